What follows belongs to an exercise in optimizing a design on an open flow for small area; a production flow would make more cautious choices. RTL that was checked went through simulation tests only; none was proved equivalent to the original. Order is by start time. A run may have started before the one above it ended, and the first run may already hold edits. Some runs may be left out. An edit can pass the tests and still lose a function that they never use. The RTL of run 3 was laid out without a check of its function. No activity file was given, so power comes from the tool's default toggle rates.

## flow/config.mk

```make
export PLATFORM = sky130hd
export DESIGN_NAME = cpu
export DESIGN_NICKNAME = cpu
export VERILOG_FILES = /design/flow/design.v
export SDC_FILE = /design/flow/constraint.sdc
export NUM_CORES = 4
export LEC_CHECK = 0
export CAP_MARGIN = 20
export CORE_MARGIN = 2
export CORE_UTILIZATION = 40
export SLEW_MARGIN = 20
```

## flow/constraint.sdc

```tcl
create_clock -name core_clock -period 7.0 [get_ports {CLK}]
set_input_delay 1.4000 -clock core_clock [delete_from_list [all_inputs] [get_ports {CLK}]]
set_output_delay 1.4000 -clock core_clock [all_outputs]
set_load 0.01 [all_outputs]
```

## flow/run.sh

```bash
#!/bin/bash
# synth_recipe.tcl (not shown) runs the flow's synth.tcl, then flattens the netlist and writes it again
# the make line also repeats each setting of config.mk as NAME=value (left out here)
make -C /OpenROAD-flow-scripts/flow DESIGN_CONFIG=/design/flow/config.mk WORK_HOME=/design/flow/orfs CLKGATE_MAP_FILE= SYNTH_SCRIPT=/design/flow/synth_recipe.tcl finish
```

## flow/design.v

```verilog
module ALU(
  OP,
  FLGIN,
  A,
  B,
  flgOut,
  out,
  shouldWriteBack
  );
input [3:0] OP;
input [7:0] FLGIN;
input [15:0] A;
input [15:0] B;
output [7:0] flgOut;
output [15:0] out;
output shouldWriteBack;
wire [15:0] nopWire;
wire [16:0] addWire;
wire [16:0] addcWire;
wire [15:0] subWire;
wire [15:0] subcWire;
wire [15:0] bslWire;
wire [15:0] bsrWire;
wire [15:0] andWire;
wire [15:0] orWire;
wire [15:0] invWire;
wire [15:0] xorWire;
wire [15:0] outputMuxWire[15:0];
assign nopWire=0;
assign addWire=A+B;
assign addcWire=A+B+FLGIN[1];
assign subWire=A-B;
assign subcWire=A-B-FLGIN[1];
assign bslWire=A<<B;
assign bsrWire=A>>B;
assign andWire=A&B;
assign orWire=A|B;
assign invWire=~A;
assign xorWire=A^B;
assign outputMuxWire[0]=nopWire;
assign outputMuxWire[1]=addWire[15:0];
assign outputMuxWire[2]=addcWire[15:0];
assign outputMuxWire[3]=subWire;
assign outputMuxWire[4]=subcWire;
assign outputMuxWire[5]=bslWire;
assign outputMuxWire[6]=bsrWire;
assign outputMuxWire[7]=andWire;
assign outputMuxWire[8]=orWire;
assign outputMuxWire[9]=invWire;
assign outputMuxWire[10]=xorWire;
assign outputMuxWire[11]=nopWire;
assign outputMuxWire[12]=nopWire;
assign outputMuxWire[13]=nopWire;
assign outputMuxWire[14]=nopWire;
assign outputMuxWire[15]=nopWire;
assign out=outputMuxWire[OP];
assign shouldWriteBack=OP>0&&OP<11;  
wire zero, carry, overflow, negative;
wire zeroMuxWire[15:0];
assign zeroMuxWire[0]=nopWire==0;
assign zeroMuxWire[1]=addWire==0;
assign zeroMuxWire[2]=addcWire==0;
assign zeroMuxWire[3]=subWire==0;
assign zeroMuxWire[4]=subcWire==0;
assign zeroMuxWire[5]=bslWire==0;
assign zeroMuxWire[6]=bsrWire==0;
assign zeroMuxWire[7]=andWire==0;
assign zeroMuxWire[8]=orWire==0;
assign zeroMuxWire[9]=invWire==0;
assign zeroMuxWire[10]=xorWire==0;
assign zeroMuxWire[11]=nopWire==0;  
assign zeroMuxWire[12]=nopWire==0;
assign zeroMuxWire[13]=nopWire==0;
assign zeroMuxWire[14]=nopWire==0;
assign zeroMuxWire[15]=nopWire==0;
assign zero=zeroMuxWire[OP];
assign carry=addWire[16]&&(OP==1)||addcWire[16]&&(OP==2);
assign overflow=0;
assign negative=subWire<0&&(OP==3)||subcWire<0&&(OP==4);
assign flgOut[0]=zero;
assign flgOut[1]=carry;
assign flgOut[2]=overflow;
assign flgOut[3]=negative;
assign flgOut[7:4]=0;
endmodule
module aluOpU(
  OP1,
  OP2,
  OP3,
  OP4,
  OP5,
  aluOp
  );
input [6:0] OP1;
input [6:0] OP2;
input [6:0] OP3;
input [6:0] OP4;
input [6:0] OP5;
output [4:0] aluOp;
assign aluOp[0]=OP1<11&&(OP1!=0);  
assign aluOp[1]=OP2<11&&OP2!=0;
assign aluOp[2]=OP3<11&&OP3!=0;
assign aluOp[3]=OP4<11&&OP4!=0;
assign aluOp[4]=OP5<11&&OP5!=0;
endmodule
module comparator(
  A,
  B,
  greater,
  less,
  same
  );
input [15:0] A;
input [15:0] B;
output greater;
output less;
output same;
assign greater=A>B;
assign same=A==B;
assign less=~(greater||same);  
endmodule
module pipeBlockedU(
  DAT1,
  DAT2,
  DAT3,
  DAT4,
  DAT5,
  blocked
  );
input [15:0] DAT1;
input [15:0] DAT2;
input [15:0] DAT3;
input [15:0] DAT4;
input [15:0] DAT5;
output blocked;
wire [6:0] o1;
wire [6:0] o2;
wire [6:0] o3;
wire [6:0] o4;
wire [6:0] o5;
assign o1=DAT1[15:9];
assign o2=DAT2[15:9];
assign o3=DAT3[15:9];
assign o4=DAT4[15:9];
assign o5=DAT5[15:9];
wire blocked1, blocked2, blocked3, blocked4, blocked5;
assign blocked1=(o1>41 && o1<46) || (o1>50 && o1<55) || o1==60 || o1==61; 
assign blocked2=(o2>41 && o2<46) || (o2>50 && o2<55) || o2==60 || o2==61 || o2==41;  
assign blocked3=(o3>41 && o3<46) || (o3>50 && o3<55) || o3==60 || o3==61 || o3==41;
assign blocked4=(o4>41 && o4<46) || (o4>50 && o4<55) || o4==60 || o4==61; 
assign blocked5=(o5==44 || o5==45); 
assign blocked=blocked1||blocked2||blocked3||blocked4||blocked5;
endmodule
module pipeBreakU(
  OS1,
  OS2,
  OS3,
  OS4,
  OS5,
  op1,
  op2,
  op3,
  op4,
  op5,
  aSel2,
  aSel3,
  aSel4,
  bSel2,
  bSel3,
  bSel4,
  cSel2,
  cSel3,
  cSel4,
  literalV
  );
input [15:0] OS1;
input [15:0] OS2;
input [15:0] OS3;
input [15:0] OS4;
input [15:0] OS5;
output [6:0] op1;
output [6:0] op2;
output [6:0] op3;
output [6:0] op4;
output [6:0] op5;
output [2:0] aSel2;
output [2:0] aSel3;
output [2:0] aSel4;
output [2:0] bSel2;
output [2:0] bSel3;
output [2:0] bSel4;
output [2:0] cSel2;
output [2:0] cSel3;
output [2:0] cSel4;
output [14:0] literalV;
assign literalV=OS2[14:0];
assign op1=OS1[15:9];
assign op2=OS2[15:9];
assign op3=OS3[15:9];
assign op4=OS4[15:9];
assign op5=OS5[15:9];
assign aSel2=OS2[8:6];
assign aSel3=OS3[8:6];
assign aSel4=OS4[8:6];
assign bSel2=OS2[5:3];
assign bSel3=OS3[5:3];
assign bSel4=OS4[5:3];
assign cSel2=OS2[2:0];
assign cSel3=OS3[2:0];
assign cSel4=OS4[2:0];
endmodule
module cpu(
  CLK,
  rst,
  MEMD,
  MEMRDY,
  addr,
  memDat,
  memWrite,
  halted
  );
input CLK;
input rst;  
input [15:0] MEMD;
input MEMRDY;
output [31:0] addr;
output [15:0] memDat;
output memWrite;
output halted;
reg halt;
assign halted=halt;
reg [15:0] memOut;
assign memDat=memOut;
reg memW;
assign memWrite=memW;
reg [15:0] opShifter[4:0];  
wire [6:0] op1;
wire [6:0] op2;
wire [6:0] op3;
wire [6:0] op4;
wire [6:0] op5;
wire [2:0] aSel2;
wire [2:0] aSel3;
wire [2:0] aSel4;
wire [2:0] bSel2;
wire [2:0] bSel3;
wire [2:0] bSel4;
wire [2:0] cSel2;
wire [2:0] cSel3;
wire [2:0] cSel4;
wire [14:0] literalValue;
pipeBreakU pbru(opShifter[0], opShifter[1], opShifter[2], opShifter[3], opShifter[4], op1, op2, op3, op4, op5, aSel2, aSel3, aSel4, bSel2, bSel3, bSel4, cSel2, cSel3, cSel4, literalValue);
reg [14:0] literalValueIntermediary;
wire [4:0] aluOp;
aluOpU aou(op1, op2, op3, op4, op5, aluOp);
wire [7:0] procFlags;  
reg [15:0] registers[7:0];  
wire [15:0] r0;
assign r0=registers[0];
wire [15:0] r1;
assign r1=registers[1];
wire [15:0] r2;
assign r2=registers[2];
wire [15:0] r3;
assign r3=registers[3];
wire [15:0] r4;
assign r4=registers[4];
wire [15:0] r5;
assign r5=registers[5];
wire [15:0] r6;
assign r6=registers[6];
wire [15:0] r7;
assign r7=registers[7];
reg [15:0] aShifter[0:3];  
reg [15:0] bShifter[0:3];
wire [15:0] as3;
assign as3=aShifter[3];
wire [15:0] as2;
assign as2=aShifter[2];
wire [15:0] as1;
assign as1=aShifter[1];
wire [15:0] as0;
assign as0=aShifter[0];
wire [15:0] bs3;
assign bs3=bShifter[3];
wire [15:0] bs2;
assign bs2=bShifter[2];
wire [15:0] bs1;
assign bs1=bShifter[1];
wire [15:0] bs0;
assign bs0=bShifter[0];
reg [31:0] abCombined;
wire [7:0] flagsOut;  
reg [7:0] flags;
assign procFlags=flags;  
wire [15:0] aluOut;
wire aluShouldWriteBack;
ALU alu(op3[3:0], procFlags, aShifter[0], bShifter[0], flagsOut, aluOut, aluShouldWriteBack); 
reg [15:0] intermediateResult;
wire z, c, o, n;
assign z=flags[0];
assign c=flags[1];
assign o=flags[2];
assign n=flags[3];
wire greater, less, same;
reg g, l, s;
comparator cmp(aShifter[0], bShifter[0], greater, less, same);
reg [31:0] pCtr;
reg [31:0] stackPointer;
reg [1:0] addrMuxSelector;
wire [31:0] addrMux[2:0];
assign addrMux[0]=pCtr;
assign addrMux[1]=stackPointer;
assign addrMux[2]=abCombined;
assign addr=addrMux[addrMuxSelector];
wire pipeBlocked;
pipeBlockedU pbu(opShifter[0], opShifter[1], opShifter[2], opShifter[3], opShifter[4], pipeBlocked);
reg [31:0] shadowPc;  
wire [15:0] aDataMux[4:0];
assign aDataMux[0]=registers[aSel2];
assign aDataMux[1]=aluOut;
assign aDataMux[2]=literalValueIntermediary;
assign aDataMux[3]=stackPointer[15:0];
assign aDataMux[4][7:0]=flags;
assign aDataMux[4][15:8]=0;
integer ri;
always@(posedge CLK) begin
if(rst) begin
  addrMuxSelector<=0;
  abCombined<=0;
  halt<=0;
  pCtr<=0;
  stackPointer<=0;
  for(ri=0; ri<8; ri=ri+1) begin
    registers[ri]<=0;
  end
  memW<=0;
  for(ri=0; ri<5; ri=ri+1) begin
    opShifter[ri]<=0;
  end
  for(ri=0; ri<4; ri=ri+1) begin
    aShifter[ri]<=0;
    bShifter[ri]<=0;
  end
  memOut<=0;
  flags<=0;
  g<=0;
  l<=0;
  s<=0;
  intermediateResult<=0;
  literalValueIntermediary<=0;
  shadowPc<=0;
end
else if(~halt) begin
  if(pipeBlocked) begin
    opShifter[0]<=0;  
  end
  else begin
    opShifter[0]<=MEMD;  
    pCtr<=pCtr+1;
  end
  opShifter[1]<=opShifter[0];
  opShifter[2]<=opShifter[1];
  opShifter[3]<=opShifter[2];
  opShifter[4]<=opShifter[3];
  if(op3>63&&aSel2==7) begin  
    aShifter[0]<=aDataMux[2];
  end
  else if(op3==40&&cSel3==aSel2) begin
    aShifter[0]<=aDataMux[3];
  end
  else if(op3==63&&cSel3==aSel2) begin
    aShifter[0]<=aDataMux[4];
  end
  else if(cSel3==aSel2&&(op3>0&&op3<11)) begin  
    aShifter[0]<=aDataMux[1];
  end
  else if(cSel4==aSel2&&(op4>0&&op4<11)) begin  
    aShifter[0]<=intermediateResult;
  end
  else if((op4>63) && (aSel2==7)) begin
    aShifter[0]<=aDataMux[2];
  end
  else begin
    aShifter[0]<=registers[aSel2]; 
  end
  aShifter[1]<=aShifter[0];
  aShifter[2]<=aShifter[1];
  aShifter[3]<=aShifter[2];
  if((op3>63)&&bSel2==7) begin  
    bShifter[0]<=aDataMux[2];
  end
  else if(op3==40&&cSel3==bSel2) begin
    bShifter[0]<=aDataMux[3];
  end
  else if(op3==63&&cSel3==bSel2) begin
    bShifter[0]<=aDataMux[4];
  end
  else if(cSel3==bSel2&&(op3>0&&op3<11)) begin  
    bShifter[0]<=aDataMux[1];
  end
  else if(cSel4==bSel2&&(op4>0&&op4<11)) begin  
    bShifter[0]<=intermediateResult;
  end
  else if((op4>63) && (bSel2==7)) begin
    bShifter[0]<=aDataMux[2];
  end
  else begin
    bShifter[0]<=registers[bSel2];
  end
  bShifter[1]<=bShifter[0];
  bShifter[2]<=bShifter[1];
  bShifter[3]<=bShifter[2];
  if(op4<11 && op4>0) begin
    registers[cSel4]<=intermediateResult; 
    flags<=flagsOut;
  end
  if(op3<11 && op3>0) begin
    intermediateResult<=aluOut;
  end
    if(op2>63) begin  
      literalValueIntermediary<=literalValue;
    end
    else if(op2==40) begin  
    end
    else if(op2==41) begin  
    end
    else if(op2==42) begin  
      addrMuxSelector<=1;
      stackPointer<=stackPointer-1;
    end
    else if(op2==43) begin  
      addrMuxSelector<=1;
    end
    else if(op2==44) begin  
      addrMuxSelector<=1;
      abCombined[31:16]<=aShifter[0]; 
      abCombined[15:0]<=bShifter[0]; 
    end
    else if(op2==45) begin  
      addrMuxSelector<=1;
    end
    else if(op2==50) begin  
    end
    else if(op2>=51&&op2<=54) begin  
      abCombined[31:16]<=aShifter[0]; 
      abCombined[15:0]<=bShifter[0]; 
    end
    else if(op2==60) begin  
      abCombined[31:16]<=aShifter[0]; 
      abCombined[15:0]<=bShifter[0]; 
      addrMuxSelector<=2;
    end
    else if(op2==61) begin  
      abCombined[31:16]<=aShifter[0]; 
      abCombined[15:0]<=bShifter[0]; 
      addrMuxSelector<=2;
      memOut<=registers[cSel2]; 
    end
    else if(op2==62) begin  
    end
    else if(op2==63) begin  
    end
    if(op3>63) begin  
    end
    else if(op3==40) begin  
    end
    else if(op3==41) begin  
    end
    else if(op3==42) begin  
      memW<=1;
      memOut<=aShifter[0];
    end
    else if(op3==43) begin  
      registers[cSel3]<=MEMD;
    end
    else if(op3==44) begin  
      memOut<=pCtr[31:16];
      memW<=1;
      stackPointer<=stackPointer-1;
    end
    else if(op3==45) begin  
      pCtr[15:0]<=MEMD;
      stackPointer<=stackPointer+1;
    end
    else if(op3==50) begin  
      g<=greater;
      l<=less;
      s<=same;
    end
    else if(op3>=51&&op3<=54) begin  
      abCombined[31:16]<=aShifter[0]; 
      abCombined[15:0]<=bShifter[0]; 
    end
    else if(op3==60) begin  
      abCombined[31:16]<=aShifter[0]; 
      abCombined[15:0]<=bShifter[0]; 
      addrMuxSelector<=2;
    end
    else if(op3==61) begin  
      abCombined[31:16]<=aShifter[0]; 
      abCombined[15:0]<=bShifter[0]; 
      addrMuxSelector<=2;
      if(op4>63&&cSel3==7) begin
	memOut[14:0]<=literalValueIntermediary;
	memOut[15]<=0;
      end
      else if(cSel4==cSel3) begin  
	if(op4>0&&op4<11) begin
	  memOut<=intermediateResult;
	end
	else if(op4==41) begin
	  memOut<=stackPointer[15:0];
	end
	else begin  
	  memOut<=registers[cSel3];
	end
      end
      else begin
	memOut<=registers[cSel3];
      end
      memW<=1;
    end
    else if(op3==62) begin  
    end
    else if(op3==63) begin  
    end
    if(op4>63) begin  
      registers[7][14:0]<=literalValueIntermediary;
      registers[7][15]<=1'b0;
    end
    else if(op4==40) begin  
      registers[cSel4]<=stackPointer[15:0];
    end
    else if(op4==41) begin  
      stackPointer[31:16]<=aShifter[1];
      stackPointer[15:0]<=bShifter[1];
    end
    else if(op4==42) begin  
      memW<=0;
      addrMuxSelector<=0;
    end
    else if(op4==43) begin  
      stackPointer<=stackPointer+1;
      addrMuxSelector<=0;
    end
    else if(op4==44) begin  
      memOut<=pCtr[15:0];
      stackPointer<=stackPointer-1;
      shadowPc[31:16]<=registers[aSel4];
      shadowPc[15:0]<=registers[bSel4];
    end
    else if(op4==45) begin  
      pCtr[31:16]<=MEMD;
      stackPointer<=stackPointer+1;
    end
    else if(op4==50) begin  
      flags[7]<=g;  
      flags[6]<=l;
      flags[5]<=s;
    end
    else if(op4==59) begin  
      halt<=1;
    end
    else if(op4==60) begin  
      registers[cSel4]<=MEMD;
      addrMuxSelector<=0;
    end
    else if(op4==51) begin  
      pCtr<=abCombined;
    end
    else if(op4==52) begin  
      if(s) begin
	pCtr<=abCombined;
      end
     end
     else if(op4==53) begin  
      if(g) begin
	pCtr[31:16]<=aShifter[2]; 
	pCtr[15:0]<=bShifter[2]; 
      end
    end
    else if(op4==54) begin  
      if(n) begin
	pCtr[31:16]<=registers[aSel4]; 
	pCtr[15:0]<=registers[bSel4]; 
      end
    end
    else if(op4==61) begin  
      memW<=0;
      addrMuxSelector<=0;
    end
    else if(op4==62) begin  
      flags<=aShifter[2][7:0];
    end
    else if(op4==63) begin  
      registers[cSel4][7:0]<=flags;
    end
    if(op5==44) begin  
      pCtr<=shadowPc;
      memW<=0;  
      addrMuxSelector<=0;  
    end
    else if(op5==45) begin  
      addrMuxSelector<=0;
    end
end
end
endmodule
```

==> results of run 1 <==
-- cell families after synthesis --
group / count (synthesis) / share of synthesized area
compound gates: 1476 / 0.248
fa+ha+maj: 59 / 0.0185
xor+xnor: 120 / 0.0258
flops: 503 / 0.279
simple gates: 1639 / 0.189
mux: 486 / 0.187
buf+inv: 557 / 0.0531
-- cells in the mapped netlist (23+ instances only) --
cell type,count
a22oi_1,61
nand4_1,50
nand2_1,504
o21ai_1,25
o211ai_1,75
mux2i_1,247
edfxtp_1,128
inv_1,73
ha_1,57
xor2_1,44
buf_1,58
o31ai_1,124
a21oi_1,332
o221ai_1,60
a22o_1,23
nand3_1,118
nor3_1,112
nor2_1,530
a211oi_1,121
and3_1,38
dfxtp_1,375
clkbuf_1,371
buf_2,48
xnor2_1,76
nor4_1,35
a221oi_1,102
nor2b_1,43
or3_1,30
a31oi_1,36
mux4_2,218
a221o_1,28
nand2b_1,32
o21ai_0,244
o22ai_1,49
-- power by group --
part / internal, mW / total (mW) / switching, mW
Clock: 1.76 / 3.13 / 1.37
Sequential: 3.08 / 3.29 / 0.210
Combinational: 0.756 / 2.20 / 1.44
Total: 5.59 / 8.62 / 3.02
-- routing by layer --
metal,wire length (um),global-route usage,vias up
met1,79100,0.513,20600
met5,79,0,-
met3,29500,0.125,639
li1,-,-,18100
met4,16100,0.247,10
met2,80700,0.521,3363
-- stage by stage --
| stage | setup WS (ns) | cells | utilization | power (mW) |
|---|---|---|---|---|
| global route | 1.89 | 6039 | 0.437 | 8.83 |
| floorplan | 2.98 | 4840 | - | 4.67 |
| detailed placement | 1.61 | 5937 | 0.419 | 5.44 |
| global placement | 1.67 | 5937 | 0.419 | 5.43 |
| CTS | 2.27 | 6039 | 0.437 | 8.51 |
| finish | 2.04 | 6045 | 0.437 | 8.62 |
-- how the worst max path moves through the flow --
| stage | to | cells after the start | startpoint |
|---|---|---|---|
| global placement | registers[3][7]$_DFFE_PP_ | 9 | rst |
| global route | flags[0]$_SDFFE_PP0N_ | 12 | bShifter[0][5]$_SDFFE_PP0N_ |
| floorplan | bShifter[0][15]$_SDFFE_PP0N_ | 15 | bShifter[0][2]$_SDFFE_PP0N_ |
| detailed placement | registers[1][1]$_DFFE_PP_ | 9 | rst |
| finish | aShifter[0][11]$_SDFFE_PP0N_ | 12 | bShifter[0][5]$_SDFFE_PP0N_ |
| CTS | aShifter[0][14]$_SDFFE_PP0N_ | 12 | bShifter[0][7]$_SDFFE_PP0N_ |
-- state kept, by name, summed over array words and instances, names as in the netlist, 32 cells and up, named ones only --
name	count
registers	128
opShifter	71
aShifter	48
bShifter	48
abCombined	32
pCtr	32
shadowPc	32
stackPointer	32
-- critical path, stage by stage (launching register included) --
cell,delay (ns)
dfxtp_1,0.71
inv_1,0.24
ha_1,0.72
or3b_2,0.22
nand4_1,0.11
a211oi_2,0.42
nand4_1,0.26
nor3_1,0.61
nand3_1,0.17
xor2_1,0.30
a221o_1,0.21
o21ai_0,0.34
o31ai_1,0.46
-- cell type report --
cell class / instances / area share
multi-input cells: 3780 / 0.617
flip-flops and latches: 503 / 0.256
repair buffers: 209 / 0.0395
well taps: 1368 / 0.0386
clock buffers: 81 / 0.0367
inverters: 77 / 0.00651
clock inverters: 21 / 0.00541
diodes: 6 / 0.000338
==> flow_metrics.tcl, run 1 <==
set metrics [dict create \
    status "no timing/DRC/antenna violations" \
    synth_nets 4918 \
    top_level_ports 69 \
    syn_area_um2 40800 \
    report.final.slew_viol_count 0 \
    grt_pass1_vias 38300 \
    leakage_nw 14.5 \
    final_cell_mix "nor2_1 (524), nand2_1 (503), dfxtp_1 (365)" \
    dr.pass1.iters 8 \
    whs_ns 0.452 \
    fin_area_um2 44400 \
    syn_avg_cell_area_um2 8.42 \
    cp_max_fo 17 \
    clock.fmax_mhz 201 \
    port_buffers 67 \
    synth_edf_count 128 \
    period_needed_ns 4.96 \
    maxCapViolations 0 \
    setup_viol 0 \
    final_common_cell "nor2_1" \
    dieArea_um2 104000 \
    cts_resized 0 \
    postCtsSetupRepairBufs 0 \
    vdd_drop_max_uv 155 \
    drive_gt1_frac 0.125 \
    rsz0062_at_grt "no" \
    wl_per_cell_um 34.0 \
    rrSetupSlack_ns 2.04 \
    ys_ff_latch 503 \
    synth_top_area_frac 0.184 \
    fin_tns_setup_ns 0 \
    clk_latency_ns 0.68 \
    rows 117 \
    holdCritStartpoint "memOut[10]$_SDFFE_PP0N_" \
    fp.dieW_um 323 \
    cts_made_buffers 55 \
    dr.first_iter.drc_count 7200 \
    numClockSinks 503 \
    crit_type "register to register" \
    antenna_found_initial 8 \
    hold_violations 0 \
    cts_hold_buf 0 \
    clk_pin_slew_worst_paths_ns 0.06 \
    ys_warn_count 8 \
    r2r_cells 12 \
    grt_max_degree 123 \
    gp_congestion 1.02 \
    start_kind "register" \
    worstHoldEndpoint "memOut[10]$_SDFFE_PP0N_" \
    routed_wl_mm 206 \
    seqCellArea_um2 11400 \
    cts_tree "built" \
    root_buffer "clkbuf_16" \
    area_delta_synth_final_pct 8.91 \
    period_share 0.709 \
    min_path_type "register to register" \
    vias_per_cell 7.05 \
    grt_pass1_wl_mm 289 \
    whs_path_depth 2 \
    multi_input_area_um2 27400 \
    power_density_nw_per_um2 194 \
    drcViolationCount 0 \
    ys_seq_area_frac 0.279 \
    htreeDepth 2 \
    worstMarginPinSlew_ns 1.15 \
    r2r_start "bShifter[0][5]$_SDFFE_PP0N_" \
    grt_overflow 0 \
    cp.required_ns 7.51 \
    hpwl_mm 149 \
    r2r-end "aShifter[0][11]$_SDFFE_PP0N_" \
    end_kind "register" \
    die_height_um 323 \
    dpl_cell_area_um2 42500 \
    ys_types 104 \
    ys.flop_type "dfxtp_1" \
    layout.nets 4704 \
    ys_top_cells_by_area "dfxtp_1 (18%), mux4_2 (12%), edfxtp_1 (9.4%)" \
    synthArstFlopShare 0 \
    syn_inst 4840 \
    yosys.area.top_type "dfxtp_1" \
    start_util 0.402 \
    slew_headroom 0.223 \
    num-fill-cells 10100 \
    core_area_um2 101000 \
    crit_arrival_ns 5.47 \
    track_usage 0.382 \
    cts_buffer_depth 3 \
    skew_ns 0.0546 \
    num_vias 42600 \
    antenna_left 0 \
]
==> run 2: changes to the inputs <==
==> flow/design.v (replaced) <==
module ALU(
  input  [3:0]  OP,
  input         CIN,
  input  [15:0] A,
  input  [15:0] B,
  output [1:0]  flgOut,
  output [15:0] out
  );
wire isAdd  = OP==4'd1;
wire isAddc = OP==4'd2;
wire isSub  = OP==4'd3;
wire isSubc = OP==4'd4;
wire sub    = isSub | isSubc;
wire cin    = isAddc ? CIN : isSub ? 1'b1 : isSubc ? ~CIN : 1'b0;
wire [16:0] sum = {1'b0, A} + {1'b0, B ^ {16{sub}}} + {16'b0, cin};
wire big = |B[15:4];
wire [15:0] shl = big ? 16'd0 : (A << B[3:0]);
wire [15:0] shr = big ? 16'd0 : (A >> B[3:0]);
reg [15:0] r;
always @(*) begin
  case (OP)
    4'd1, 4'd2, 4'd3, 4'd4: r = sum[15:0];
    4'd5:  r = shl;
    4'd6:  r = shr;
    4'd7:  r = A & B;
    4'd8:  r = A | B;
    4'd9:  r = ~A;
    4'd10: r = A ^ B;
    default: r = 16'd0;
  endcase
end
assign out = r;
wire carry = (isAdd | isAddc) & sum[16];
assign flgOut = {carry, (r == 16'd0) & ~carry};
endmodule
module cpu(
  CLK,
  rst,
  MEMD,
  MEMRDY,
  addr,
  memDat,
  memWrite,
  halted
  );
input CLK;
input rst;
input [15:0] MEMD;
input MEMRDY;
output [31:0] addr;
output [15:0] memDat;
output memWrite;
output halted;
reg halt;
reg [15:0] os0, os1, os2, os3;  
reg c5, r5;                     
reg [5:0] ab5;                  
reg [15:0] registers[7:0];
reg [15:0] aS0, bS0;            
reg [31:0] abCombined;
reg [15:0] intermediateResult;
reg [15:0] memOut;
reg memW;
reg [7:0] flags;
reg g, s;
reg [31:0] pCtr;
reg [31:0] stackPointer;
reg [1:0] addrMuxSelector;
reg popHi, popLo;               
assign halted = halt;
assign memDat = memOut;
assign memWrite = memW;
assign addr = addrMuxSelector == 2'd0 ? pCtr :
              addrMuxSelector == 2'd1 ? stackPointer : abCombined;
wire [6:0] op1 = os0[15:9];
wire [6:0] op2 = os1[15:9];
wire [6:0] op3 = os2[15:9];
wire [6:0] op4 = os3[15:9];
wire [2:0] aSel2 = os1[8:6];
wire [2:0] bSel2 = os1[5:3];
wire [2:0] cSel3 = os2[2:0];
wire [2:0] aSel4 = os3[8:6];
wire [2:0] bSel4 = os3[5:3];
wire [2:0] cSel4 = os3[2:0];
function blk;
  input [6:0] op;
  blk = (op >= 7'd42 && op <= 7'd45) || (op >= 7'd51 && op <= 7'd54) || op == 7'd60 || op == 7'd61;
endfunction
function isAlu;
  input [6:0] op;
  isAlu = op >= 7'd1 && op <= 7'd10;
endfunction
wire l3 = os2[15];
wire l4 = os3[15];
wire alu3 = isAlu(op3);
wire alu4 = isAlu(op4);
wire st3 = op3 == 7'd61;
wire jn4 = op4 == 7'd54;
wire cl4 = op4 == 7'd44;
wire pipeBlocked = halt || blk(op1) || blk(op2) || op2 == 7'd41 ||
                   blk(op3) || op3 == 7'd41 || blk(op4) || c5 || r5;
wire [2:0] pa = aSel2 | ({3{st3}} & cSel3) | ({3{jn4}} & aSel4) | ({3{c5}} & ab5[5:3]);
wire [2:0] pb = bSel2 | ({3{jn4}} & bSel4) | ({3{c5}} & ab5[2:0]);
wire [15:0] rA = registers[pa];
wire [15:0] rB = registers[pb];
wire [15:0] aluOut;
wire [1:0] aluFlags;
ALU alu(op3[3:0], flags[1], aS0, bS0, aluFlags, aluOut);
wire greater = aS0 > bS0;
wire same = aS0 == bS0;
wire [15:0] lit4 = {1'b0, l3 ? os2[14:0] : os3[14:0]};
reg [15:0] aNext, bNext;
always @(*) begin
  if (l3 && aSel2 == 3'd7) aNext = {1'b0, os2[14:0]};
  else if (op3 == 7'd40 && cSel3 == aSel2) aNext = stackPointer[15:0];
  else if (op3 == 7'd63 && cSel3 == aSel2) aNext = {8'd0, flags};
  else if (cSel3 == aSel2 && alu3) aNext = aluOut;
  else if (cSel4 == aSel2 && alu4) aNext = intermediateResult;
  else if (l4 && aSel2 == 3'd7) aNext = {1'b0, os3[14:0]};
  else aNext = rA;
  if (l3 && bSel2 == 3'd7) bNext = {1'b0, os2[14:0]};
  else if (op3 == 7'd40 && cSel3 == bSel2) bNext = stackPointer[15:0];
  else if (op3 == 7'd63 && cSel3 == bSel2) bNext = {8'd0, flags};
  else if (cSel3 == bSel2 && alu3) bNext = aluOut;
  else if (cSel4 == bSel2 && alu4) bNext = intermediateResult;
  else if (l4 && bSel2 == 3'd7) bNext = {1'b0, os3[14:0]};
  else bNext = rB;
end
reg [15:0] storeVal;
always @(*) begin
  if (l4 && cSel3 == 3'd7) storeVal = {1'b0, os3[14:0]};
  else if (cSel4 == cSel3 && alu4) storeVal = intermediateResult;
  else if (cSel4 == cSel3 && op4 == 7'd41) storeVal = stackPointer[15:0];
  else storeVal = rA;
end
wire popW = op4 == 7'd43;
wire weHi = alu4 || l4 || op4 == 7'd40 || op4 == 7'd60 || (popW && popHi);
wire weLo = alu4 || l4 || op4 == 7'd40 || op4 == 7'd60 || op4 == 7'd63 || (popW && popLo);
wire [2:0] wSel = l4 ? 3'd7 : cSel4;
reg [15:0] wData;
always @(*) begin
  if (alu4) wData = intermediateResult;
  else if (l4) wData = lit4;
  else if (op4 == 7'd40) wData = stackPointer[15:0];
  else if (op4 == 7'd60) wData = MEMD;
  else if (op4 == 7'd63) wData = {8'd0, flags};
  else wData = memOut;
end
integer ri;
always @(posedge CLK) begin
  for (ri = 0; ri < 8; ri = ri + 1) begin
    if (rst || (weHi && wSel == ri)) registers[ri][15:8] <= rst ? 8'd0 : wData[15:8];
    if (rst || (weLo && wSel == ri)) registers[ri][7:0] <= rst ? 8'd0 : wData[7:0];
  end
end
always @(posedge CLK) begin
  aS0 <= aNext;
  bS0 <= bNext;
  intermediateResult <= aluOut;
  if (!halt && op3 != 7'd53) abCombined <= {aS0, bS0};
  if (!halt) begin
    if (st3) memOut <= storeVal;
    else if (op3 == 7'd44) memOut <= pCtr[31:16];
    else if (cl4) memOut <= pCtr[15:0];
    else if (op3 == 7'd43) memOut <= MEMD;
    else if (op3 == 7'd62) memOut <= abCombined[31:16];
    else memOut <= aS0;
  end
  if (op3 == 7'd43) begin
    popHi <= !((l4 && cSel3 == 3'd7) || (op4 == 7'd40 && cSel4 == cSel3));
    popLo <= !((l4 && cSel3 == 3'd7) || ((op4 == 7'd40 || op4 == 7'd63) && cSel4 == cSel3));
  end
  ab5 <= os3[8:3];
end
always @(posedge CLK) begin
  if (rst) begin
    halt <= 1'b0;
    os0 <= 16'd0; os1 <= 16'd0; os2 <= 16'd0; os3 <= 16'd0;
    c5 <= 1'b0; r5 <= 1'b0;
    memW <= 1'b0;
    flags <= 8'd0;
    g <= 1'b0; s <= 1'b0;
    pCtr <= 32'd0;
    stackPointer <= 32'd0;
    addrMuxSelector <= 2'd0;
  end else begin
    if (op4 == 7'd59) begin
      halt <= 1'b1;
      os0 <= 16'd0; os1 <= 16'd0; os2 <= 16'd0; os3 <= 16'd0;
      c5 <= 1'b0; r5 <= 1'b0;
    end else begin
      os0 <= pipeBlocked ? 16'd0 : MEMD;
      os1 <= os0; os2 <= os1; os3 <= os2;
      c5 <= cl4; r5 <= op4 == 7'd45;
    end
    if (op3 == 7'd42 || op3 == 7'd44 || st3) memW <= 1'b1;
    else if (op4 == 7'd42 || op4 == 7'd61 || c5) memW <= 1'b0;
    if (alu4) flags <= {6'd0, aluFlags};
    else if (op4 == 7'd50) flags[7:5] <= {g, ~(g | s), s};
    else if (op4 == 7'd62) flags <= memOut[7:0];
    if (op3 == 7'd50) begin
      g <= greater;
      s <= same;
    end
    if (c5 || (jn4 && flags[3])) pCtr <= {rA, rB};
    else if (op4 == 7'd51 || (op4 == 7'd52 && s) || (op4 == 7'd53 && g)) pCtr <= abCombined;
    else if (op4 == 7'd45) pCtr[31:16] <= MEMD;
    else if (op3 == 7'd45) pCtr[15:0] <= MEMD;
    else if (!pipeBlocked) pCtr <= pCtr + 32'd1;
    if (op4 == 7'd41) stackPointer <= abCombined;
    else if (op4 == 7'd43 || op4 == 7'd45 || op3 == 7'd45) stackPointer <= stackPointer + 32'd1;
    else if (cl4 || op3 == 7'd44 || op2 == 7'd42) stackPointer <= stackPointer - 32'd1;
    if (c5 || r5 || op4 == 7'd42 || op4 == 7'd43 || op4 == 7'd60 || op4 == 7'd61) addrMuxSelector <= 2'd0;
    else if (op3 == 7'd60 || op3 == 7'd61 || op2 == 7'd60 || op2 == 7'd61) addrMuxSelector <= 2'd2;
    else if (op2 >= 7'd42 && op2 <= 7'd45) addrMuxSelector <= 2'd1;
  end
end
endmodule
==> run 2 against run 1 <==
Still clean. Total power shrank 14%. Sequential cell count shrank 127. Setup slack got worse by 0.96 ns. Cell count down 36%. Critical path depth increased by 4. Non-clock buffer count decreased by 59. Count of clock-buffer cells in the layout decreased by 27. Core utilization grew 1.1 points.
==> flow_metrics.tcl, run 2 <==
set metrics [dict create \
    clk_pin_slew_worst_paths_ns 0.06 \
    vdd_drop_max_uv 146 \
    largest_register_ffs 128 \
    end_kind "register" \
    max_stage_delay_ns 0.82 \
    crit_type "register to register" \
    fin_util 0.449 \
    port_buffers 67 \
    leakage_nw 10.9 \
    start_kind "register" \
    htreeDepth 2 \
    cts_hold_buf 0 \
    grt_pass1_vias 24300 \
    syn_area_um2 25800 \
    p_int_mw 4.70 \
    status "no timing/DRC/antenna violations" \
    ys_top_cells_by_area "edfxtp_1 (21%), dfxtp_1 (15%), nand2_1 (4.8%)" \
    antenna_left 0 \
    power_density_nw_per_um2 256 \
    cp.required_ns 7.51 \
    whs_ns 0.426 \
    synthArstFlopShare 0 \
    num_vias 26300 \
    syn_inst 3014 \
    die_height_um 258 \
    hold_violations 0 \
    top_register "registers" \
    crit_chain "nor2b_1 > buf_4 > nand3_1 > buf_4 > nand2_1 > inv_1 > ha_1 > nor2b_1 > o2111ai_1 > a211oi_1 > a21oi_1 > o21ai_0 > a221o_1 > a31oi_1 > or4_1 > o211ai_1" \
    cts_tree "built" \
    start_util 0.403 \
    skew_ns 0.0314 \
    report.final.slew_viol_count 0 \
    grt_pass1_wl_mm 171 \
    ys_types 105 \
    cp_slowest_cell "dfxtp_1" \
    min_path_type "register to register" \
    fp.dieW_um 258 \
    synth_top_area_frac 0.207 \
    drive_gt1_frac 0.0827 \
    top_level_ports 69 \
    ys_warn_count 3 \
    clkPwrFrac 0.321 \
    cts_made_buffers 42 \
    clk_latency_ns 0.61 \
    routed_wl_mm 120 \
    drcViolationCount 0 \
    yosys.area.top_type "edfxtp_1" \
    dr.pass1.iters 10 \
    syn_avg_cell_area_um2 8.57 \
    ys_seq_area_frac 0.361 \
    fin_tns_setup_ns 0 \
    antenna_found_initial 7 \
    seqCellArea_um2 9320 \
    hpwl_mm 86.1 \
    crit_arrival_ns 6.43 \
    gp_congestion 1.09 \
    track_usage 0.348 \
    combPwrFrac 0.267 \
    rows 93 \
    vias_per_cell 6.80 \
    cp_max_fo 27 \
    clock.fmax_mhz 169 \
    cts_buffer_depth 3 \
    p_sw_frac 0.363 \
    grt_max_degree 66 \
    worstMarginPinSlew_ns 1.20 \
    cts_resized 0 \
    area_delta_synth_final_pct 11.5 \
    ys_ff_latch 376 \
    grt_overflow 0 \
    dr.first_iter.drc_count 4093 \
    layout.nets 3095 \
    multi_input_area_um2 15300 \
    power_frac_seq 0.411 \
    synth_common_cells "nand2_1 (331), nor2_1 (274), a21oi_1 (233), dfxtp_1 (198), o21ai_0 (186)" \
    dieArea_um2 66600 \
    setup_viol 0 \
    period_share 0.846 \
    numClockSinks 376 \
    synth_edf_count 178 \
    root_buffer "clkbuf_16" \
    slew_headroom 0.194 \
    synth_nets 3131 \
    period_needed_ns 5.92 \
    maxCapViolations 0 \
    total_power_mw 7.38 \
    wl_per_cell_um 31.0 \
    yosys.cell_count.top_type "nand2_1" \
    rsz0062_at_grt "no" \
    p_switching_mw 2.68 \
    ys.flop_type "dfxtp_1" \
    num-fill-cells 6190 \
    final_cell_mix "nand2_1 (331), nor2_1 (271), a21oi_1 (230)" \
    final_common_cell "nand2_1" \
    postCtsSetupRepairBufs 0 \
    core_area_um2 64100 \
]
==> run 2: cell count changes in the layout (fill, tap and decap cells not counted), sizes merged, moves of 59 or more <==
cell,before,now
o31ai,125,12
mux4,218,20
o21ai,269,196
mux2i,247,121
a221oi,104,25
dfxtp,375,198
buf,143,84
nor2,530,274
a21oi,332,234
nor3,118,59
nand2,505,331
==> run 2: layout make-up <==
class / instances / area share
timing repair buffer: 150 / 0.0457
multi-input combinational: 2324 / 0.532
tap: 855 / 0.0372
clock buffer: 54 / 0.0406
clock inverter: 24 / 0.00987
sequential: 376 / 0.324
antenna: 3 / 0.000261
inverter: 84 / 0.0110
==> run 2: logic make-up after synthesis <==
kind of cell | count (synthesis) | share of synthesized area
XOR/XNOR | 90 | 0.0305
flip-flops | 376 | 0.361
buffers and inverters | 314 | 0.0499
multiplexers | 158 | 0.0719
adder cells (fa/ha/maj) | 98 | 0.0484
AND/OR/NAND/NOR | 1014 | 0.186
AO/OA/AOI/OAI | 964 | 0.253
==> run 2: through the flow <==
step	worst slack (ns)	std cells	cell area [um^2]
after floorplan	2.06	3014	25800
after CTS	1.46	3866	28700
after detailed placement	1.50	3788	27300
final	1.08	3870	28800
after global placement	1.58	3786	27200
after global routing	0.980	3867	28800
==> run 2: metal layers <==
layer / part of all wire / wire length, um / vias to the layer above / global-route usage
met3: 0.12 / 14500 / 464 / 0.0970
met1: 0.39 / 46700 / 12700 / 0.455
met4: 0.071 / 8570 / 6 / 0.205
met2: 0.42 / 50200 / 1903 / 0.512
met5: 0.00037 / 44 / - / 0
li1: - / - / 11200 / -
==> run 2: worst paths after layout <==
path	end	slack, ns	from	cells past startpoint
min	os1[8]$_SDFF_PP0_	0.43	os0[8]$_SDFF_PP0_	1
max	stackPointer[28]$_SDFFE_PP0P_	1.08	os2[9]$_SDFF_PP0_	16
max reg2reg	stackPointer[28]$_SDFFE_PP0P_	1.08	os2[9]$_SDFF_PP0_	16
min reg2reg	os1[8]$_SDFF_PP0_	0.43	os0[8]$_SDFF_PP0_	1
==> run 2: critical path: cells and delay by family, from the launching register on <==
family | cells | cell delay (ns)
buf+inv | 3 | 0.97
simple gates | 5 | 1.44
flops | 1 | 0.82
compound gates | 7 | 2.13
fa+ha+maj | 1 | 0.46
==> run 2: power groups by stage <==
| stage | combinational, mW | sequential (mW) | clock, mW |
|---|---|---|---|
| after floorplan | 1.25 | 2.81 | 0 |
| after global placement | 1.86 | 3.04 | 0 |
| after detailed placement | 1.89 | 3.04 | 0 |
| after CTS | 1.90 | 3.00 | 2.38 |
| after global routing | 2.09 | 3.03 | 2.47 |
| final | 1.97 | 3.04 | 2.37 |
==> run 3: changes to the inputs <==
--- a/flow/design.v
+++ b/flow/design.v
@@ -14,8 +14,15 @@
 wire cin    = isAddc ? CIN : isSub ? 1'b1 : isSubc ? ~CIN : 1'b0;
 wire [16:0] sum = {1'b0, A} + {1'b0, B ^ {16{sub}}} + {16'b0, cin};
 wire big = |B[15:4];
-wire [15:0] shl = big ? 16'd0 : (A << B[3:0]);
-wire [15:0] shr = big ? 16'd0 : (A >> B[3:0]);
+function [15:0] rev;
+  input [15:0] x;
+  integer i;
+  for (i = 0; i < 16; i = i + 1) rev[i] = x[15 - i];
+endfunction
+wire right = OP[1];
+wire [15:0] shIn = right ? rev(A) : A;
+wire [15:0] shl = big ? 16'd0 : (shIn << B[3:0]);
+wire [15:0] shr = rev(shl);
 reg [15:0] r;
 always @(*) begin
   case (OP)
@@ -146,6 +153,18 @@
   else if (op4 == 7'd63) wData = {8'd0, flags};
   else wData = memOut;
 end
+wire spInc = op4 == 7'd43 || op4 == 7'd45 || op3 == 7'd45;
+wire spDec = cl4 || op3 == 7'd44 || op2 == 7'd42;
+reg [31:0] spStep;
+reg spCarry;
+integer si;
+always @(*) begin
+  spCarry = 1'b1;
+  for (si = 0; si < 32; si = si + 1) begin
+    spStep[si] = stackPointer[si] ^ spCarry;
+    spCarry = spCarry & (stackPointer[si] ^ ~spInc);
+  end
+end
 integer ri;
 always @(posedge CLK) begin
   for (ri = 0; ri < 8; ri = ri + 1) begin
@@ -208,8 +227,7 @@
     else if (op3 == 7'd45) pCtr[15:0] <= MEMD;
     else if (!pipeBlocked) pCtr <= pCtr + 32'd1;
     if (op4 == 7'd41) stackPointer <= abCombined;
-    else if (op4 == 7'd43 || op4 == 7'd45 || op3 == 7'd45) stackPointer <= stackPointer + 32'd1;
-    else if (cl4 || op3 == 7'd44 || op2 == 7'd42) stackPointer <= stackPointer - 32'd1;
+    else if (spInc || spDec) stackPointer <= spStep;
     if (c5 || r5 || op4 == 7'd42 || op4 == 7'd43 || op4 == 7'd60 || op4 == 7'd61) addrMuxSelector <= 2'd0;
     else if (op3 == 7'd60 || op3 == 7'd61 || op2 == 7'd60 || op2 == 7'd61) addrMuxSelector <= 2'd2;
     else if (op2 >= 7'd42 && op2 <= 7'd45) addrMuxSelector <= 2'd1;
--- a/flow/config.mk
+++ b/flow/config.mk
@@ -7,5 +7,6 @@
 export LEC_CHECK = 0
 export CAP_MARGIN = 20
 export CORE_MARGIN = 2
-export CORE_UTILIZATION = 40
+export CORE_UTILIZATION = 55
+export CTS_BUF_LIST = sky130_fd_sc_hd__clkbuf_4
 export SLEW_MARGIN = 20
==> run 3 against run 2 <==
Still clean on timing, DRC and antenna. Fmax up 14%. Critical path depth stayed put. Hold slack got worse by 0.0017 ns. Cell count down 8.4%. Die area fell by 29%. Non-clock buffer count shrank 9. Final area shrank 5.2%. Critical endpoint is now aS0[14]$_DFF_P_. Largest power group unchanged. Highest routed layer unchanged.
==> flow_metrics.tcl, run 3 <==
set metrics [dict create \
    ys_top_cells_by_area "edfxtp_1 (21%), dfxtp_1 (16%), mux2i_1 (4.5%)" \
    crit_arrival_ns 5.94 \
    root_buffer "clkbuf_4" \
    end_kind "register" \
    fp.dieW_um 217 \
    period_share 0.743 \
    start_kind "register" \
    top_level_ports 69 \
    cts_made_buffers 99 \
    top_register "registers" \
    area_delta_synth_final_pct 9.67 \
    start_util 0.560 \
    numClockSinks 376 \
    grt_pass1_vias 23800 \
    skew_ns 0.107 \
    dr.pass1.iters 12 \
    clk_latency_ns 0.93 \
    report.final.slew_viol_count 0 \
    core_area_um2 44400 \
    num_vias 26000 \
    worstMarginPinSlew_ns 1.34 \
    r2r_cells 16 \
    hold_violations 0 \
    ys_warn_count 3 \
    ys_types 98 \
    min_path_type "register to register" \
    clk_pin_slew_worst_paths_ns 0.07 \
    antenna_left 0 \
    synth_nets 2955 \
    clock.fmax_mhz 192 \
    hpwl_mm 81.2 \
    cts_hold_buf 0 \
    cts_buffer_depth 3 \
    dieArea_um2 47000 \
    fin_util 0.615 \
    dr.first_iter.drc_count 4262 \
    ys.flop_type "dfxtp_1" \
    setup_viol 0 \
    vias_per_cell 7.34 \
    rows 77 \
    track_usage 0.477 \
    syn_avg_cell_area_um2 8.67 \
    ys_ff_latch 376 \
    grt_pass1_wl_mm 163 \
    period_needed_ns 5.20 \
    final_cell_mix "nand2_1 (293), nor2_1 (273), dfxtp_1 (195)" \
    antenna_found_initial 11 \
    maxCapViolations 0 \
    crit_type "register to register" \
    grt_overflow 0 \
    syn_area_um2 24900 \
    slew_headroom 0.110 \
    whs_path_depth 1 \
    ys_seq_area_frac 0.374 \
    synth_edf_count 178 \
    final_common_cell "nand2_1" \
    postCtsSetupRepairBufs 0 \
    syn_inst 2870 \
    rsz0062_at_grt "no" \
    fin_tns_setup_ns 0 \
    synth_common_cells "nand2_1 (294), nor2_1 (276), dfxtp_1 (198), clkbuf_1 (195), a21oi_1 (184)" \
    yosys.area.top_type "edfxtp_1" \
    yosys.cell_count.top_type "nand2_1" \
    drive_gt1_frac 0.116 \
    synthArstFlopShare 0 \
    layout.nets 2955 \
    port_buffers 67 \
    cts_resized 0 \
    cts_tree "built" \
    die_height_um 217 \
    gp_congestion 1.07 \
    vdd_drop_max_uv 232 \
    status "no timing/DRC/antenna violations" \
    leakage_nw 10.0 \
    cp.required_ns 7.74 \
    grt_max_degree 68 \
    whs_ns 0.425 \
    routed_wl_mm 114 \
    cp_max_fo 19 \
    largest_register_ffs 128 \
    synth_top_area_frac 0.215 \
    drcViolationCount 0 \
    htreeDepth 3 \
    wl_per_cell_um 32.2 \
    power_density_nw_per_um2 259 \
]
-- run 3: changes by cell type after synthesis, moves of 24 or more --
cell	previous run	this run
a21oi_1	233	184
and2_1	76	50
buf_2	54	30
clkbuf_1	155	195
ha_1	95	64
nand2_1	331	294
o21ai_0	186	142
-- run 3: routing by layer --
layer	GRT usage	vias to the layer above	wire length (um)
met5	0	-	53
met4	0.276	8	8390
met3	0.169	541	17000
met2	0.697	2327	47100
met1	0.609	12400	41700
li1	-	10800	-
-- run 3: final timing paths --
path | from | to | slack (ns)
setup / recovery | os2[11]$_SDFF_PP0_ | aS0[14]$_DFF_P_ | 1.80
hold reg to reg | os0[2]$_SDFF_PP0_ | os1[2]$_SDFF_PP0_ | 0.42
hold / removal | os0[2]$_SDFF_PP0_ | os1[2]$_SDFF_PP0_ | 0.42
setup reg to reg | os2[11]$_SDFF_PP0_ | aS0[14]$_DFF_P_ | 1.80
-- run 3: kinds of logic after synthesis --
| kind of cell | synth area share |
|---|---|
| fa+ha+maj | 0.0338 |
| simple gates | 0.189 |
| xor+xnor | 0.0348 |
| buf+inv | 0.0515 |
| flops | 0.374 |
| compound gates | 0.236 |
| mux | 0.0813 |
-- run 3: power breakdown --
group	total [mW]	switching, mW	internal [mW]
Combinational	2.15	1.38	0.778
Clock	1.93	0.997	0.930
Sequential	3.00	0.379	2.62
-- run 3: cell type report --
class	count	area, um^2
tap	592	741
timing repair buffer	141	1260
clock inverter	42	214
sequential	376	9310
multi-input combinational	2167	14400
clock buffer	134	1010
antenna	6	15.0
inverter	85	319
fill	3820	17100
-- run 3: critical path: stages (launching register included) --
cell      delay (ns)
dfxtp_1         0.30
buf_4           0.20
nor2b_1         0.42
a22oi_1         0.18
nor2_2          0.32
xnor2_1         0.14
fa_1            0.51
fa_1            0.46
a211oi_1        0.36
o21ai_0         0.22
a211oi_1        0.69
o21ai_0         0.27
mux2i_1         0.18
a221oi_1        0.46
inv_1           0.12
nor2_1          0.12
o21ai_0         0.09
-- run 3: per-stage QoR --
stage / setup slack (ns) / instance area, um^2 / power, mW / cells
2_1_floorplan: 1.90 / 24900 / 4.11 / 2870
3_3_place_gp: 2.04 / 26000 / 5.01 / 3357
3_5_place_dp: 2.02 / 26000 / 5.03 / 3357
4_1_cts: 2.03 / 27200 / 6.92 / 3533
5_1_grt: 1.61 / 27300 / 7.28 / 3538
6_report: 1.80 / 27300 / 7.08 / 3543
==> run 4: changes to the inputs <==
--- a/flow/design.v
+++ b/flow/design.v
@@ -3,6 +3,7 @@
   input         CIN,
   input  [15:0] A,
   input  [15:0] B,
+  input  [15:0] M,
   output [1:0]  flgOut,
   output [15:0] out
   );
@@ -33,12 +34,13 @@
     4'd8:  r = A | B;
     4'd9:  r = ~A;
     4'd10: r = A ^ B;
+    4'd11: r = M;
     default: r = 16'd0;
   endcase
 end
 assign out = r;
 wire carry = (isAdd | isAddc) & sum[16];
-assign flgOut = {carry, (r == 16'd0) & ~carry};
+assign flgOut = {carry, ((r == 16'd0) | OP == 4'd11) & ~carry};
 endmodule
 module cpu(
   CLK,
@@ -112,46 +114,31 @@
 wire [15:0] rB = registers[pb];
 wire [15:0] aluOut;
 wire [1:0] aluFlags;
-ALU alu(op3[3:0], flags[1], aS0, bS0, aluFlags, aluOut);
+ALU alu(op3[3:0], flags[1], aS0, bS0, MEMD, aluFlags, aluOut);
 wire greater = aS0 > bS0;
 wire same = aS0 == bS0;
 wire [15:0] lit4 = {1'b0, l3 ? os2[14:0] : os3[14:0]};
-reg [15:0] aNext, bNext;
-always @(*) begin
-  if (l3 && aSel2 == 3'd7) aNext = {1'b0, os2[14:0]};
-  else if (op3 == 7'd40 && cSel3 == aSel2) aNext = stackPointer[15:0];
-  else if (op3 == 7'd63 && cSel3 == aSel2) aNext = {8'd0, flags};
-  else if (cSel3 == aSel2 && alu3) aNext = aluOut;
-  else if (cSel4 == aSel2 && alu4) aNext = intermediateResult;
-  else if (l4 && aSel2 == 3'd7) aNext = {1'b0, os3[14:0]};
-  else aNext = rA;
-  if (l3 && bSel2 == 3'd7) bNext = {1'b0, os2[14:0]};
-  else if (op3 == 7'd40 && cSel3 == bSel2) bNext = stackPointer[15:0];
-  else if (op3 == 7'd63 && cSel3 == bSel2) bNext = {8'd0, flags};
-  else if (cSel3 == bSel2 && alu3) bNext = aluOut;
-  else if (cSel4 == bSel2 && alu4) bNext = intermediateResult;
-  else if (l4 && bSel2 == 3'd7) bNext = {1'b0, os3[14:0]};
-  else bNext = rB;
-end
-reg [15:0] storeVal;
-always @(*) begin
-  if (l4 && cSel3 == 3'd7) storeVal = {1'b0, os3[14:0]};
-  else if (cSel4 == cSel3 && alu4) storeVal = intermediateResult;
-  else if (cSel4 == cSel3 && op4 == 7'd41) storeVal = stackPointer[15:0];
-  else storeVal = rA;
-end
+wire fw3 = op3 == 7'd40 || op3 == 7'd63 || alu3;
+wire [15:0] x3 = l3 ? lit4 : alu3 ? aluOut : op3 == 7'd63 ? {8'd0, flags} : stackPointer[15:0];
+wire [15:0] x4 = l4 ? lit4 : intermediateResult;
+wire aHit3 = (l3 && aSel2 == 3'd7) || (fw3 && cSel3 == aSel2);
+wire aHit4 = (l4 && aSel2 == 3'd7) || (alu4 && cSel4 == aSel2);
+wire bHit3 = (l3 && bSel2 == 3'd7) || (fw3 && cSel3 == bSel2);
+wire bHit4 = (l4 && bSel2 == 3'd7) || (alu4 && cSel4 == bSel2);
+wire [15:0] aNext = aHit3 ? x3 : aHit4 ? x4 : rA;
+wire [15:0] bNext = bHit3 ? x3 : bHit4 ? x4 : rB;
+wire sHit4 = (l4 && cSel3 == 3'd7) || (alu4 && cSel4 == cSel3);
+wire [15:0] storeVal = sHit4 ? x4 : (op4 == 7'd41 && cSel4 == cSel3) ? stackPointer[15:0] : rA;
 wire popW = op4 == 7'd43;
 wire weHi = alu4 || l4 || op4 == 7'd40 || op4 == 7'd60 || (popW && popHi);
 wire weLo = alu4 || l4 || op4 == 7'd40 || op4 == 7'd60 || op4 == 7'd63 || (popW && popLo);
 wire [2:0] wSel = l4 ? 3'd7 : cSel4;
 reg [15:0] wData;
 always @(*) begin
-  if (alu4) wData = intermediateResult;
-  else if (l4) wData = lit4;
+  if (alu4 || l4 || popW) wData = x4;
   else if (op4 == 7'd40) wData = stackPointer[15:0];
   else if (op4 == 7'd60) wData = MEMD;
-  else if (op4 == 7'd63) wData = {8'd0, flags};
-  else wData = memOut;
+  else wData = {8'd0, flags};
 end
 wire spInc = op4 == 7'd43 || op4 == 7'd45 || op3 == 7'd45;
 wire spDec = cl4 || op3 == 7'd44 || op2 == 7'd42;
@@ -181,7 +168,6 @@
     if (st3) memOut <= storeVal;
     else if (op3 == 7'd44) memOut <= pCtr[31:16];
     else if (cl4) memOut <= pCtr[15:0];
-    else if (op3 == 7'd43) memOut <= MEMD;
     else if (op3 == 7'd62) memOut <= abCombined[31:16];
     else memOut <= aS0;
   end
==> flow/flow/run.sh (new file) <==
#!/bin/bash
# Layout flow for this design: the standard layout (standard.sh) with
#  - synthesis as standard.sh runs it, except that ABC maps the logic with
#    flow/abc.script (delay-optimal mapping with extra area recovery, without
#    the gate upsizing and buffering of ORFS's speed script; the resizer
#    buffers and sizes after placement). Registers are mapped before ABC
#    runs, so they are the standard synthesis's, with the same names and cells.
#  - buf_1 port buffers,
#  - a clock tree of clkbuf_8 clusters of at most 12 sinks, without dummy loads.
# Each tool's output goes to synth.log and layout.log in this folder; ORFS's
# per-step logs are under orfs/logs.
set -euo pipefail
here=$(pwd)
mkdir -p synth_scripts
for f in "$FLOW_HOME"/scripts/*; do ln -s "$f" synth_scripts/; done
rm synth_scripts/abc_speed.script
cp flow/abc.script synth_scripts/abc_speed.script
SCRIPTS_DIR=$here/synth_scripts bash standard.sh synth > synth.log 2>&1
export BUFFER_PORTS_ARGS="-buffer_cell sky130_fd_sc_hd__buf_1"
export CTS_ARGS="-sink_clustering_enable -repair_clock_nets -dont_use_dummy_load -buf_list sky130_fd_sc_hd__clkbuf_8 -sink_clustering_size 12 -sink_clustering_max_diameter 60"
bash standard.sh > layout.log 2>&1
==> flow/flow/abc.script (new file) <==
&get -n
&st
&dch
&nf -F 10 -A 4
&put
topo
==> flow/standard.sh (new file) <==
#!/bin/bash
# synth_recipe.tcl (not shown) runs the flow's synth.tcl, then flattens the netlist and writes it again
# the make line also repeats each setting of config.mk as NAME=value (left out here)
make -C /OpenROAD-flow-scripts/flow DESIGN_CONFIG=/design/flow/config.mk WORK_HOME=/design/flow/orfs CLKGATE_MAP_FILE= SYNTH_SCRIPT=/design/flow/synth_recipe.tcl "${@:-finish}"
--- a/flow/config.mk
+++ b/flow/config.mk
@@ -8,5 +8,4 @@
 export CAP_MARGIN = 20
 export CORE_MARGIN = 2
 export CORE_UTILIZATION = 55
-export CTS_BUF_LIST = sky130_fd_sc_hd__clkbuf_4
 export SLEW_MARGIN = 20
removed: flow/run.sh
==> run 4 against run 3 <==
Area after synthesis is 13% lower. Combinational power is 48% lower. Die area is 13% lower. Sequential share of layout area is 5.2 points higher. Via count is 18% lower. Cell count is 13% lower. Critical path depth is 2 higher. Setup slack worse by 0.12 ns. Synthesized cell count is 17% lower. Critical endpoint is now flags[0]$_SDFFE_PP0P_. Clock skew is 0.0012 ns higher. Final area is 13% lower. Count of clock-buffer cells in the layout is 94 lower.
==> flow_metrics.tcl, run 4 <==
set metrics [dict create \
    cts_hold_buf 0 \
    rsz0062_at_grt "no" \
    critical_path.top_delay_family "compound AO/OA/AOI/OAI gates" \
    end_kind "register" \
    fp.dieW_um 202 \
    synth_edf_count 178 \
    synth_nets 2459 \
    syn_avg_cell_area_um2 9.07 \
    fin_util 0.613 \
    port_buffers 67 \
    syn_inst 2374 \
    clk_pin_slew_worst_paths_ns 0.08 \
    hold_violations 0 \
    dr.pass1.iters 12 \
    yosys.area.top_type "edfxtp_1" \
    grt_pass1_vias 19500 \
    routed_wl_mm 90.5 \
    final_cell_mix "a21oi_1 (310), nor2_1 (268), nand2_1 (205), o21ai_0 (205), dfxtp_1 (197)" \
    whs_path_depth 0 \
    final_common_cell "a21oi_1" \
    clk_latency_ns 0.65 \
    start_kind "register" \
    core_area_um2 38600 \
    skew_ns 0.108 \
    num_vias 21500 \
    total_power_mw 5.10 \
    status "no timing/DRC/antenna violations" \
    start_util 0.557 \
    report.final.slew_viol_count 0 \
    drive_gt1_frac 0.0579 \
    synth_top_area_frac 0.248 \
    slew_headroom 0.189 \
    ys.flop_type "dfxtp_1" \
    die_height_um 202 \
    synthArstFlopShare 0 \
    cts_buffer_depth 3 \
    synth_common_cells "a21oi_1 (313), nor2_1 (270), o21ai_0 (208), nand2_1 (207), dfxtp_1 (198)" \
    wl_per_cell_um 29.4 \
    cts_tree "built" \
    cp.depth 18 \
    ys_top_cells_by_area "edfxtp_1 (25%), dfxtp_1 (18%), a21oi_1 (7.3%)" \
    gp_congestion 1.02 \
    period_share 0.761 \
    crit_chain "nand2b_1 > nor2_1 > a31oi_2 > buf_4 > xnor2_1 > fa_1 > fa_1 > a221o_1 > a21o_1 > a21oi_1 > nor2_1 > a211oi_1 > xor2_1 > o221ai_1 > a31o_1 > o41ai_1 > a31oi_1 > nor3_1" \
    layout.nets 2642 \
    worstMarginPinSlew_ns 1.20 \
    power_density_nw_per_um2 215 \
    top_register "registers" \
    ys_types 62 \
    ys_ff_latch 376 \
    numClockSinks 376 \
    antenna_left 0 \
    grt_pass1_wl_mm 132 \
    top_level_ports 69 \
    max_stage_delay_ns 0.61 \
    dr.first_iter.drc_count 3779 \
    critPathBufInv 1 \
    grt_max_degree 57 \
    largest_register_ffs 128 \
    ys_seq_area_frac 0.432 \
    root_buffer "clkbuf_8" \
    crit_arrival_ns 5.85 \
    setup_viol 0 \
    area_delta_synth_final_pct 10.0 \
    fin_area_um2 23700 \
    leakage_nw 8.69 \
    syn_area_um2 21500 \
    vias_per_cell 6.98 \
    clock.fmax_mhz 188 \
    rows 72 \
    track_usage 0.437 \
    min_path_type "register to register" \
    antenna_found_initial 7 \
    vdd_drop_max_uv 161 \
    crit_type "register to register" \
    drcViolationCount 0 \
    ys_warn_count 3 \
    maxCapViolations 0 \
    dpl_cell_area_um2 23100 \
    cp_max_fo 18 \
    cts_resized 0 \
    whs_ns 0.374 \
    dieArea_um2 40700 \
    cp_slowest_cell "dfxtp_1" \
    htreeDepth 2 \
    period_needed_ns 5.32 \
    grt_overflow 0 \
    cts_made_buffers 40 \
    hpwl_mm 64.4 \
    fin_tns_setup_ns 0 \
    r2r_cells 18 \
    yosys.cell_count.top_type "a21oi_1" \
    postCtsSetupRepairBufs 0 \
    cp.required_ns 7.52 \
]
[run 4: per-stage QoR]
step           setup slack, ns  instances
2_1_floorplan            0.827       2374
3_3_place_gp              1.85       3033
3_5_place_dp              1.80       3033
4_1_cts                   1.79       3073
5_1_grt                   1.36       3073
6_report                  1.68       3074
[run 4: final timing paths]
kind	from	slack [ns]	to
setup / recovery	os2[12]$_SDFF_PP0_	1.68	flags[0]$_SDFFE_PP0P_
hold / removal	os3[4]$_SDFF_PP0_	0.37	ab5[1]$_DFF_P_
setup reg to reg	os2[12]$_SDFF_PP0_	1.68	flags[0]$_SDFFE_PP0P_
hold reg to reg	os3[4]$_SDFF_PP0_	0.37	ab5[1]$_DFF_P_
[run 4: power breakdown]
| part | switching (mW) | internal (mW) | total, mW |
|---|---|---|---|
| Clock | 0.754 | 0.509 | 1.26 |
| Sequential | 0.245 | 2.48 | 2.72 |
| Combinational | 0.738 | 0.379 | 1.12 |
| Total | 1.74 | 3.37 | 5.10 |
[run 4: logic make-up after synthesis]
family                     Yosys count  share of synthesized area
adders and majority gates           66                     0.0390
xor gates and xnor gates           114                     0.0464
and+or+nand+nor                    809                      0.175
DFF                                376                      0.432
muxes                               99                     0.0503
buffers and inverters               51                    0.00889
AOI/OAI and AO/OA                  859                      0.248
[run 4: cell type report]
class                           count  area, um^2
Tap cell                          518         648
Clock buffer                       40         551
Inverter                           51         191
Sequential cell                   376        9310
Antenna cell                        1        2.50
Fill cell                        3377       15000
Multi-Input combinational cell   1947       12200
Timing Repair Buffer              141         811
[run 4: metal layers]
layer	track usage	vias to the layer above	routed length, um
li1	-	9397	-
met1	0.597	10100	34500
met2	0.633	1619	37200
met3	0.105	317	12500
met4	0.248	6	6340
met5	0	-	37
==> run 5: changes to the inputs <==
--- a/flow/design.v
+++ b/flow/design.v
@@ -121,14 +121,13 @@
 wire fw3 = op3 == 7'd40 || op3 == 7'd63 || alu3;
 wire [15:0] x3 = l3 ? lit4 : alu3 ? aluOut : op3 == 7'd63 ? {8'd0, flags} : stackPointer[15:0];
 wire [15:0] x4 = l4 ? lit4 : intermediateResult;
-wire aHit3 = (l3 && aSel2 == 3'd7) || (fw3 && cSel3 == aSel2);
-wire aHit4 = (l4 && aSel2 == 3'd7) || (alu4 && cSel4 == aSel2);
+wire aHit3 = (l3 && pa == 3'd7) || (fw3 && cSel3 == pa);
+wire aHit4 = (l4 && pa == 3'd7) || (alu4 && cSel4 == pa);
+wire aLsr = st3 && op4 == 7'd41 && cSel4 == pa;
 wire bHit3 = (l3 && bSel2 == 3'd7) || (fw3 && cSel3 == bSel2);
 wire bHit4 = (l4 && bSel2 == 3'd7) || (alu4 && cSel4 == bSel2);
-wire [15:0] aNext = aHit3 ? x3 : aHit4 ? x4 : rA;
+wire [15:0] aNext = aHit3 ? x3 : aHit4 ? x4 : aLsr ? stackPointer[15:0] : rA;
 wire [15:0] bNext = bHit3 ? x3 : bHit4 ? x4 : rB;
-wire sHit4 = (l4 && cSel3 == 3'd7) || (alu4 && cSel4 == cSel3);
-wire [15:0] storeVal = sHit4 ? x4 : (op4 == 7'd41 && cSel4 == cSel3) ? stackPointer[15:0] : rA;
 wire popW = op4 == 7'd43;
 wire weHi = alu4 || l4 || op4 == 7'd40 || op4 == 7'd60 || (popW && popHi);
 wire weLo = alu4 || l4 || op4 == 7'd40 || op4 == 7'd60 || op4 == 7'd63 || (popW && popLo);
@@ -165,7 +164,7 @@
   intermediateResult <= aluOut;
   if (!halt && op3 != 7'd53) abCombined <= {aS0, bS0};
   if (!halt) begin
-    if (st3) memOut <= storeVal;
+    if (st3) memOut <= aNext;
     else if (op3 == 7'd44) memOut <= pCtr[31:16];
     else if (cl4) memOut <= pCtr[15:0];
     else if (op3 == 7'd62) memOut <= abCombined[31:16];
==> run 5 against run 4 <==
Setup slack got worse by 0.66 ns. Area after synthesis decreased by 0.41%. Sequential share of layout area increased by 0.24 points. Via count increased by 0.46%. Synthesized cell count decreased by 0.29%. Combinational power about the same. Register-to-register slack got worse by 0.66 ns. Largest cell class unchanged. Largest power group unchanged.
==> flow_metrics.tcl, run 5 <==
set metrics [dict create \
    largest_register_ffs 128 \
    cts_made_buffers 41 \
    dp_cells 3018 \
    dr.pass1.iters 7 \
    fp.dieW_um 201 \
    final_cell_mix "a21oi_1 (294), nor2_1 (272), nand2_1 (233)" \
    routed_wl_mm 90.8 \
    syn_avg_cell_area_um2 9.06 \
    ys_types 62 \
    syn_inst 2367 \
    crit_arrival_ns 6.48 \
    synth_nets 2452 \
    hpwl_mm 64.8 \
    setup_ws_ns 1.01 \
    start_kind "register" \
    synth_top_area_frac 0.249 \
    area_delta_synth_final_pct 9.79 \
    dr.first_iter.drc_count 3503 \
    track_usage 0.442 \
    antenna_found_initial 10 \
    crit_type "register to register" \
    yosys.area.top_type "edfxtp_1" \
    setup_viol 0 \
    ys.flop_type "dfxtp_1" \
    fin_tns_setup_ns 0 \
    period_needed_ns 5.99 \
    final_cell_count_no_fill 3065 \
    root_buffer "clkbuf_8" \
    hold_violations 0 \
    cp_max_fo 8 \
    grt_max_degree 66 \
    report.final.slew_viol_count 0 \
    vdd_drop_max_uv 196 \
    layout.nets 2628 \
    num-fill-cells 3445 \
    antenna_left 0 \
    synthArstFlopShare 0 \
    worstMarginPinSlew_ns 1.19 \
    end_kind "register" \
    postCtsSetupRepairBufs 0 \
    yosys.cell_count.top_type "a21oi_1" \
    dp_worst_setup_slack_ns 1.19 \
    numClockSinks 376 \
    vias_per_cell 7.03 \
    dieArea_um2 40600 \
    port_buffers 67 \
    drcViolationCount 0 \
    drive_gt1_frac 0.0575 \
    cts_hold_buf 0 \
    cts_tree "built" \
    top_level_ports 69 \
    clk_latency_ns 0.65 \
    clock.fmax_mhz 167 \
    min_path_type "register to register" \
    synth_edf_count 178 \
    core_area_um2 38600 \
    grt_pass1_vias 19700 \
    status "no timing/DRC/antenna violations" \
    ys_ff_latch 376 \
    final_common_cell "a21oi_1" \
    power_density_nw_per_um2 220 \
    period_share 0.856 \
    gp_congestion 1.01 \
    clk_pin_slew_worst_paths_ns 0.08 \
    ys_seq_area_frac 0.434 \
    rows 72 \
    total_power_mw 5.17 \
    ys_top_cells_by_area "edfxtp_1 (25%), dfxtp_1 (18%), a21oi_1 (6.9%)" \
    die_height_um 201 \
    grt_pass1_wl_mm 132 \
    leakage_nw 8.65 \
    syn_area_um2 21400 \
    skew_ns 0.0749 \
    start_util 0.556 \
    ys_warn_count 3 \
    cts_buffer_depth 3 \
    rsz0062_at_grt "no" \
    grt_overflow 0 \
    synth_common_cells "a21oi_1 (295), nor2_1 (275), nand2_1 (234), o21ai_0 (200), dfxtp_1 (198)" \
    cp.required_ns 7.49 \
    rrSetupSlack_ns 1.01 \
    htreeDepth 2 \
    maxCapViolations 0 \
    wl_per_cell_um 29.6 \
    slew_headroom 0.197 \
    cts_resized 0 \
    top_register "registers" \
    num_vias 21600 \
]
[run 5: cell count changes after synthesis, sizes merged, moves of 7 or more]
cell    previous run  this run
mux4               6        15
clkinv            51        69
a22o              18        27
a21oi            313       295
a31oi             13        21
mux2i             79        47
o21ai            208       200
nand2b            20        13
nor2b             26         7
a22oi            110        96
o211ai             9        25
nor3              66        56
nand2            207       234
[run 5: layer usage]
layer / track usage / up-vias / part of all wire
met5: 0 / - / 0.000077
met3: 0.115 / 319 / 0.14
met2: 0.628 / 1703 / 0.41
met1: 0.591 / 10200 / 0.37
li1: - / 9364 / -
met4: 0.300 / 2 / 0.079
[run 5: kinds of logic (layout without fill, tap and decap cells)]
kind of cell / after synthesis / after routing / share of synthesized area
buffers and inverters: 69 / 243 / 0.0121
muxes: 70 / 70 / 0.0419
xor gates and xnor gates: 114 / 114 / 0.0466
AOI/OAI and AO/OA: 852 / 852 / 0.250
other: 0 / 6 / 0
DFF: 376 / 376 / 0.434
and+or+nand+nor: 820 / 820 / 0.176
adders and majority gates: 66 / 66 / 0.0392
[run 5: worst paths after layout]
kind                 startpoint                       endpoint  cells after the start
max          os2[14]$_SDFF_PP0_  stackPointer[31]$_SDFFE_PP0P_                     14
min           os3[8]$_SDFF_PP0_                 ab5[5]$_DFF_P_                      0
max reg2reg  os2[14]$_SDFF_PP0_  stackPointer[31]$_SDFFE_PP0P_                     14
min reg2reg   os3[8]$_SDFF_PP0_                 ab5[5]$_DFF_P_                      0
[run 5: stage by stage]
| step | util | cell area, um^2 | hold WS [ns] |
|---|---|---|---|
| final | 0.611 | 23500 | 0.363 |
| after global routing | 0.610 | 23500 | 0.368 |
| after CTS | 0.610 | 23500 | 0.358 |
| after detailed placement | 0.595 | 22900 | 0.361 |
| after global placement | 0.595 | 22900 | 0.361 |
| after floorplan | - | 21400 | 0.350 |
[run 5: power by group]
part           internal, mW  leakage (nW)  switching, mW
sequential             2.48          3.51          0.263
clock                 0.521         0.295          0.766
combinational         0.390          4.85          0.750
[run 5: worst max-delay path, stage by stage, from the launching register on]
cell and delay (ns):
dfxtp_1 0.45, or3b_1 0.50, nor3_2 0.71, o21ai_0 0.30, mux2i_1 0.40, nand4_1 0.26, nor4_1 0.71, nand4_1 0.31
or3b_1 0.56, nor3_1 0.47, nand3_1 0.41, nor4_1 0.44, xnor2_1 0.16, a21o_1 0.13, a21oi_1 0.06
[run 5: area by class of cell]
class                           count  area [um^2]  share of cell area
Antenna cell                        6         15.0            0.000638
Clock buffer                       41          564              0.0240
Sequential cell                   376         9310               0.395
Timing Repair Buffer              133          751              0.0319
Tap cell                          518          648              0.0275
Multi-Input combinational cell   1922        12000               0.510
Inverter                           69          259              0.0110
==> run 6: changes to the inputs <==
--- a/flow/design.v
+++ b/flow/design.v
@@ -5,7 +5,8 @@
   input  [15:0] B,
   input  [15:0] M,
   output [1:0]  flgOut,
-  output [15:0] out
+  output [15:0] out,
+  output [15:0] P
   );
 wire isAdd  = OP==4'd1;
 wire isAddc = OP==4'd2;
@@ -13,7 +14,9 @@
 wire isSubc = OP==4'd4;
 wire sub    = isSub | isSubc;
 wire cin    = isAddc ? CIN : isSub ? 1'b1 : isSubc ? ~CIN : 1'b0;
-wire [16:0] sum = {1'b0, A} + {1'b0, B ^ {16{sub}}} + {16'b0, cin};
+wire [15:0] bx = B ^ {16{sub}};
+assign P = A ^ bx;
+wire [16:0] sum = {1'b0, A} + {1'b0, bx} + {16'b0, cin};
 wire big = |B[15:4];
 function [15:0] rev;
   input [15:0] x;
@@ -24,16 +27,18 @@
 wire [15:0] shIn = right ? rev(A) : A;
 wire [15:0] shl = big ? 16'd0 : (shIn << B[3:0]);
 wire [15:0] shr = rev(shl);
+wire [3:0] tt = OP == 4'd7 ? 4'b1000 : OP == 4'd8 ? 4'b1110 : OP == 4'd9 ? 4'b0011 : 4'b0110;
+reg [15:0] lg;
+integer li;
+always @(*)
+  for (li = 0; li < 16; li = li + 1) lg[li] = tt[{A[li], B[li]}];
 reg [15:0] r;
 always @(*) begin
   case (OP)
     4'd1, 4'd2, 4'd3, 4'd4: r = sum[15:0];
     4'd5:  r = shl;
     4'd6:  r = shr;
-    4'd7:  r = A & B;
-    4'd8:  r = A | B;
-    4'd9:  r = ~A;
-    4'd10: r = A ^ B;
+    4'd7, 4'd8, 4'd9, 4'd10: r = lg;
     4'd11: r = M;
     default: r = 16'd0;
   endcase
@@ -67,7 +72,6 @@
 reg [15:0] registers[7:0];
 reg [15:0] aS0, bS0;            
 reg [31:0] abCombined;
-reg [15:0] intermediateResult;
 reg [15:0] memOut;
 reg memW;
 reg [7:0] flags;
@@ -114,20 +118,28 @@
 wire [15:0] rB = registers[pb];
 wire [15:0] aluOut;
 wire [1:0] aluFlags;
-ALU alu(op3[3:0], flags[1], aS0, bS0, MEMD, aluFlags, aluOut);
-wire greater = aS0 > bS0;
-wire same = aS0 == bS0;
+wire [15:0] aluP;
+ALU alu(op3[3:0], flags[1], aS0, bS0, MEMD, aluFlags, aluOut, aluP);
+wire same = ~|aluP;
+reg greater;
+integer gi;
+always @(*) begin
+  greater = 1'b0;
+  for (gi = 0; gi < 16; gi = gi + 1)
+    greater = aluP[gi] ? aS0[gi] : greater;
+end
 wire [15:0] lit4 = {1'b0, l3 ? os2[14:0] : os3[14:0]};
 wire fw3 = op3 == 7'd40 || op3 == 7'd63 || alu3;
 wire [15:0] x3 = l3 ? lit4 : alu3 ? aluOut : op3 == 7'd63 ? {8'd0, flags} : stackPointer[15:0];
-wire [15:0] x4 = l4 ? lit4 : intermediateResult;
-wire aHit3 = (l3 && pa == 3'd7) || (fw3 && cSel3 == pa);
-wire aHit4 = (l4 && pa == 3'd7) || (alu4 && cSel4 == pa);
-wire aLsr = st3 && op4 == 7'd41 && cSel4 == pa;
+wire [15:0] x4 = l4 ? lit4 : memOut;
+wire aHit3 = (l3 && aSel2 == 3'd7) || (fw3 && cSel3 == aSel2);
+wire aHit4 = (l4 && aSel2 == 3'd7) || (alu4 && cSel4 == aSel2);
 wire bHit3 = (l3 && bSel2 == 3'd7) || (fw3 && cSel3 == bSel2);
 wire bHit4 = (l4 && bSel2 == 3'd7) || (alu4 && cSel4 == bSel2);
-wire [15:0] aNext = aHit3 ? x3 : aHit4 ? x4 : aLsr ? stackPointer[15:0] : rA;
+wire [15:0] aNext = aHit3 ? x3 : aHit4 ? x4 : rA;
 wire [15:0] bNext = bHit3 ? x3 : bHit4 ? x4 : rB;
+wire sHit4 = (l4 && cSel3 == 3'd7) || (alu4 && cSel4 == cSel3);
+wire [15:0] storeVal = sHit4 ? x4 : (op4 == 7'd41 && cSel4 == cSel3) ? stackPointer[15:0] : rA;
 wire popW = op4 == 7'd43;
 wire weHi = alu4 || l4 || op4 == 7'd40 || op4 == 7'd60 || (popW && popHi);
 wire weLo = alu4 || l4 || op4 == 7'd40 || op4 == 7'd60 || op4 == 7'd63 || (popW && popLo);
@@ -161,14 +173,14 @@
 always @(posedge CLK) begin
   aS0 <= aNext;
   bS0 <= bNext;
-  intermediateResult <= aluOut;
   if (!halt && op3 != 7'd53) abCombined <= {aS0, bS0};
   if (!halt) begin
-    if (st3) memOut <= aNext;
+    if (st3) memOut <= storeVal;
     else if (op3 == 7'd44) memOut <= pCtr[31:16];
     else if (cl4) memOut <= pCtr[15:0];
     else if (op3 == 7'd62) memOut <= abCombined[31:16];
-    else memOut <= aS0;
+    else if (op3 == 7'd42) memOut <= aS0;
+    else memOut <= aluOut;
   end
   if (op3 == 7'd43) begin
     popHi <= !((l4 && cSel3 == 3'd7) || (op4 == 7'd40 && cSel4 == cSel3));
==> run 6 against run 5 <==
Still clean. Fmax rose by 2.3%. Core utilization rose by 0.12 points. Register-to-register slack improved by 0.13 ns. First-iteration DRC count fell by 10%. Non-clock buffer count rose by 6. Final area fell by 2.8%.
==> flow_metrics.tcl, run 6 <==
set metrics [dict create \
    seqCellArea_um2 8990 \
    r2r-end "stackPointer[31]$_SDFFE_PP0P_" \
    dp_cells 2943 \
    grt_pass1_wl_mm 129 \
    hpwl_mm 64.1 \
    yosys.area.top_type "edfxtp_1" \
    dieArea_um2 39300 \
    num-fill-cells 3293 \
    track_usage 0.456 \
    final_common_cell "a21oi_1" \
    num_vias 21100 \
    top_level_ports 69 \
    r2r_start "os2[12]$_SDFF_PP0_" \
    worstMarginPinSlew_ns 1.28 \
    numClockSinks 360 \
    cp_max_fo 13 \
    ys_types 63 \
    core_area_um2 37400 \
    port_buffers 67 \
    hold_violations 0 \
    routed_wl_mm 89.9 \
    rsz0062_at_grt "no" \
    multi_input_area_um2 11800 \
    grt_pass1_vias 19100 \
    whs_path_depth 0 \
    clk_latency_ns 0.64 \
    cp_slowest_cell "nor4_1" \
    crit_chain "nand2_1 > nor3_1 > buf_4 > o21ai_0 > mux2i_1 > nand4_1 > nor4_1 > nand4_1 > or4b_1 > nor4_1 > buf_4 > nand3_1 > nor4_1 > xor2_1 > o21ai_0 > a21oi_1" \
    largest_register_ffs 128 \
    synth_common_cells "a21oi_1 (288), nand2_1 (241), nor2_1 (221), o21ai_0 (192), dfxtp_1 (182)" \
    min_path_type "register to register" \
    grt_overflow 0 \
    syn_inst 2293 \
    syn_area_um2 20700 \
    cts_resized 0 \
    synth_nets 2332 \
    drcViolationCount 0 \
    root_buffer "clkbuf_8" \
    clk_pin_slew_worst_paths_ns 0.09 \
    ys_top_cells_by_area "edfxtp_1 (26%), dfxtp_1 (18%), a21oi_1 (6.9%)" \
    top_register "registers" \
    yosys.cell_count.top_type "a21oi_1" \
    grt-busiest-layer "met2" \
    fp.dieW_um 198 \
    ys.flop_type "dfxtp_1" \
    cts_buffer_depth 3 \
    cts_hold_buf 0 \
    drive_gt1_frac 0.0587 \
    dr.pass1.iters 10 \
    rows 71 \
    final_cell_mix "a21oi_1 (287), nand2_1 (241), nor2_1 (219)" \
    worstHoldEndpoint "ab5[1]$_DFF_P_" \
    holdCritStartpoint "os3[4]$_SDFF_PP0_" \
    report.final.slew_viol_count 0 \
    fin_tns_setup_ns 0 \
    maxCapViolations 0 \
    dr.first_iter.drc_count 3149 \
    period_needed_ns 5.86 \
    vias_per_cell 7.08 \
    grt_max_degree 68 \
    cts_made_buffers 40 \
    period_share 0.836 \
    rrSetupSlack_ns 1.14 \
    crit_arrival_ns 6.33 \
    power_density_nw_per_um2 219 \
    met1_usage 0.616 \
    r2r_cells 16 \
    status "no timing/DRC/antenna violations" \
    postCtsSetupRepairBufs 0 \
    final_cell_count_no_fill 2987 \
    crit_type "register to register" \
    synth_edf_count 178 \
    end_kind "register" \
    critPathBufInv 2 \
    gp_congestion 1.03 \
    fin_util 0.612 \
    antenna_found_initial 10 \
    antenna_left 0 \
    vdd_drop_max_uv 185 \
    grtUsageMet3 0.118 \
    synthArstFlopShare 0 \
    start_kind "register" \
    area_delta_synth_final_pct 10.3 \
    syn_avg_cell_area_um2 9.05 \
    critical_path.top_delay_family "simple AND/OR/NAND/NOR gates" \
    ys_ff_latch 360 \
    max_stage_delay_ns 0.78 \
    cts_tree "built" \
    slew_headroom 0.142 \
    die_height_um 198 \
    crit_top_cell "nor4_1" \
    leakage_nw 8.44 \
    wl_per_cell_um 30.1 \
    skew_ns 0.0582 \
    ys_seq_area_frac 0.433 \
    total_power_mw 5.00 \
    grt_util_met2 0.641 \
    clock.fmax_mhz 171 \
    start_util 0.555 \
    setup_viol 0 \
    synth_top_area_frac 0.258 \
    ys_warn_count 3 \
    cp.required_ns 7.47 \
    layout.nets 2513 \
    htreeDepth 2 \
]
-- run 6: cell count changes in the layout (fill, tap and decap cells not counted), moves of 12 or more --
cell      delta
dfxtp_1     -17
mux2i_1     +28
nor2b_1     +13
nor2_1      -53
o22ai_1     +13
clkinv_1    -40
ha_1        -46
o211ai_1    +12
-- run 6: metal layers --
metal,share of wire,up-vias
met5,0.00016,-
met4,0.078,2
met3,0.14,329
met2,0.41,1558
met1,0.38,10000
li1,-,9254
-- run 6: worst reg2reg max path: stages (launching register included) --
cell	delay [ns]
dfxtp_1	0.63
nand2_1	0.30
nor3_1	0.36
buf_4	0.24
o21ai_0	0.16
mux2i_1	0.42
nand4_1	0.29
nor4_1	0.78
nand4_1	0.28
or4b_1	0.69
nor4_1	0.31
buf_4	0.18
nand3_1	0.26
nor4_1	0.44
xor2_1	0.10
o21ai_0	0.16
a21oi_1	0.09
-- run 6: through the flow --
step                hold WS [ns]  instance area [um^2]  worst slack, ns
floorplan                  0.350                 20700             1.01
global placement           0.357                 22300             1.40
detailed placement         0.363                 22300             1.33
CTS                        0.350                 22900             1.28
global route               0.362                 22900            0.697
finish                     0.355                 22900             1.14
-- run 6: logic make-up after synthesis --
logic type	Yosys count	synth area share
AO/OA/AOI/OAI	883	0.273
XOR/XNOR	113	0.0477
AND/OR/NAND/NOR	793	0.179
multiplexers	95	0.0492
buffers and inverters	29	0.00525
adder cells (fa/ha/maj)	20	0.0128
flip-flops	360	0.433
-- run 6: layout make-up --
| cell class | count | share of cell area |
|---|---|---|
| Timing Repair Buffer | 139 | 0.0348 |
| Tap cell | 511 | 0.0279 |
| Clock buffer | 40 | 0.0241 |
| Multi-Input combinational cell | 1904 | 0.515 |
| Antenna cell | 4 | 0.000437 |
| Inverter | 29 | 0.00476 |
| Sequential cell | 360 | 0.393 |
-- run 6: how the worst max path moves through the flow --
stage | from | to | slack (ns) | cells past startpoint
6_report | os2[12]$_SDFF_PP0_ | stackPointer[31]$_SDFFE_PP0P_ | 1.14 | 16
5_1_grt | os2[12]$_SDFF_PP0_ | stackPointer[31]$_SDFFE_PP0P_ | 0.70 | 16
4_1_cts | os2[12]$_SDFF_PP0_ | stackPointer[31]$_SDFFE_PP0P_ | 1.28 | 16
3_5_place_dp | os2[12]$_SDFF_PP0_ | stackPointer[31]$_SDFFE_PP0P_ | 1.33 | 16
3_3_place_gp | os2[12]$_SDFF_PP0_ | stackPointer[31]$_SDFFE_PP0P_ | 1.40 | 16
2_1_floorplan | os2[15]$_SDFF_PP0_ | stackPointer[31]$_SDFFE_PP0P_ | 1.01 | 14
-- run 6: power by group --
part	leakage (nW)	total [mW]	switching [mW]	internal [mW]
Combinational	4.76	1.11	0.733	0.377
Clock	0.288	1.26	0.751	0.508
Sequential	3.39	2.63	0.265	2.36
Total	8.44	5.00	1.75	3.25
==> run 7: changes to the inputs <==
--- a/flow/config.mk
+++ b/flow/config.mk
@@ -5,7 +5,8 @@
 export SDC_FILE = /design/flow/constraint.sdc
 export NUM_CORES = 4
 export LEC_CHECK = 0
-export CAP_MARGIN = 20
+export CAP_MARGIN = 5
 export CORE_MARGIN = 2
 export CORE_UTILIZATION = 55
-export SLEW_MARGIN = 20
+export GPL_TIMING_DRIVEN = 0
+export SLEW_MARGIN = 5
==> run 7 against run 6 <==
Still clean. Global-route usage decreased by 0.67 points. Sequential power grew 3%. Register-to-register slack lost 0.92 ns. Area after synthesis unchanged. Hold slack improved by 0.0093 ns. Clock power decreased by 3%. Largest power group unchanged. Cell count decreased by 1.2%. Clock skew increased by 0.014 ns. Largest cell class unchanged. Highest routed layer is now met4. Critical endpoint is now flags[0]$_SDFFE_PP0P_.
==> flow_metrics.tcl, run 7 <==
set metrics [dict create \
    hold_violations 0 \
    synth_edf_count 178 \
    fp.dieW_um 198 \
    r2r_start "os2[10]$_SDFF_PP0_" \
    clk_latency_ns 0.65 \
    grt_pass1_vias 19000 \
    track_usage 0.449 \
    num_vias 21100 \
    die_height_um 198 \
    vias_per_cell 7.15 \
    max_stage_delay_ns 0.95 \
    syn_avg_cell_area_um2 9.05 \
    crit_chain "nor2_1 > a22oi_2 > xnor2_1 > fa_1 > fa_1 > nand3_1 > nand2_1 > a21o_1 > a21o_1 > xor2_1 > a211oi_1 > o21ai_0 > nor4_1 > nand4_1 > nor4_1 > a41o_1 > a31oi_1 > nor3_1" \
    ys_warn_count 3 \
    power_density_nw_per_um2 216 \
    dr.pass1.iters 12 \
    setup_ws_ns 0.221 \
    largest_register_ffs 128 \
    grt_pass1_wl_mm 128 \
    dp_worst_setup_slack_ns -0.735 \
    port_buffers 67 \
    rsz0062_at_grt "no" \
    crit_type "register to register" \
    report.final.slew_viol_count 0 \
    cp.required_ns 7.57 \
    yosys.area.top_type "edfxtp_1" \
    seqCellArea_um2 8990 \
    wl_met3_mm 12.4 \
    top_level_ports 69 \
    gp_congestion 0.992 \
    ys.flop_type "dfxtp_1" \
    start_kind "register" \
    ys_top_cells_by_area "edfxtp_1 (26%), dfxtp_1 (18%), a21oi_1 (6.9%)" \
    rows 71 \
    dpl_cell_area_um2 22300 \
    ys_types 63 \
    setup_viol 0 \
    numClockSinks 360 \
    cp-startpoint "os2[10]$_SDFF_PP0_" \
    cts_tree "built" \
    final_common_cell "a21oi_1" \
    num-fill-cells 3301 \
    layout.nets 2478 \
    whs_ns 0.365 \
    synth_common_cells "a21oi_1 (288), nand2_1 (241), nor2_1 (221), o21ai_0 (192), dfxtp_1 (182)" \
    r2r-end "flags[0]$_SDFFE_PP0P_" \
    topRoutingLayerUsed "met4" \
    status "no timing/DRC/antenna violations" \
    leakage_nw 8.36 \
    synth_top_area_frac 0.258 \
    multi_input_area_um2 11900 \
    root_buffer "clkbuf_8" \
    antenna_found_initial 3 \
    slew_headroom 0.114 \
    top_register "registers" \
    grt_max_degree 50 \
    routed_wl_mm 88.7 \
    yosys.cell_count.top_type "a21oi_1" \
    skew_ns 0.0724 \
    final_cell_mix "a21oi_1 (286), nand2_1 (240), nor2_1 (214)" \
    met2_wirelength_mm 36.2 \
    postCtsSetupRepairBufs 0 \
    worstMarginPinSlew_ns 1.32 \
    area_delta_synth_final_pct 10.5 \
    dr.first_iter.drc_count 3318 \
    syn_area_um2 20700 \
    rrSetupSlack_ns 0.22 \
    period_share 0.968 \
    htreeDepth 2 \
    cp_slowest_cell "dfxtp_2" \
    ys_seq_area_frac 0.433 \
    cp_max_fo 33 \
    cts_buffer_depth 3 \
    hpwl_mm 65.3 \
    core_area_um2 37400 \
    drive_gt1_frac 0.0521 \
    clock.fmax_mhz 148 \
    synthArstFlopShare 0 \
    dieArea_um2 39300 \
    min_path_type "register to register" \
    endpoint "flags[0]$_SDFFE_PP0P_" \
    drcViolationCount 0 \
    ys_ff_latch 360 \
    synth_nets 2332 \
    maxCapViolations 0 \
    met1Wirelength_mm 33.7 \
    antenna_left 0 \
    whs_path_depth 0 \
    period_needed_ns 6.78 \
    wl_per_cell_um 30.0 \
    start_util 0.555 \
    syn_inst 2293 \
    clk_pin_slew_worst_paths_ns 0.08 \
    end_kind "register" \
    r2r_cells 18 \
    crit_arrival_ns 7.35 \
    grt_overflow 0 \
    cts_made_buffers 38 \
    fin_tns_setup_ns 0 \
    vdd_drop_max_uv 230 \
    fin_area_um2 22900 \
]
run 7: what timing repair did:
item | in CTS | in global routing
hold endpoints to repair | 0 | 0
gates resized for setup | 4 | 1
hold buffers | 0 | 0
endpoints found under the setup margin | 10 | 4
run 7: routing by layer:
layer,vias to the layer above,track usage
met3,298,0.121
met1,10000,0.601
met5,-,0
li1,9186,-
met4,0,0.287
met2,1613,0.640
run 7: where the power goes:
part           internal [mW]  switching (mW)
logic                  0.368           0.665
clock network          0.485           0.736
registers               2.36           0.334
run 7: final cells by class:
class	instances	share of cell area
Clock buffer	38	0.0228
Timing Repair Buffer	106	0.0336
Inverter	29	0.00475
Tap cell	511	0.0279
Sequential cell	360	0.392
Multi-Input combinational cell	1904	0.518
Antenna cell	4	0.000437
run 7: logic make-up after synthesis:
kind of cell,count (synthesis),share of synthesized area
simple gates,793,0.179
xor+xnor,113,0.0477
fa+ha+maj,20,0.0128
flops,360,0.433
mux,95,0.0492
buf+inv,29,0.00525
compound gates,883,0.273
run 7: critical path: cells and delay by family, from the launching register on:
kind	cells	cell delay [ns]
adder cells (fa/ha/maj)	2	0.95
flip-flops	1	0.95
AND/OR/NAND/NOR	7	2.09
AO/OA/AOI/OAI	7	2.26
XOR/XNOR	2	0.45
run 7: worst min path at each step:
stage / startpoint / slack, ns / endpoint
2_1_floorplan: os3[6]$_SDFF_PP0_ / 0.35 / ab5[3]$_DFF_P_
3_5_place_dp: os3[6]$_SDFF_PP0_ / 0.37 / ab5[3]$_DFF_P_
3_3_place_gp: os3[6]$_SDFF_PP0_ / 0.36 / ab5[3]$_DFF_P_
5_1_grt: os3[8]$_SDFF_PP0_ / 0.39 / ab5[5]$_DFF_P_
6_report: os3[8]$_SDFF_PP0_ / 0.36 / ab5[5]$_DFF_P_
4_1_cts: os3[8]$_SDFF_PP0_ / 0.37 / ab5[5]$_DFF_P_
run 7: metrics by stage:
stage	total power [mW]	cells	util
final	4.95	2952	0.613
after global routing	5.08	2948	0.613
after CTS	4.87	2947	0.612
after detailed placement	3.70	2909	0.597
after global placement	3.67	2871	0.578
after floorplan	3.19	2293	-
==> run 8: changes to the inputs <==
--- a/flow/design.v
+++ b/flow/design.v
@@ -132,14 +132,13 @@
 wire fw3 = op3 == 7'd40 || op3 == 7'd63 || alu3;
 wire [15:0] x3 = l3 ? lit4 : alu3 ? aluOut : op3 == 7'd63 ? {8'd0, flags} : stackPointer[15:0];
 wire [15:0] x4 = l4 ? lit4 : memOut;
-wire aHit3 = (l3 && aSel2 == 3'd7) || (fw3 && cSel3 == aSel2);
-wire aHit4 = (l4 && aSel2 == 3'd7) || (alu4 && cSel4 == aSel2);
+wire aHit3 = (l3 && pa == 3'd7) || (fw3 && cSel3 == pa);
+wire aHit4 = (l4 && pa == 3'd7) || (alu4 && cSel4 == pa);
+wire aLsr = st3 && op4 == 7'd41 && cSel4 == pa;
 wire bHit3 = (l3 && bSel2 == 3'd7) || (fw3 && cSel3 == bSel2);
 wire bHit4 = (l4 && bSel2 == 3'd7) || (alu4 && cSel4 == bSel2);
-wire [15:0] aNext = aHit3 ? x3 : aHit4 ? x4 : rA;
+wire [15:0] aNext = aHit3 ? x3 : aHit4 ? x4 : aLsr ? stackPointer[15:0] : rA;
 wire [15:0] bNext = bHit3 ? x3 : bHit4 ? x4 : rB;
-wire sHit4 = (l4 && cSel3 == 3'd7) || (alu4 && cSel4 == cSel3);
-wire [15:0] storeVal = sHit4 ? x4 : (op4 == 7'd41 && cSel4 == cSel3) ? stackPointer[15:0] : rA;
 wire popW = op4 == 7'd43;
 wire weHi = alu4 || l4 || op4 == 7'd40 || op4 == 7'd60 || (popW && popHi);
 wire weLo = alu4 || l4 || op4 == 7'd40 || op4 == 7'd60 || op4 == 7'd63 || (popW && popLo);
@@ -175,7 +174,7 @@
   bS0 <= bNext;
   if (!halt && op3 != 7'd53) abCombined <= {aS0, bS0};
   if (!halt) begin
-    if (st3) memOut <= storeVal;
+    if (st3) memOut <= aNext;
     else if (op3 == 7'd44) memOut <= pCtr[31:16];
     else if (cl4) memOut <= pCtr[15:0];
     else if (op3 == 7'd62) memOut <= abCombined[31:16];
==> flow/config.mk (replaced) <==
export PLATFORM = sky130hd
export DESIGN_NAME = cpu
export DESIGN_NICKNAME = cpu
export VERILOG_FILES = /design/flow/design.v
export SDC_FILE = /design/flow/constraint.sdc
export NUM_CORES = 4
export LEC_CHECK = 0
export CAP_MARGIN = 20
export CORE_MARGIN = 2
export CORE_UTILIZATION = 55
export SLEW_MARGIN = 20
==> run 8 against run 7 <==
Global-route usage up 0.22 points. Total power down 1.3%. Count of clock-buffer cells in the layout did not move. Cell count rose by 0.24%. Largest power group unchanged. Clock power hardly changed. Still clean on timing, DRC and antenna. First-iteration DRC count is 0.72% lower. Synthesized cell count is 0.48% higher. Critical path depth down 2.
==> flow_metrics.tcl, run 8 <==
set metrics [dict create \
    status "no timing/DRC/antenna violations" \
    hpwl_mm 62.3 \
    dieArea_um2 39200 \
    synthArstFlopShare 0 \
    power_density_nw_per_um2 215 \
    yosys.area.top_type "edfxtp_1" \
    worstMarginPinSlew_ns 1.30 \
    combPwrFrac 0.214 \
    routed_wl_mm 88.6 \
    htreeDepth 2 \
    skew_ns 0.0643 \
    holdCritStartpoint "os3[3]$_SDFF_PP0_" \
    p_sw_frac 0.341 \
    clkPwrFrac 0.248 \
    vias_per_cell 7.22 \
    die_height_um 198 \
    cp-startpoint "os2[13]$_SDFF_PP0_" \
    syn_avg_cell_area_um2 8.98 \
    clock.fmax_mhz 166 \
    clk_pin_slew_worst_paths_ns 0.08 \
    syn_inst 2304 \
    grt_max_degree 66 \
    cp_max_fo 12 \
    wl_per_cell_um 30.0 \
    port_buffers 67 \
    power_frac_seq 0.538 \
    final_common_cell "nand2_1" \
    antenna_found_initial 8 \
    r2r-end "stackPointer[31]$_SDFFE_PP0P_" \
    cp.required_ns 7.49 \
    slew_headroom 0.127 \
    p_switching_mw 1.67 \
    dp_worst_setup_slack_ns 1.13 \
    yosys.cell_count.top_type "nand2_1" \
    ys_warn_count 3 \
    start_kind "register" \
    grt_overflow 0 \
    track_usage 0.451 \
    worstHoldEndpoint "ab5[0]$_DFF_P_" \
    core_area_um2 37300 \
    postCtsSetupRepairBufs 0 \
    cts_tree "built" \
    r2r_start "os2[13]$_SDFF_PP0_" \
    top_level_ports 69 \
    cts_made_buffers 38 \
    vdd_drop_max_uv 189 \
    grt_pass1_wl_mm 128 \
    setup_ws_ns 0.973 \
    min_path_type "register to register" \
    ys_types 67 \
    gp_congestion 1.03 \
    rsz0062_at_grt "no" \
    hold_violations 0 \
    leakage_nw 8.17 \
    synth_edf_count 178 \
    total_power_mw 4.89 \
    clk_latency_ns 0.64 \
    antenna_left 0 \
    fin_util 0.609 \
    grt_pass1_vias 19200 \
    rrSetupSlack_ns 0.97 \
    p_int_mw 3.22 \
    num-fill-cells 3341 \
    drcViolationCount 0 \
    period_share 0.861 \
    r2r_cells 16 \
    end_kind "register" \
    ys.flop_type "dfxtp_1" \
    synth_common_cells "nand2_1 (292), a21oi_1 (255), nor2_1 (244), o21ai_0 (190), dfxtp_1 (182)" \
    top_register "registers" \
    fp.dieW_um 198 \
    ys_ff_latch 360 \
    crit_arrival_ns 6.52 \
    crit_type "register to register" \
    cts_resized 0 \
    report.final.slew_viol_count 0 \
    setup_viol 0 \
    period_needed_ns 6.03 \
    num_vias 21400 \
    drive_gt1_frac 0.0601 \
    root_buffer "clkbuf_8" \
    maxCapViolations 0 \
    syn_area_um2 20700 \
    whs_ns 0.373 \
    ys_seq_area_frac 0.435 \
    layout.nets 2521 \
    whs_path_depth 0 \
    numClockSinks 360 \
    synth_nets 2343 \
    synth_top_area_frac 0.258 \
    cts_buffer_depth 3 \
    cts_hold_buf 0 \
    fin_tns_setup_ns 0 \
    rows 71 \
    area_delta_synth_final_pct 9.91 \
    final_cell_mix "nand2_1 (291), a21oi_1 (255), nor2_1 (237)" \
    dr.first_iter.drc_count 3294 \
    largest_register_ffs 128 \
    start_util 0.554 \
    dr.pass1.iters 9 \
    ys_top_cells_by_area "edfxtp_1 (26%), dfxtp_1 (18%), a21oi_1 (6.2%)" \
]
[run 8: changes by cell type after synthesis, sizes merged, moves of 14 or more]
cell	change
xor2	-14
a21oi	-33
a31oi	+18
nand2	+51
nor2	+23
a211oi	-17
[run 8: area by class of cell]
type	count	area, um^2	share of cell area
Tap cell	474	593	0.0261
Sequential cell	360	8990	0.395
Timing Repair Buffer	138	788	0.0347
Inverter	23	86.3	0.00380
Multi-Input combinational cell	1921	11700	0.516
Antenna cell	5	12.5	0.000550
Clock buffer	38	523	0.0230
[run 8: power groups by stage]
stage / clock network (mW) / logic (mW) / registers [mW]
5_1_grt: 1.29 / 1.11 / 2.63
2_1_floorplan: 0 / 0.635 / 2.54
4_1_cts: 1.21 / 1.01 / 2.61
3_3_place_gp: 0 / 0.988 / 2.65
3_5_place_dp: 0 / 1.00 / 2.65
6_report: 1.21 / 1.05 / 2.63
[run 8: cell families after synthesis]
kind of cell	Yosys count	share of synthesized area
flops	360	0.435
xor+xnor	112	0.0474
buf+inv	23	0.00417
fa+ha+maj	20	0.0128
mux	83	0.0468
compound gates	831	0.258
simple gates	875	0.196
[run 8: worst max-delay path by stage]
stage          slack [ns]                            end  depth (start not counted)
2_1_floorplan        1.09          flags[0]$_SDFFE_PP0P_                         19
3_3_place_gp         1.25  stackPointer[31]$_SDFFE_PP0P_                         16
3_5_place_dp         1.13  stackPointer[31]$_SDFFE_PP0P_                         16
4_1_cts              1.15  stackPointer[31]$_SDFFE_PP0P_                         16
5_1_grt              0.59  stackPointer[31]$_SDFFE_PP0P_                         16
6_report             0.97  stackPointer[31]$_SDFFE_PP0P_                         16
[run 8: critical path, cell delays in order, from the launching register on]
cell	delay, ns
dfxtp_1	0.46
or3b_1	0.57
nor3_2	0.70
buf_4	0.33
o21ai_0	0.16
mux2i_1	0.51
nand4_1	0.38
or4_1	0.72
nor4_1	0.31
buf_4	0.19
and4b_1	0.27
and3_1	0.28
nand3_1	0.26
nor4_1	0.39
xnor2_1	0.17
a21o_1	0.13
a21oi_1	0.06
[run 8: per-stage QoR]
stage / instance area (um^2) / cells
4_1_cts: 22700 / 2954
3_3_place_gp: 22200 / 2916
5_1_grt: 22700 / 2954
2_1_floorplan: 20700 / 2304
6_report: 22700 / 2959
3_5_place_dp: 22200 / 2916
[run 8: per-layer routing]
layer	vias to the layer above	global-route usage	routed length [um]
met5	-	0	32
met3	402	0.150	12900
li1	9233	-	-
met2	1634	0.649	36900
met4	6	0.282	6630
met1	10100	0.585	32100
==> run 9: changes to the inputs <==
--- a/flow/design.v
+++ b/flow/design.v
@@ -79,7 +79,6 @@
 reg [31:0] pCtr;
 reg [31:0] stackPointer;
 reg [1:0] addrMuxSelector;
-reg popHi, popLo;               
 assign halted = halt;
 assign memDat = memOut;
 assign memWrite = memW;
@@ -139,6 +138,10 @@
 wire bHit4 = (l4 && bSel2 == 3'd7) || (alu4 && cSel4 == bSel2);
 wire [15:0] aNext = aHit3 ? x3 : aHit4 ? x4 : aLsr ? stackPointer[15:0] : rA;
 wire [15:0] bNext = bHit3 ? x3 : bHit4 ? x4 : rB;
+wire popHiN = !((l4 && cSel3 == 3'd7) || (op4 == 7'd40 && cSel4 == cSel3));
+wire popLoN = !((l4 && cSel3 == 3'd7) || ((op4 == 7'd40 || op4 == 7'd63) && cSel4 == cSel3));
+wire popHi = os3[4];
+wire popLo = os3[3];
 wire popW = op4 == 7'd43;
 wire weHi = alu4 || l4 || op4 == 7'd40 || op4 == 7'd60 || (popW && popHi);
 wire weLo = alu4 || l4 || op4 == 7'd40 || op4 == 7'd60 || op4 == 7'd63 || (popW && popLo);
@@ -180,10 +183,6 @@
     else if (op3 == 7'd62) memOut <= abCombined[31:16];
     else if (op3 == 7'd42) memOut <= aS0;
     else memOut <= aluOut;
-  end
-  if (op3 == 7'd43) begin
-    popHi <= !((l4 && cSel3 == 3'd7) || (op4 == 7'd40 && cSel4 == cSel3));
-    popLo <= !((l4 && cSel3 == 3'd7) || ((op4 == 7'd40 || op4 == 7'd63) && cSel4 == cSel3));
   end
   ab5 <= os3[8:3];
 end
@@ -206,6 +205,7 @@
     end else begin
       os0 <= pipeBlocked ? 16'd0 : MEMD;
       os1 <= os0; os2 <= os1; os3 <= os2;
+      if (op3 == 7'd43) os3[4:3] <= {popHiN, popLoN};
       c5 <= cl4; r5 <= op4 == 7'd45;
     end
     if (op3 == 7'd42 || op3 == 7'd44 || st3) memW <= 1'b1;
==> run 9 against run 8 <==
Count of clock-buffer cells in the layout up 1. Sequential power about the same. Global-route usage up 0.24 points. Non-clock buffer count up 10. Via count up 0.30%. Critical path depth down 1. Clock power about the same. Clock skew up 0.010 ns. Setup slack worse by 0.35 ns. First-iteration DRC count up 3.6%.
==> flow_metrics.tcl, run 9 <==
set metrics [dict create \
    status "no timing/DRC/antenna violations" \
    critPathBufInv 1 \
    max_stage_delay_ns 0.96 \
    largest_register_ffs 128 \
    ys.flop_type "dfxtp_1" \
    start_kind "register" \
    htreeDepth 2 \
    cp_slowest_cell "o22ai_1" \
    area_delta_synth_final_pct 10.2 \
    clock.fmax_mhz 157 \
    r2r_start "os2[14]$_SDFF_PP0_" \
    antenna_found_initial 4 \
    period_needed_ns 6.38 \
    slew_headroom 0.186 \
    whs_path_depth 0 \
    seqCellArea_um2 8930 \
    min_path_type "register to register" \
    hold_violations 0 \
    synth_nets 2361 \
    leakage_nw 8.30 \
    r2r-end "stackPointer[31]$_SDFFE_PP0P_" \
    layout.nets 2550 \
    top_register "registers" \
    ys_warn_count 3 \
    syn_area_um2 20600 \
    ys_top_cells_by_area "edfxtp_1 (26%), dfxtp_1 (18%), a21oi_1 (6.8%)" \
    whs_ns 0.381 \
    synth_top_area_frac 0.256 \
    cts_hold_buf 0 \
    port_buffers 67 \
    rsz0062_at_grt "no" \
    synth_common_cells "nand2_1 (284), a21oi_1 (281), nor2_1 (262), o21ai_0 (211), dfxtp_1 (182)" \
    setup_ws_ns 0.621 \
    holdCritStartpoint "os3[8]$_SDFF_PP0_" \
    skew_ns 0.0743 \
    dr.pass1.iters 7 \
    syn_inst 2322 \
    ys_seq_area_frac 0.433 \
    vdd_drop_max_uv 200 \
    cts_resized 0 \
    drive_gt1_frac 0.0622 \
    yosys.cell_count.top_type "nand2_1" \
    end_kind "register" \
    ys_ff_latch 358 \
    period_share 0.911 \
    numClockSinks 358 \
    met1Wirelength_mm 33.4 \
    postCtsSetupRepairBufs 0 \
    yosys.area.top_type "edfxtp_1" \
    crit_type "register to register" \
    clk_pin_slew_worst_paths_ns 0.08 \
    dr.first_iter.drc_count 3413 \
    vias_per_cell 7.19 \
    worstHoldEndpoint "ab5[5]$_DFF_P_" \
    wl_met3_mm 12.4 \
    grt_pass1_wl_mm 130 \
    antenna_left 0 \
    synthArstFlopShare 0 \
    cp.required_ns 7.45 \
    met2_wirelength_mm 35.7 \
    multi_input_area_um2 11700 \
    wl_per_cell_um 29.7 \
    cts_made_buffers 39 \
    rows 70 \
    synth_edf_count 176 \
    cts_tree "built" \
    ys_types 66 \
    final_common_cell "nand2_1" \
    final_cell_mix "nand2_1 (283), a21oi_1 (281), nor2_1 (258)" \
    num_vias 21400 \
    cp_max_fo 8 \
    critical_path.top_delay_family "simple AND/OR/NAND/NOR gates" \
    track_usage 0.454 \
    crit_chain "or3b_1 > o22ai_1 > nor2_1 > xnor2_1 > nor4b_1 > nand3b_1 > or4b_1 > or4b_1 > nor4_1 > buf_4 > nand3_1 > nor4_1 > xor2_1 > o21ai_0 > a21oi_1" \
    fp.dieW_um 198 \
    grt_pass1_vias 19500 \
    r2r_cells 15 \
    num-fill-cells 3281 \
    core_area_um2 36800 \
    routed_wl_mm 88.6 \
    syn_avg_cell_area_um2 8.88 \
    dpl_cell_area_um2 22200 \
    dp_worst_setup_slack_ns 0.936 \
    rrSetupSlack_ns 0.62 \
    clk_latency_ns 0.66 \
    power_density_nw_per_um2 220 \
    maxCapViolations 0 \
    root_buffer "clkbuf_8" \
    dieArea_um2 39100 \
    topRoutingLayerUsed "met4" \
    hpwl_mm 62.6 \
    report.final.slew_viol_count 0 \
    cts_buffer_depth 3 \
    fin_tns_setup_ns 0 \
    grt_overflow 0 \
    grt_max_degree 66 \
    fin_area_um2 22700 \
    top_level_ports 69 \
    setup_viol 0 \
    cp-startpoint "os2[14]$_SDFF_PP0_" \
    worstMarginPinSlew_ns 1.22 \
    start_util 0.561 \
    gp_congestion 1.01 \
    drcViolationCount 0 \
    die_height_um 198 \
    crit_arrival_ns 6.83 \
]
-- run 9: through the flow --
stage | util | power, mW | std cells
floorplan | - | 3.21 | 2322
global placement | 0.602 | 3.70 | 2938
detailed placement | 0.602 | 3.73 | 2938
CTS | 0.617 | 4.91 | 2977
global route | 0.617 | 5.13 | 2977
finish | 0.617 | 5.00 | 2979
-- run 9: metal layers --
| metal | vias up | track usage |
|---|---|---|
| met5 | - | 0 |
| met4 | 0 | 0.318 |
| met3 | 334 | 0.104 |
| met2 | 1662 | 0.634 |
| met1 | 10100 | 0.620 |
| li1 | 9293 | - |
-- run 9: worst max path at each step --
stage,to,cells after the start
final,stackPointer[31]$_SDFFE_PP0P_,15
after global routing,stackPointer[31]$_SDFFE_PP0P_,15
after CTS,stackPointer[31]$_SDFFE_PP0P_,15
after detailed placement,stackPointer[31]$_SDFFE_PP0P_,15
after global placement,stackPointer[31]$_SDFFE_PP0P_,15
after floorplan,stackPointer[31]$_SDFFE_PP0P_,14
-- run 9: final cells by class --
| cell class | instances | share of cell area |
|---|---|---|
| multi-input combinational | 1936 | 0.515 |
| sequential | 358 | 0.393 |
| timing repair buffer | 148 | 0.0379 |
| tap | 468 | 0.0258 |
| clock buffer | 39 | 0.0236 |
| inverter | 28 | 0.00463 |
| antenna | 2 | 0.000220 |
-- run 9: report_power, final --
| group | total (mW) | internal, mW | switching (mW) |
|---|---|---|---|
| clock network | 1.24 | 0.496 | 0.743 |
| registers | 2.63 | 2.36 | 0.278 |
| logic | 1.12 | 0.386 | 0.738 |
-- run 9: logic make-up after synthesis --
family / synth area share
multiplexers: 0.0393
AND/OR/NAND/NOR: 0.195
flip-flops: 0.433
adder cells (fa/ha/maj): 0.0129
XOR/XNOR: 0.0501
buffers and inverters: 0.00510
AO/OA/AOI/OAI: 0.265
-- run 9: worst register-to-register path, stage by stage (launching register included) --
cell and delay, ns:
dfxtp_1 0.49, or3b_1 0.53, o22ai_1 0.97, nor2_1 0.24, xnor2_1 0.23, nor4b_1 0.67
nand3b_1 0.27, or4b_1 0.64, or4b_1 0.63, nor4_1 0.32, buf_4 0.18, nand3_1 0.24
nor4_1 0.41, xor2_1 0.11, o21ai_0 0.16, a21oi_1 0.09
==> run 10: changes to the inputs <==
--- a/flow/design.v
+++ b/flow/design.v
@@ -25,24 +25,20 @@
 endfunction
 wire right = OP[1];
 wire [15:0] shIn = right ? rev(A) : A;
-wire [15:0] shl = big ? 16'd0 : (shIn << B[3:0]);
+wire [15:0] shl = shIn << B[3:0];
 wire [15:0] shr = rev(shl);
 wire [3:0] tt = OP == 4'd7 ? 4'b1000 : OP == 4'd8 ? 4'b1110 : OP == 4'd9 ? 4'b0011 : 4'b0110;
 reg [15:0] lg;
 integer li;
 always @(*)
   for (li = 0; li < 16; li = li + 1) lg[li] = tt[{A[li], B[li]}];
-reg [15:0] r;
-always @(*) begin
-  case (OP)
-    4'd1, 4'd2, 4'd3, 4'd4: r = sum[15:0];
-    4'd5:  r = shl;
-    4'd6:  r = shr;
-    4'd7, 4'd8, 4'd9, 4'd10: r = lg;
-    4'd11: r = M;
-    default: r = 16'd0;
-  endcase
-end
+wire selSum = OP >= 4'd1 && OP <= 4'd4;
+wire selShl = OP == 4'd5 && !big;
+wire selShr = OP == 4'd6 && !big;
+wire selLg  = OP >= 4'd7 && OP <= 4'd10;
+wire selM   = OP == 4'd11;
+wire [15:0] r = ({16{selSum}} & sum[15:0]) | ({16{selShl}} & shl) | ({16{selShr}} & shr) |
+                ({16{selLg}} & lg) | ({16{selM}} & M);
 assign out = r;
 wire carry = (isAdd | isAddc) & sum[16];
 assign flgOut = {carry, ((r == 16'd0) | OP == 4'd11) & ~carry};
==> run 10 against run 9 <==
Clock skew is 0.0063 ns higher. Synthesized cell count is 0.78% lower. Core utilization is 0.15 points higher. Die area hardly changed. Count of clock-buffer cells in the layout stayed put. Cell count is 0.30% lower. Combinational power hardly changed. Global-route usage is 0.56 points higher.
==> flow_metrics.tcl, run 10 <==
set metrics [dict create \
    status "no timing/DRC/antenna violations" \
    port_buffers 67 \
    dr.first_iter.drc_count 3842 \
    root_buffer "clkbuf_8" \
    ys.flop_type "dfxtp_1" \
    synth_edf_count 176 \
    grt_overflow 0 \
    hpwl_mm 63.1 \
    fin_tns_setup_ns 0 \
    crit_chain "or2_0 > a21oi_1 > o21ai_4 > xnor2_1 > fa_1 > nand3_1 > nand2_1 > a221oi_1 > nor2_1 > o21ai_0 > nand2b_1 > a21oi_1 > xor2_1 > o21ai_0 > nor2_1 > a211oi_1 > nor2_1 > a21oi_1 > a221o_1" \
    fp.dieW_um 198 \
    r2r-end "memOut[15]$_DFFE_PN_" \
    worstMarginPinSlew_ns 1.17 \
    crit_type "register to register" \
    leakage_nw 8.51 \
    period_share 0.831 \
    num_vias 21800 \
    skew_ns 0.0807 \
    numClockSinks 358 \
    syn_area_um2 20600 \
    ys_top_cells_by_area "edfxtp_1 (26%), dfxtp_1 (18%), a21oi_1 (7.2%)" \
    clk_latency_ns 0.64 \
    cts_buffer_depth 3 \
    rrSetupSlack_ns 1.18 \
    fin_area_um2 22800 \
    report.final.slew_viol_count 0 \
    antenna_found_initial 11 \
    start_util 0.560 \
    num-fill-cells 3241 \
    hold_violations 0 \
    drcViolationCount 0 \
    track_usage 0.459 \
    final_cell_count_no_fill 2970 \
    cts_tree "built" \
    grt_pass1_vias 19200 \
    ys_ff_latch 358 \
    rows 70 \
    cts_made_buffers 39 \
    end_kind "register" \
    maxCapViolations 0 \
    synthArstFlopShare 0 \
    grt_max_degree 60 \
    period_needed_ns 5.82 \
    largest_register_ffs 128 \
    ys_types 60 \
    synth_top_area_frac 0.256 \
    syn_inst 2304 \
    drive_gt1_frac 0.0654 \
    whs_path_depth 0 \
    dieArea_um2 39000 \
    clk_pin_slew_worst_paths_ns 0.09 \
    dp_cells 2920 \
    die_height_um 198 \
    core_area_um2 36800 \
    setup_viol 0 \
    syn_avg_cell_area_um2 8.94 \
    max_stage_delay_ns 0.73 \
    slew_headroom 0.220 \
    ys_seq_area_frac 0.433 \
    power_density_nw_per_um2 219 \
    routed_wl_mm 90.6 \
    cts_hold_buf 0 \
    top_level_ports 69 \
    final_common_cell "a21oi_1" \
    dr.pass1.iters 10 \
    top_register "registers" \
    synth_common_cells "a21oi_1 (295), nor2_1 (294), nand2_1 (230), o21ai_0 (210), dfxtp_1 (182)" \
    gp_congestion 1.04 \
    vias_per_cell 7.34 \
    yosys.area.top_type "edfxtp_1" \
    rsz0062_at_grt "no" \
    area_delta_synth_final_pct 10.5 \
    yosys.cell_count.top_type "a21oi_1" \
    cts_resized 0 \
    htreeDepth 2 \
    min_path_type "register to register" \
    r2r_cells 19 \
    final_cell_mix "a21oi_1 (292), nor2_1 (290), nand2_1 (229)" \
    postCtsSetupRepairBufs 0 \
    layout.nets 2532 \
    antenna_left 0 \
    cp_slowest_cell "o21ai_0" \
    cp_max_fo 16 \
    grt_pass1_wl_mm 130 \
    worstHoldEndpoint "ab5[3]$_DFF_P_" \
    vdd_drop_max_uv 215 \
    holdCritStartpoint "os3[6]$_SDFF_PP0_" \
    synth_nets 2343 \
    r2r_start "os2[9]$_SDFF_PP0_" \
    cp.required_ns 7.49 \
    crit_arrival_ns 6.31 \
    wl_per_cell_um 30.5 \
    dpl_cell_area_um2 22200 \
    ys_warn_count 3 \
    total_power_mw 4.99 \
    clock.fmax_mhz 172 \
    start_kind "register" \
]
-- run 10: changes by cell type in the layout (fill, tap and decap cells not counted), moves of 12 or more --
| cell | delta |
|---|---|
| nand2_1 | -54 |
| nor2_1 | +32 |
| a221oi_1 | -22 |
| a22oi_1 | +21 |
| a221o_1 | +20 |
| nor3_1 | +19 |
| a22o_1 | -16 |
| mux2i_1 | +16 |
| a31oi_1 | -14 |
| o2bb2ai_1 | -12 |
-- run 10: logic make-up (layout without fill, tap and decap cells) --
family,count (synthesis),after routing,share of synthesized area
fa+ha+maj,20,20,0.0129
compound gates,837,837,0.254
flops,358,358,0.433
xor+xnor,112,112,0.0476
buf+inv,22,209,0.00401
simple gates,861,861,0.192
other cells,0,11,0
mux,94,94,0.0564
-- run 10: power by group --
part | internal, mW | switching [mW] | leakage [nW]
clock | 0.497 | 0.734 | 0.280
combinational | 0.404 | 0.734 | 4.86
sequential | 2.37 | 0.258 | 3.37
total | 3.27 | 1.73 | 8.51
-- run 10: worst max-delay path, delay by kind of cell (launching register included) --
kind                     cells  cell delay (ns)
AO/OA/AOI/OAI                9             2.93
XOR/XNOR                     2             0.38
adder cells (fa/ha/maj)      1             0.51
flip-flops                   1             0.71
AND/OR/NAND/NOR              7             1.16
-- run 10: layout make-up --
cell class                      count  area [um^2]  area share
Multi-Input combinational cell   1924        11700       0.516
Clock buffer                       39          537      0.0236
Sequential cell                   358         8930       0.392
Tap cell                          468          586      0.0257
Inverter                           22         82.6     0.00363
Antenna cell                       11         27.5     0.00121
Timing Repair Buffer              148          867      0.0381
-- run 10: through the flow --
| step | util | setup slack, ns | hold WS (ns) |
|---|---|---|---|
| 2_1_floorplan | - | 0.949 | 0.352 |
| 3_3_place_gp | 0.603 | 1.49 | 0.374 |
| 3_5_place_dp | 0.603 | 1.35 | 0.381 |
| 4_1_cts | 0.618 | 1.32 | 0.393 |
| 5_1_grt | 0.618 | 0.842 | 0.401 |
| 6_report | 0.619 | 1.18 | 0.396 |
-- run 10: how the worst max path moves through the flow --
stage,start,end,depth (start not counted)
after floorplan,os2[10]$_SDFF_PP0_,memOut[10]$_DFFE_PN_,18
after global placement,os2[9]$_SDFF_PP0_,memOut[15]$_DFFE_PN_,19
after detailed placement,os2[9]$_SDFF_PP0_,flags[0]$_SDFFE_PP0P_,18
after CTS,os2[9]$_SDFF_PP0_,flags[0]$_SDFFE_PP0P_,18
after global routing,os2[9]$_SDFF_PP0_,memOut[15]$_DFFE_PN_,19
final,os2[9]$_SDFF_PP0_,memOut[15]$_DFFE_PN_,19
-- run 10: per-layer routing --
| metal | track usage | up-vias | share of wire |
|---|---|---|---|
| li1 | - | 9243 | - |
| met1 | 0.624 | 10300 | 0.37 |
| met2 | 0.641 | 1915 | 0.41 |
| met3 | 0.149 | 359 | 0.16 |
| met4 | 0.258 | 4 | 0.065 |
| met5 | 0.0268 | - | 0.00029 |
==> run 11: changes to the inputs <==
--- a/flow/flow/run.sh
+++ b/flow/flow/run.sh
@@ -6,7 +6,7 @@
 #    buffers and sizes after placement). Registers are mapped before ABC
 #    runs, so they are the standard synthesis's, with the same names and cells.
 #  - buf_1 port buffers,
-#  - a clock tree of clkbuf_8 clusters of at most 12 sinks, without dummy loads.
+#  - a clock tree of clkbuf_8 clusters of at most 14 sinks, without dummy loads.
 # Each tool's output goes to synth.log and layout.log in this folder; ORFS's
 # per-step logs are under orfs/logs.
 set -euo pipefail
@@ -17,5 +17,5 @@
 cp flow/abc.script synth_scripts/abc_speed.script
 SCRIPTS_DIR=$here/synth_scripts bash standard.sh synth > synth.log 2>&1
 export BUFFER_PORTS_ARGS="-buffer_cell sky130_fd_sc_hd__buf_1"
-export CTS_ARGS="-sink_clustering_enable -repair_clock_nets -dont_use_dummy_load -buf_list sky130_fd_sc_hd__clkbuf_8 -sink_clustering_size 12 -sink_clustering_max_diameter 60"
+export CTS_ARGS="-sink_clustering_enable -repair_clock_nets -dont_use_dummy_load -buf_list sky130_fd_sc_hd__clkbuf_8 -sink_clustering_size 14 -sink_clustering_max_diameter 64"
 bash standard.sh > layout.log 2>&1
--- a/flow/config.mk
+++ b/flow/config.mk
@@ -7,5 +7,6 @@
 export LEC_CHECK = 0
 export CAP_MARGIN = 20
 export CORE_MARGIN = 2
-export CORE_UTILIZATION = 55
+export CORE_UTILIZATION = 65
+export PLACE_DENSITY = 0.72
 export SLEW_MARGIN = 20
==> run 11 against run 10 <==
Still clean on timing, DRC and antenna. Clock skew fell by 0.044 ns. Register-to-register slack barely moved. Cell count fell by 2.4%. Die area fell by 15%. Count of clock-buffer cells in the layout fell by 8. Wire length fell by 3.7%. Sequential share of layout area rose by 0.36 points. Area after synthesis did not move. Global-route usage rose by 5.7 points. Non-clock buffer count did not move. Core utilization rose by 10 points. Largest cell class unchanged. Highest routed layer unchanged.
==> flow_metrics.tcl, run 11 <==
set metrics [dict create \
    status "no timing/DRC/antenna violations" \
    cts_made_buffers 31 \
    setup_viol 0 \
    root_buffer "clkbuf_8" \
    rrSetupSlack_ns 1.17 \
    report.final.slew_viol_count 0 \
    r2r_cells 17 \
    num-fill-cells 2456 \
    total_power_mw 4.87 \
    seqCellArea_um2 8930 \
    top_level_ports 69 \
    synth_simple_gate_area_frac 0.192 \
    crit_arrival_ns 6.34 \
    syn_avg_cell_area_um2 8.94 \
    holdCritStartpoint "os3[7]$_SDFF_PP0_" \
    cts_resized 0 \
    rsz0062_at_grt "no" \
    grt_pass1_wl_mm 127 \
    skew_ns 0.0365 \
    yosys.cell_count.top_type "a21oi_1" \
    muxShareOfSynthArea 0.0564 \
    postCtsSetupRepairBufs 0 \
    drive_gt1_frac 0.0616 \
    dr.first_iter.drc_count 4933 \
    rows 65 \
    ys_warn_count 3 \
    die_height_um 182 \
    cts_buffer_depth 3 \
    final_common_cell "a21oi_1" \
    clk_pin_slew_worst_paths_ns 0.09 \
    min_path_type "register to register" \
    fp.dieW_um 182 \
    routed_wl_mm 87.3 \
    hpwl_mm 60.2 \
    vias_per_cell 7.66 \
    leakage_nw 8.44 \
    power_density_nw_per_um2 216 \
    dr.pass1.iters 14 \
    ys.flop_type "dfxtp_1" \
    cp_max_fo 37 \
    p_switching_mw 1.71 \
    port_buffers 67 \
    num_vias 22200 \
    numClockSinks 358 \
    layout.nets 2524 \
    hold_violations 0 \
    largest_register_ffs 128 \
    drcViolationCount 0 \
    wl_per_cell_um 30.1 \
    top_register "registers" \
    worstMarginPinSlew_ns 1.17 \
    period_needed_ns 5.83 \
    multi_input_area_um2 11700 \
    final_cell_mix "a21oi_1 (292), nor2_1 (290), nand2_1 (229)" \
    cts_hold_buf 0 \
    synthArstFlopShare 0 \
    worstHoldEndpoint "ab5[4]$_DFF_P_" \
    start_util 0.656 \
    clock.fmax_mhz 171 \
    track_usage 0.516 \
    antenna_left 0 \
    grt_overflow 0 \
    combPwrFrac 0.238 \
    ys_ff_latch 358 \
    maxCapViolations 0 \
    synth_top_family_by_area "compound AO/OA/AOI/OAI gates" \
    vdd_drop_max_uv 196 \
    fin_tns_setup_ns 0 \
    crit_type "register to register" \
    synth_top_area_frac 0.256 \
    ys_types 60 \
    setup_ws_ns 1.17 \
    clkPwrFrac 0.223 \
    r2r-end "stackPointer[31]$_SDFFE_PP0P_" \
    fin_util 0.719 \
    slew_headroom 0.209 \
    htreeDepth 1 \
    whs_path_depth 0 \
    ys_seq_area_frac 0.433 \
    dieArea_um2 33100 \
    p_sw_frac 0.351 \
    yosys.area.top_type "edfxtp_1" \
    grt_max_degree 59 \
    synth_nets 2343 \
    core_area_um2 31400 \
    r2r_start "os3[14]$_SDFF_PP0_" \
    syn_inst 2304 \
    dp_worst_setup_slack_ns 1.44 \
    synth_edf_count 176 \
    synth_common_cells "a21oi_1 (295), nor2_1 (294), nand2_1 (230), o21ai_0 (210), dfxtp_1 (182)" \
    area_delta_synth_final_pct 9.47 \
    ys_top_cells_by_area "edfxtp_1 (26%), dfxtp_1 (18%), a21oi_1 (7.2%)" \
    cts_tree "built" \
    power_frac_seq 0.540 \
    grt_pass1_vias 19800 \
    synth_xor_area_frac 0.0476 \
    end_kind "register" \
    cp.required_ns 7.51 \
    clk_latency_ns 0.67 \
    antenna_found_initial 10 \
    period_share 0.833 \
    synth_adder_area_share 0.0129 \
    gp_congestion 1.08 \
    synth_compound_area_frac 0.254 \
    p_int_mw 3.16 \
    start_kind "register" \
    syn_area_um2 20600 \
]
-- run 11: how the worst max path moves through the flow --
stage | depth (start not counted) | end | from | slack, ns
after detailed placement | 17 | stackPointer[31]$_SDFFE_PP0P_ | os3[14]$_SDFF_PP0_ | 1.44
after global routing | 17 | stackPointer[31]$_SDFFE_PP0P_ | os3[14]$_SDFF_PP0_ | 0.93
after floorplan | 18 | memOut[10]$_DFFE_PN_ | os2[10]$_SDFF_PP0_ | 0.95
final | 17 | stackPointer[31]$_SDFFE_PP0P_ | os3[14]$_SDFF_PP0_ | 1.17
after CTS | 17 | stackPointer[31]$_SDFFE_PP0P_ | os3[14]$_SDFF_PP0_ | 1.39
after global placement | 17 | stackPointer[31]$_SDFFE_PP0P_ | os3[14]$_SDFF_PP0_ | 1.40
-- run 11: layer usage --
metal,routed length [um],track usage,vias up
met5,44,0.0193,-
met3,15100,0.200,587
met2,34200,0.721,2236
li1,-,-,9214
met1,29800,0.666,10200
met4,8020,0.336,6
-- run 11: stage by stage --
stage	instances	cell area, um^2	hold slack, ns
after detailed placement	2854	22100	0.368
after global routing	2886	22500	0.397
after CTS	2885	22500	0.381
final	2899	22600	0.379
after floorplan	2304	20600	0.352
after global placement	2854	22100	0.359
-- run 11: logic make-up after synthesis --
group	after synthesis
xor gates and xnor gates	112
and+or+nand+nor	861
adders and majority gates	20
DFF	358
AOI/OAI and AO/OA	837
muxes	94
buffers and inverters	22
-- run 11: layout make-up --
class / instances / share of cell area
diodes: 14 / 0.00155
clock buffers: 31 / 0.0189
inverters: 22 / 0.00366
multi-input cells: 1924 / 0.519
flip-flops and latches: 358 / 0.396
well taps: 402 / 0.0223
repair buffers: 148 / 0.0383
-- run 11: critical path, cell delays in order (launching register included) --
cell and delay [ns]:
dfxtp_1 0.39, or3b_1 0.54, or3_1 0.40, buf_4 0.26, a21oi_1 0.26, mux2i_1 0.24
nor4_1 0.46, buf_4 0.22, nand4_1 0.28, nor4_1 0.47, buf_4 0.23, and4_1 0.27
and4_1 0.33, nand4_1 0.29, nor4_1 0.63, xor2_1 0.12, o21ai_0 0.17, a21oi_1 0.10
-- run 11: power groups by stage --
stage               sequential, mW  combinational [mW]  clock [mW]
floorplan                     2.55               0.686           0
global placement              2.64                1.06           0
detailed placement            2.64                1.08           0
CTS                           2.60                1.09        1.06
global route                  2.62                1.22        1.13
finish                        2.63                1.16        1.09
==> run 12: changes to the inputs <==
--- a/flow/config.mk
+++ b/flow/config.mk
@@ -7,6 +7,6 @@
 export LEC_CHECK = 0
 export CAP_MARGIN = 20
 export CORE_MARGIN = 2
-export CORE_UTILIZATION = 65
-export PLACE_DENSITY = 0.72
+export CORE_UTILIZATION = 60
+export PLACE_DENSITY = 0.68
 export SLEW_MARGIN = 20
==> run 12 against run 11 <==
Final area grew 0.17%. Area after synthesis stayed put. Critical path depth rose by 3. Critical endpoint is now memOut[15]$_DFFE_PN_. Synthesized cell count unchanged. Still clean on timing, DRC and antenna. Fmax fell by 1.6%. Critical path type unchanged. Clock skew rose by 0.024 ns.
==> flow_metrics.tcl, run 12 <==
set metrics [dict create \
    status "no timing/DRC/antenna violations" \
    dieArea_um2 35800 \
    synth_common_cells "a21oi_1 (295), nor2_1 (294), nand2_1 (230), o21ai_0 (210), dfxtp_1 (182)" \
    dr.first_iter.drc_count 4152 \
    rsz0062_at_grt "no" \
    power_density_nw_per_um2 217 \
    skew_ns 0.0609 \
    wl_per_cell_um 29.9 \
    synth_edf_count 176 \
    cts_resized 0 \
    critical_path.top_delay_family "compound AO/OA/AOI/OAI gates" \
    postCtsSetupRepairBufs 0 \
    syn_avg_cell_area_um2 8.94 \
    start_kind "register" \
    ys_seq_area_frac 0.433 \
    core_area_um2 33700 \
    crit_arrival_ns 6.42 \
    max_stage_delay_ns 0.79 \
    clock.fmax_mhz 169 \
    crit_type "register to register" \
    grt_pass1_wl_mm 126 \
    antenna_found_initial 8 \
    syn_inst 2304 \
    clk_latency_ns 0.64 \
    ys_types 60 \
    drive_gt1_frac 0.0621 \
    fp.dieW_um 189 \
    cp_slowest_cell "o21ai_0" \
    rows 67 \
    grt_pass1_vias 19300 \
    yosys.cell_count.top_type "a21oi_1" \
    clk_pin_slew_worst_paths_ns 0.09 \
    fin_tns_setup_ns 0 \
    end_kind "register" \
    leakage_nw 8.42 \
    largest_register_ffs 128 \
    drcViolationCount 0 \
    grt_max_degree 64 \
    cts_buffer_depth 3 \
    cp.required_ns 7.49 \
    die_height_um 189 \
    ys.flop_type "dfxtp_1" \
    yosys.area.top_type "edfxtp_1" \
    grt_overflow 0 \
    synth_top_area_frac 0.256 \
    ys_ff_latch 358 \
    report.final.slew_viol_count 0 \
    ys_top_cells_by_area "edfxtp_1 (26%), dfxtp_1 (18%), a21oi_1 (7.2%)" \
    num_vias 22000 \
    gp_congestion 1.02 \
    min_path_type "register to register" \
    fin_util 0.671 \
    cts_tree "built" \
    synthArstFlopShare 0 \
    numClockSinks 358 \
    syn_area_um2 20600 \
    critPathBufInv 1 \
    start_util 0.611 \
    cp_max_fo 10 \
    routed_wl_mm 87.7 \
    port_buffers 67 \
    area_delta_synth_final_pct 9.66 \
    layout.nets 2520 \
    crit_chain "or2_0 > a21oi_1 > o21ai_2 > buf_4 > xnor2_1 > fa_1 > nand3_1 > nand2_1 > a221oi_1 > nor2_1 > o21ai_0 > nand2b_1 > a21oi_1 > xor2_1 > o21ai_0 > nor2_1 > a211oi_1 > nor2_1 > a21oi_1 > a221o_1" \
    hold_violations 0 \
    final_common_cell "a21oi_1" \
    antenna_left 0 \
    slew_headroom 0.135 \
    worstMarginPinSlew_ns 1.28 \
    period_needed_ns 5.93 \
    root_buffer "clkbuf_8" \
    synth_nets 2343 \
    final_cell_mix "a21oi_1 (292), nor2_1 (286), nand2_1 (229)" \
    setup_viol 0 \
    htreeDepth 2 \
    period_share 0.847 \
    num-fill-cells 2829 \
    cts_made_buffers 34 \
    dr.pass1.iters 10 \
    ys_warn_count 3 \
    hpwl_mm 60.4 \
    top_level_ports 69 \
    vias_per_cell 7.49 \
    maxCapViolations 0 \
    cts_hold_buf 0 \
    vdd_drop_max_uv 207 \
    track_usage 0.478 \
    top_register "registers" \
]
run 12: cell counts after synthesis:
No cell type changed its count.
run 12: logic make-up after synthesis:
family,synth area share
and+or+nand+nor,0.192
xor gates and xnor gates,0.0476
buffers and inverters,0.00401
muxes,0.0564
DFF,0.433
AOI/OAI and AO/OA,0.254
adders and majority gates,0.0129
run 12: layer usage:
layer  GRT usage  vias to the layer above  wire length [um]
met4       0.286                        6              6560
met5           0                        -                49
met1       0.640                    10300             31400
li1            -                     9214                 -
met3       0.161                      437             14400
met2       0.668                     2030             35300
run 12: final timing paths:
path	from	to	cells past startpoint	slack, ns
max	os2[9]$_SDFF_PP0_	memOut[15]$_DFFE_PN_	20	1.07
min	os3[6]$_SDFF_PP0_	ab5[3]$_DFF_P_	0	0.38
max reg2reg	os2[9]$_SDFF_PP0_	memOut[15]$_DFFE_PN_	20	1.07
min reg2reg	os3[6]$_SDFF_PP0_	ab5[3]$_DFF_P_	0	0.38
run 12: through the flow:
stage / hold WS [ns] / worst slack, ns / cells / power, mW / cell area, um^2
floorplan: 0.352 / 0.949 / 2304 / 3.24 / 20600
global placement: 0.363 / 1.49 / 2893 / 3.71 / 22100
detailed placement: 0.360 / 1.42 / 2893 / 3.73 / 22100
CTS: 0.380 / 1.38 / 2927 / 4.82 / 22600
global route: 0.384 / 0.842 / 2927 / 5.03 / 22600
finish: 0.382 / 1.07 / 2935 / 4.91 / 22600
run 12: cell type report:
class / instances / area (um^2) / area share
Antenna cell: 8 / 20.0 / 0.000886
Sequential cell: 358 / 8930 / 0.395
Clock buffer: 34 / 468 / 0.0207
Tap cell: 448 / 561 / 0.0248
Multi-Input combinational cell: 1924 / 11700 / 0.519
Timing Repair Buffer: 141 / 811 / 0.0359
Inverter: 22 / 82.6 / 0.00365
run 12: report_power, final:
group | internal [mW] | switching (mW) | total [mW]
clock network | 0.436 | 0.701 | 1.14
logic | 0.402 | 0.744 | 1.15
registers | 2.37 | 0.260 | 2.63
total | 3.20 | 1.70 | 4.91

-- what the ideal ports hide --
No port has a modelled driver above. Below, the same layouts with a new extraction and two added sets of constraints.
Step 1, drivers: a clkbuf_16 drives CLK and a buf_2 each remaining input, both assumed.
Step 2 adds t to the input delays and takes it off the output delays; t is the mean of the earliest and latest rising clock arrival at the registers after step 1. Input paths then give back, and output paths get back, about the clock's delay inside the block.
Slacks: ideal ports / drivers / drivers and shift; pairs: ideal ports / drivers.
run | shift t [ns] | setup WS [ns] | clock arrival spread, ns
run 1 | 0.723 | 2.035 / 2.035 / 1.420 | 0.057 / 0.056
run 2 | 0.652 | 1.079 / 1.079 / 1.079 | 0.032 / 0.032
run 3 | 0.934 | 1.797 / 1.797 / 1.797 | 0.106 / 0.107
run 4 | 0.649 | 1.676 / 1.676 / 1.676 | 0.110 / 0.110
run 5 | 0.665 | 1.011 / 1.011 / 1.011 | 0.075 / 0.075
run 6 | 0.667 | 1.145 / 1.145 / 1.145 | 0.059 / 0.058
run 7 | 0.666 | 0.221 / 0.221 / 0.221 | 0.073 / 0.073
run 8 | 0.662 | 0.973 / 0.973 / 0.973 | 0.067 / 0.067
run 9 | 0.674 | 0.621 / 0.621 / 0.621 | 0.074 / 0.074
run 10 | 0.652 | 1.182 / 1.182 / 1.182 | 0.081 / 0.081
run 11 | 0.710 | 1.169 / 1.169 / 1.169 | 0.037 / 0.037
run 12 | 0.662 | 1.074 / 1.074 / 1.074 | 0.061 / 0.061
After both steps setup and hold are still met in every run listed. The setup slack of run 1, which loses most, moves by 0.000 ns with the drivers and by -0.615 ns with both steps.
